This design comes from an exercise in tuning for small area on the open sky130 flow, not from production work. At most, simulation tests tie the RTL to the original design; equivalence was not proved. Order is by start time. A run may have started before the one above it ended, and the first run may already hold edits. The series may have gaps, and a smaller design here may also do less where the tests do not look. Only the layout flow was run in run 1; the RTL was not checked for function there.

**design.v**
```verilog
module scct_counter (
		     clk,
		     rst,
		     counter,
		     counter_changed,
		     irq_enable_i, irq_enable_i_wen,
		     irq_status_i, irq_status_i_wen,
		     prescaler_i, prescaler_i_wen,
		     counter_i, counter_i_wen,
		     irq_enable_o,
		     irq_status_o,
		     prescaler_o
		     );
   input 	 clk;
   input 	 rst;
   output [32-1:0] counter;
   input 				irq_enable_i;
   input 				irq_enable_i_wen;
   input 				irq_status_i;
   input 				irq_status_i_wen;
   input [32-1:0] 	prescaler_i;
   input 				prescaler_i_wen;
   input [32-1:0] 	counter_i;
   input 				counter_i_wen;
   output 				irq_enable_o;
   output 				irq_status_o;
   output [32-1:0] prescaler_o;
   output 				counter_changed;
   reg [32:0] 	my_counter;
   reg 					counter_changed;
   reg [32-1:0] 	prescaler;
   reg [32-1:0] 	prescaler_shadow;  
   reg [32-1:0] 	prescaler_count;
   reg 					irq_enable;
   reg 					irq_status;
   wire 				prescaler_match;
   wire 				counter_overflow;
   assign prescaler_match = (prescaler_count == prescaler_shadow);
   assign counter[32-1:0] = my_counter[32-1:0];
   assign counter_overflow = my_counter[32];
   assign prescaler_o = prescaler;
   assign irq_enable_o = irq_enable;
   assign irq_status_o = irq_status;
   always @(posedge clk or posedge rst)
     begin
	if (rst)
	  begin
	  end
	else
	  begin
	  end  
     end  
   always @(posedge clk or posedge rst)
     begin
	if(rst)
	  begin
	     prescaler_shadow <= 32'b0;
	     prescaler_count <= 32'b0;
	     my_counter <= 0;
	     irq_status <= 0;
	     prescaler <= 32'b0;
	     irq_enable <= 0;
	     counter_changed <= 0;
	  end  
	else
	  begin
	     prescaler_count <= prescaler_count + 1;
	     if (prescaler_match)
	       begin
		  my_counter <= my_counter + 1;
		  prescaler_count <= 32'b0;
		  prescaler_shadow <= prescaler;
		  counter_changed <= 1;
	       end
	     else
	       begin
		  counter_changed <= 0;
	       end  
	     if (counter_overflow)
	       begin
		  my_counter[32] <= 0;
		  irq_status <= irq_enable ? 1 : 0;
	       end
	     if (irq_enable_i_wen)
	       irq_enable <= irq_enable_i;
	     if ( (irq_status_i_wen) && (irq_status_i == 1) && (!counter_overflow))
	       begin
		  irq_status <= 0;
	       end
	     if (prescaler_i_wen)
	       prescaler <= prescaler_i;
	     if (counter_i_wen)
	       my_counter <= {1'b0, counter_i};
	  end  
     end  
endmodule  
module scct_channel (
		 clk, rst, counter, counter_changed,
		 icoc_select_i, icoc_select_i_wen,
		 icoc_action_i, icoc_action_i_wen,
		 i_cc_reg, i_cc_reg_wen,
		 irq_enable_i, irq_enable_i_wen,
		 irq_status_i, irq_status_i_wen,
		 force_oc_i, force_oc_i_wen,
		 icoc_select_o, icoc_action_o, cc_reg_o, irq_enable_o, irq_status_o,
		 pin_i, pin_o
		 );
   input 			     clk;
   input 			     rst;
   input [32-1:0] counter;
   input 			       counter_changed;
   input 			       icoc_select_i;
   input 			       icoc_select_i_wen;
   input [1:0] 			       icoc_action_i;
   input 			       icoc_action_i_wen;
   input [32-1:0] i_cc_reg;
   input 			       i_cc_reg_wen;
   input 			       irq_enable_i;
   input 			       irq_enable_i_wen;
   input 			       irq_status_i;  
   input 			       irq_status_i_wen;
   input 			       force_oc_i;
   input 			       force_oc_i_wen;
   output 			       icoc_select_o;
   output [1:0] 		       icoc_action_o;
   output [32-1:0] cc_reg_o;
   output 				irq_enable_o;
   output 				irq_status_o;
   input 				pin_i;
   output 				pin_o;
   reg 					outval;
   reg 					icoc_select;
   reg [1:0] 				icoc_action;
   reg 					irq_enable;
   reg 					irq_status;
   reg 					icirq;  
   reg 					ocirq;  
   wire 				intistat;
   reg [32-1:0] 	cc_reg;
   wire 				oc_match;
   reg 					last_input_state;
   assign icoc_select_o = icoc_select;
   assign icoc_action_o = icoc_action;
   assign cc_reg_o = cc_reg;
   assign irq_enable_o = irq_enable;
   assign irq_status_o = irq_status;
   assign pin_o = outval;
   assign intistat = (icoc_select == 1'b0) ? icirq : ocirq;
   assign oc_match = (cc_reg == counter) && counter_changed;
   always @(posedge clk or posedge rst)
     begin
	if (rst)
	  begin
	     cc_reg <= 32'b0;
	     icoc_select <= 1'b0;
	     icoc_action <= 2'b00;
	     irq_enable <= 1'b0;
	     icirq <= 1'b0;
	     ocirq <= 1'b0;
	     irq_status <= 1'b0;
	     outval <= 1'b0;
	     last_input_state <= 1'b0;	     
	  end
	else
	  begin
	     if (icoc_select_i_wen)
	       begin
		  icoc_select <= icoc_select_i;
		  case (icoc_select_i)
		    1'b0: icirq <= 0;
		    1'b1: ocirq <= 0;
		  endcase  
	       end
	     if (icoc_action_i_wen)
	       icoc_action <= icoc_action_i;
	     if (i_cc_reg_wen)
	       cc_reg <= i_cc_reg;
	     if (irq_enable_i_wen)
	       irq_enable <= irq_enable_i;
	     if ( (irq_status_i_wen) && (irq_status_i == 1) )
	       begin
		  icirq <= 0;
		  ocirq <= 0;
		  irq_status <= 0;
	       end
	     else
 	       irq_status <= irq_enable ? intistat : 0;
	     if (icoc_select == 1'b1)
	       begin
		  if ( oc_match || (force_oc_i_wen && force_oc_i) )
		    begin
		       case (icoc_action)
			 2'b01: outval <= 1;
			 2'b10: outval <= 0;
			 2'b11: outval <= !outval;
		       endcase
		       if (oc_match) ocirq <= 1;
		    end
	       end  
	     else if (icoc_select == 1'b0)
	       begin
		  if ( (icoc_action[0] == 1) && (last_input_state == 0) && (pin_i == 1) )
		    begin
		       cc_reg <= counter;
		       icirq <= 1;
		    end
		  else if ( (icoc_action[1] == 1) && (last_input_state == 1) && (pin_i == 0) )
		    begin
		       cc_reg <= counter;
		       icirq <= 1;
		    end
	       end
	     last_input_state <= pin_i;
	  end
     end
endmodule  
module scct (
	     clk,
	     rst,
	     address,
	     read,
	     readdata,
	     writedata,
	     write,
	     irq,
	     pins_i,
	     pins_o
	     );
   input clk;
   input rst;
   input [4:0] address;
   input 			  read;   
   output [31:0] 		  readdata;
   input [31:0] 		  writedata;
   input 			  write;
   output 			  irq;
   input [8-1:0]   pins_i;
   output [8-1:0]  pins_o;
   reg [31:0] 		  readdata;
   wire [32-1:0] counter;
   reg 				      ctr_irq_enable_i;
   reg 				      ctr_irq_enable_i_wen;
   reg 				      ctr_irq_status_i;
   reg 				      ctr_irq_status_i_wen;
   reg [32-1:0]  ctr_prescaler_i;
   reg 				      ctr_prescaler_i_wen;
   wire 			      ctr_irq_enable_o;
   wire 			      ctr_irq_status_o;
   wire [32-1:0] ctr_prescaler_o;
   wire 			      ctr_counter_changed;
   reg [32-1:0]  ctr_counter_i;
   reg 				      ctr_counter_i_wen;
   reg [8-1:0] 	      ch_icoc_select_i;
   reg 				      ch_icoc_select_i_wen;
   reg [8*2-1:0]       ch_icoc_action_i;
   reg 				      ch_icoc_action_i_wen;
   reg [32-1:0]  ch_i_cc_reg [0:8-1];
   reg [8-1:0] 	      ch_i_cc_reg_wen;
   reg [8-1:0] 	      ch_irq_enable_i;
   reg 				      ch_irq_enable_i_wen;
   reg [8-1:0] 	      ch_irq_status_i;
   reg 				      ch_irq_status_i_wen;
   reg [8-1:0] 	      ch_force_oc_i;
   reg 				      ch_force_oc_i_wen;
   wire [8-1:0] 	      ch_icoc_select_o;
   wire [8*2-1:0]      ch_icoc_action_o;
   wire [32-1:0] ch_cc_reg_o [0:8-1];
   wire [8-1:0] 	      ch_irq_enable_o;
   wire [8-1:0] 	      ch_irq_status_o;
   reg 				      irq;
   always @(ctr_irq_status_o or ch_irq_status_o)
     irq <= ((ctr_irq_status_o == 1) || (ch_irq_status_o != 0)) ? 1 : 0;
   scct_counter my_counter(
			   .clk(clk),
			   .rst(rst),
			   .counter(counter),
			   .counter_changed(ctr_counter_changed),
			   .irq_enable_i(ctr_irq_enable_i),
			   .irq_enable_i_wen(ctr_irq_enable_i_wen),
			   .irq_status_i(ctr_irq_status_i),
			   .irq_status_i_wen(ctr_irq_status_i_wen),
			   .prescaler_i(ctr_prescaler_i),
			   .prescaler_i_wen(ctr_prescaler_i_wen),
			   .counter_i(ctr_counter_i),
			   .counter_i_wen(ctr_counter_i_wen),
			   .irq_enable_o(ctr_irq_enable_o),
			   .irq_status_o(ctr_irq_status_o),
			   .prescaler_o(ctr_prescaler_o)
			   );
   scct_channel channel0(
                    .clk(clk),
                    .rst(rst),
                    .counter(counter),
                    .counter_changed(ctr_counter_changed),
                    .icoc_select_i(ch_icoc_select_i[0]),
                    .icoc_select_i_wen(ch_icoc_select_i_wen),
                    .icoc_action_i(ch_icoc_action_i[1:0]),
                    .icoc_action_i_wen(ch_icoc_action_i_wen),
                    .i_cc_reg(ch_i_cc_reg[0]),
                    .i_cc_reg_wen(ch_i_cc_reg_wen[0]),
                    .irq_enable_i(ch_irq_enable_i[0]),
                    .irq_enable_i_wen(ch_irq_enable_i_wen),
                    .irq_status_i(ch_irq_status_i[0]),
                    .irq_status_i_wen(ch_irq_status_i_wen),
                    .force_oc_i(ch_force_oc_i[0]),
                    .force_oc_i_wen(ch_force_oc_i_wen),
                    .icoc_select_o(ch_icoc_select_o[0]),
                    .icoc_action_o(ch_icoc_action_o[1:0]),
                    .cc_reg_o(ch_cc_reg_o[0]),
                    .irq_enable_o(ch_irq_enable_o[0]),
                    .irq_status_o(ch_irq_status_o[0]),
                    .pin_i(pins_i[0]),
                    .pin_o(pins_o[0])
                    );
   scct_channel channel1(
                    .clk(clk),
                    .rst(rst),
                    .counter(counter),
                    .counter_changed(ctr_counter_changed),
                    .icoc_select_i(ch_icoc_select_i[1]),
                    .icoc_select_i_wen(ch_icoc_select_i_wen),
                    .icoc_action_i(ch_icoc_action_i[3:2]),
                    .icoc_action_i_wen(ch_icoc_action_i_wen),
                    .i_cc_reg(ch_i_cc_reg[1]),
                    .i_cc_reg_wen(ch_i_cc_reg_wen[1]),
                    .irq_enable_i(ch_irq_enable_i[1]),
                    .irq_enable_i_wen(ch_irq_enable_i_wen),
                    .irq_status_i(ch_irq_status_i[1]),
                    .irq_status_i_wen(ch_irq_status_i_wen),
                    .force_oc_i(ch_force_oc_i[1]),
                    .force_oc_i_wen(ch_force_oc_i_wen),
                    .icoc_select_o(ch_icoc_select_o[1]),
                    .icoc_action_o(ch_icoc_action_o[3:2]),
                    .cc_reg_o(ch_cc_reg_o[1]),
                    .irq_enable_o(ch_irq_enable_o[1]),
                    .irq_status_o(ch_irq_status_o[1]),
                    .pin_i(pins_i[1]),
                    .pin_o(pins_o[1])
                    );
   scct_channel channel2(
                    .clk(clk),
                    .rst(rst),
                    .counter(counter),
                    .counter_changed(ctr_counter_changed),
                    .icoc_select_i(ch_icoc_select_i[2]),
                    .icoc_select_i_wen(ch_icoc_select_i_wen),
                    .icoc_action_i(ch_icoc_action_i[5:4]),
                    .icoc_action_i_wen(ch_icoc_action_i_wen),
                    .i_cc_reg(ch_i_cc_reg[2]),
                    .i_cc_reg_wen(ch_i_cc_reg_wen[2]),
                    .irq_enable_i(ch_irq_enable_i[2]),
                    .irq_enable_i_wen(ch_irq_enable_i_wen),
                    .irq_status_i(ch_irq_status_i[2]),
                    .irq_status_i_wen(ch_irq_status_i_wen),
                    .force_oc_i(ch_force_oc_i[2]),
                    .force_oc_i_wen(ch_force_oc_i_wen),
                    .icoc_select_o(ch_icoc_select_o[2]),
                    .icoc_action_o(ch_icoc_action_o[5:4]),
                    .cc_reg_o(ch_cc_reg_o[2]),
                    .irq_enable_o(ch_irq_enable_o[2]),
                    .irq_status_o(ch_irq_status_o[2]),
                    .pin_i(pins_i[2]),
                    .pin_o(pins_o[2])
                    );
   scct_channel channel3(
                    .clk(clk),
                    .rst(rst),
                    .counter(counter),
                    .counter_changed(ctr_counter_changed),
                    .icoc_select_i(ch_icoc_select_i[3]),
                    .icoc_select_i_wen(ch_icoc_select_i_wen),
                    .icoc_action_i(ch_icoc_action_i[7:6]),
                    .icoc_action_i_wen(ch_icoc_action_i_wen),
                    .i_cc_reg(ch_i_cc_reg[3]),
                    .i_cc_reg_wen(ch_i_cc_reg_wen[3]),
                    .irq_enable_i(ch_irq_enable_i[3]),
                    .irq_enable_i_wen(ch_irq_enable_i_wen),
                    .irq_status_i(ch_irq_status_i[3]),
                    .irq_status_i_wen(ch_irq_status_i_wen),
                    .force_oc_i(ch_force_oc_i[3]),
                    .force_oc_i_wen(ch_force_oc_i_wen),
                    .icoc_select_o(ch_icoc_select_o[3]),
                    .icoc_action_o(ch_icoc_action_o[7:6]),
                    .cc_reg_o(ch_cc_reg_o[3]),
                    .irq_enable_o(ch_irq_enable_o[3]),
                    .irq_status_o(ch_irq_status_o[3]),
                    .pin_i(pins_i[3]),
                    .pin_o(pins_o[3])
                    );
   scct_channel channel4(
                    .clk(clk),
                    .rst(rst),
                    .counter(counter),
                    .counter_changed(ctr_counter_changed),
                    .icoc_select_i(ch_icoc_select_i[4]),
                    .icoc_select_i_wen(ch_icoc_select_i_wen),
                    .icoc_action_i(ch_icoc_action_i[9:8]),
                    .icoc_action_i_wen(ch_icoc_action_i_wen),
                    .i_cc_reg(ch_i_cc_reg[4]),
                    .i_cc_reg_wen(ch_i_cc_reg_wen[4]),
                    .irq_enable_i(ch_irq_enable_i[4]),
                    .irq_enable_i_wen(ch_irq_enable_i_wen),
                    .irq_status_i(ch_irq_status_i[4]),
                    .irq_status_i_wen(ch_irq_status_i_wen),
                    .force_oc_i(ch_force_oc_i[4]),
                    .force_oc_i_wen(ch_force_oc_i_wen),
                    .icoc_select_o(ch_icoc_select_o[4]),
                    .icoc_action_o(ch_icoc_action_o[9:8]),
                    .cc_reg_o(ch_cc_reg_o[4]),
                    .irq_enable_o(ch_irq_enable_o[4]),
                    .irq_status_o(ch_irq_status_o[4]),
                    .pin_i(pins_i[4]),
                    .pin_o(pins_o[4])
                    );
   scct_channel channel5(
                    .clk(clk),
                    .rst(rst),
                    .counter(counter),
                    .counter_changed(ctr_counter_changed),
                    .icoc_select_i(ch_icoc_select_i[5]),
                    .icoc_select_i_wen(ch_icoc_select_i_wen),
                    .icoc_action_i(ch_icoc_action_i[11:10]),
                    .icoc_action_i_wen(ch_icoc_action_i_wen),
                    .i_cc_reg(ch_i_cc_reg[5]),
                    .i_cc_reg_wen(ch_i_cc_reg_wen[5]),
                    .irq_enable_i(ch_irq_enable_i[5]),
                    .irq_enable_i_wen(ch_irq_enable_i_wen),
                    .irq_status_i(ch_irq_status_i[5]),
                    .irq_status_i_wen(ch_irq_status_i_wen),
                    .force_oc_i(ch_force_oc_i[5]),
                    .force_oc_i_wen(ch_force_oc_i_wen),
                    .icoc_select_o(ch_icoc_select_o[5]),
                    .icoc_action_o(ch_icoc_action_o[11:10]),
                    .cc_reg_o(ch_cc_reg_o[5]),
                    .irq_enable_o(ch_irq_enable_o[5]),
                    .irq_status_o(ch_irq_status_o[5]),
                    .pin_i(pins_i[5]),
                    .pin_o(pins_o[5])
                    );
   scct_channel channel6(
                    .clk(clk),
                    .rst(rst),
                    .counter(counter),
                    .counter_changed(ctr_counter_changed),
                    .icoc_select_i(ch_icoc_select_i[6]),
                    .icoc_select_i_wen(ch_icoc_select_i_wen),
                    .icoc_action_i(ch_icoc_action_i[13:12]),
                    .icoc_action_i_wen(ch_icoc_action_i_wen),
                    .i_cc_reg(ch_i_cc_reg[6]),
                    .i_cc_reg_wen(ch_i_cc_reg_wen[6]),
                    .irq_enable_i(ch_irq_enable_i[6]),
                    .irq_enable_i_wen(ch_irq_enable_i_wen),
                    .irq_status_i(ch_irq_status_i[6]),
                    .irq_status_i_wen(ch_irq_status_i_wen),
                    .force_oc_i(ch_force_oc_i[6]),
                    .force_oc_i_wen(ch_force_oc_i_wen),
                    .icoc_select_o(ch_icoc_select_o[6]),
                    .icoc_action_o(ch_icoc_action_o[13:12]),
                    .cc_reg_o(ch_cc_reg_o[6]),
                    .irq_enable_o(ch_irq_enable_o[6]),
                    .irq_status_o(ch_irq_status_o[6]),
                    .pin_i(pins_i[6]),
                    .pin_o(pins_o[6])
                    );
   scct_channel channel7(
                    .clk(clk),
                    .rst(rst),
                    .counter(counter),
                    .counter_changed(ctr_counter_changed),
                    .icoc_select_i(ch_icoc_select_i[7]),
                    .icoc_select_i_wen(ch_icoc_select_i_wen),
                    .icoc_action_i(ch_icoc_action_i[15:14]),
                    .icoc_action_i_wen(ch_icoc_action_i_wen),
                    .i_cc_reg(ch_i_cc_reg[7]),
                    .i_cc_reg_wen(ch_i_cc_reg_wen[7]),
                    .irq_enable_i(ch_irq_enable_i[7]),
                    .irq_enable_i_wen(ch_irq_enable_i_wen),
                    .irq_status_i(ch_irq_status_i[7]),
                    .irq_status_i_wen(ch_irq_status_i_wen),
                    .force_oc_i(ch_force_oc_i[7]),
                    .force_oc_i_wen(ch_force_oc_i_wen),
                    .icoc_select_o(ch_icoc_select_o[7]),
                    .icoc_action_o(ch_icoc_action_o[15:14]),
                    .cc_reg_o(ch_cc_reg_o[7]),
                    .irq_enable_o(ch_irq_enable_o[7]),
                    .irq_status_o(ch_irq_status_o[7]),
                    .pin_i(pins_i[7]),
                    .pin_o(pins_o[7])
                    );
   always @(posedge clk or posedge rst)
     begin
	if (rst)
	  begin
	     readdata <= 0;
	  end
	else
	  begin
	     if (read)
	       begin
		  case (address)
		    5'h00: readdata <= counter;
		    5'h01: readdata <= ctr_prescaler_o;
		    5'h02: readdata <= ctr_irq_enable_o;
		    5'h03: readdata <= ctr_irq_status_o;
		    5'h08: readdata <= {24'b0, ch_icoc_select_o};
		    5'h09: readdata <= {16'b0, ch_icoc_action_o};
		    5'h0a: readdata <= {24'b0, ch_irq_enable_o};
		    5'h0b: readdata <= {24'b0, ch_irq_status_o};
		    5'h0c: readdata <= 32'b0;
		    5'h0d: readdata <= {24'b0, pins_i};
		    5'h0e: readdata <= {24'b0, pins_o};
		    5'h10: readdata <= ch_cc_reg_o[0];
		    5'h11: readdata <= ch_cc_reg_o[1];
		    5'h12: readdata <= ch_cc_reg_o[2];
		    5'h13: readdata <= ch_cc_reg_o[3];
		    5'h14: readdata <= ch_cc_reg_o[4];
		    5'h15: readdata <= ch_cc_reg_o[5];
		    5'h16: readdata <= ch_cc_reg_o[6];
		    5'h17: readdata <= ch_cc_reg_o[7];
		    default:;
		  endcase  
	       end
	  end
     end
   always @(posedge clk or posedge rst)
     begin
	if (rst)
	  begin
	  end
	else
	  begin
	  end
     end
   always @(posedge clk or posedge rst)
     begin
	if (rst)
	  begin
	     ctr_prescaler_i_wen <= 0;
	     ctr_counter_i_wen <= 0;
	     ctr_irq_enable_i_wen <= 0;
	     ctr_irq_status_i_wen <= 0;
	     ch_icoc_select_i_wen <= 0;
	     ch_icoc_action_i_wen <= 0;
	     ch_irq_enable_i_wen <= 0;
	     ch_irq_status_i_wen <= 0;
	     ch_force_oc_i_wen <= 0;
	     ch_i_cc_reg_wen[0] <= 0;
	     ch_i_cc_reg_wen[1] <= 0;
	     ch_i_cc_reg_wen[2] <= 0;
	     ch_i_cc_reg_wen[3] <= 0;
	     ch_i_cc_reg_wen[4] <= 0;
	     ch_i_cc_reg_wen[5] <= 0;
	     ch_i_cc_reg_wen[6] <= 0;
	     ch_i_cc_reg_wen[7] <= 0;
	  end
	else
	  begin
	     ctr_prescaler_i_wen <= 0;
	     ctr_counter_i_wen <= 0;
	     ctr_irq_enable_i_wen <= 0;
	     ctr_irq_status_i_wen <= 0;
	     ch_icoc_select_i_wen <= 0;
	     ch_icoc_action_i_wen <= 0;
	     ch_irq_enable_i_wen <= 0;
	     ch_irq_status_i_wen <= 0;
	     ch_force_oc_i_wen <= 0;
	     ch_i_cc_reg_wen <= 0;
	     if (write)
	       begin
		  case (address)
		    5'h00: begin
		       ctr_counter_i <= writedata;
		       ctr_counter_i_wen <= 1;
		    end
		    5'h01: begin
		       ctr_prescaler_i <= writedata;
		       ctr_prescaler_i_wen <= 1;
		    end
		    5'h02: begin
		       ctr_irq_enable_i <= writedata;
		       ctr_irq_enable_i_wen <= 1;
		    end
		    5'h03: begin
		       ctr_irq_status_i <= writedata;
		       ctr_irq_status_i_wen <= 1;
		    end
		    5'h08: begin
		       ch_icoc_select_i <= writedata[7:0];
		       ch_icoc_select_i_wen <= 1;
		    end
		    5'h09: begin
		       ch_icoc_action_i <= writedata[15:0];
		       ch_icoc_action_i_wen <= 1;
		    end
		    5'h0a: begin
		       ch_irq_enable_i <= writedata[7:0];
		       ch_irq_enable_i_wen <= 1;
		    end
		    5'h0b: begin
		       ch_irq_status_i <= writedata[7:0];
		       ch_irq_status_i_wen <= 1;
		    end
		    5'h0c: begin
		       ch_force_oc_i <= writedata[7:0];
		       ch_force_oc_i_wen <= 1;
		    end
		    5'h10: begin
		       ch_i_cc_reg[0] <= writedata;
		       ch_i_cc_reg_wen[0] <= 1;
		    end
		    5'h11: begin
		       ch_i_cc_reg[1] <= writedata;
		       ch_i_cc_reg_wen[1] <= 1;
		    end
		    5'h12: begin
		       ch_i_cc_reg[2] <= writedata;
		       ch_i_cc_reg_wen[2] <= 1;
		    end
		    5'h13: begin
		       ch_i_cc_reg[3] <= writedata;
		       ch_i_cc_reg_wen[3] <= 1;
		    end
		    5'h14: begin
		       ch_i_cc_reg[4] <= writedata;
		       ch_i_cc_reg_wen[4] <= 1;
		    end
		    5'h15: begin
		       ch_i_cc_reg[5] <= writedata;
		       ch_i_cc_reg_wen[5] <= 1;
		    end
		    5'h16: begin
		       ch_i_cc_reg[6] <= writedata;
		       ch_i_cc_reg_wen[6] <= 1;
		    end
		    5'h17: begin
		       ch_i_cc_reg[7] <= writedata;
		       ch_i_cc_reg_wen[7] <= 1;
		    end
		    default: begin
		    end
		  endcase  
	       end  
	  end  
     end  
endmodule  
```
**run.sh**
```bash
#!/bin/bash
# synth_recipe.tcl (not shown) runs the flow's synth.tcl, then flattens the netlist and writes it again
# the make line also repeats each setting of config.mk as NAME=value (left out here)
make -C /OpenROAD-flow-scripts/flow DESIGN_CONFIG=/design/flow/config.mk WORK_HOME=/design/flow/orfs CLKGATE_MAP_FILE= SYNTH_SCRIPT=/design/flow/synth_recipe.tcl finish
```
**config.mk**
```make
export PLATFORM = sky130hd
export DESIGN_NAME = scct
export DESIGN_NICKNAME = scct
export VERILOG_FILES = /design/flow/design.v
export SDC_FILE = /design/flow/constraint.sdc
export NUM_CORES = 4
export LEC_CHECK = 0
export CAP_MARGIN = 20
export CORE_MARGIN = 2
export CORE_UTILIZATION = 40
export PLACE_DENSITY = 0.6
export SLEW_MARGIN = 20
```
**constraint.sdc**
```tcl
create_clock -name core_clock -period 8.0 [get_ports {clk}]
set_input_delay 1.6000 -clock core_clock [delete_from_list [all_inputs] [get_ports {clk}]]
set_output_delay 1.6000 -clock core_clock [all_outputs]
set_load 0.01 [all_outputs]
```
==> results of run 1 <==
==> through the flow <==
step	hold WS (ns)	setup TNS (ns)	util	instance area, sq um
global placement	0.432	0	0.428	41400
detailed placement	0.446	0	0.429	41500
CTS	0.459	0	0.462	44700
finish	0.453	0	0.463	44800
floorplan	0.430	-1305.82	-	39100
global route	0.470	0	0.463	44800
==> cells by family (layout without fill, tap and decap cells) <==
| kind of cell | count (synthesis) | in the layout | synth area share |
|---|---|---|---|
| multiplexers | 324 | 324 | 0.0850 |
| other | 0 | 1 | 0 |
| flip-flops | 879 | 879 | 0.611 |
| XOR/XNOR | 334 | 334 | 0.0749 |
| AND/OR/NAND/NOR | 932 | 932 | 0.111 |
| AO/OA/AOI/OAI | 565 | 565 | 0.0902 |
| adder cells (fa/ha/maj) | 2 | 2 | 0.000641 |
| buffers and inverters | 265 | 365 | 0.0271 |
==> layout by cell type (no fill, tap or decap), types with 53 or more instances in the layout <==
cell type and count:
mux2i_1 265, clkbuf_16 99, o21ai_0 303, xnor2_1 101
nand4_1 65, edfxtp_1 370, nor2_1 83, xor2_1 233
buf_4 69, mux2_2 59, nand2_1 499, nor4_1 53
nand3_1 65, clkdlybuf4s50_1 89, a22oi_1 133, dfrtp_1 499
==> critical path, stage by stage <==
cell,delay [ns]
clkdlybuf4s50_1,0.93
nand2_1,0.76
nor3_4,1.10
buf_4,0.49
==> cell type report <==
type	count	area, sq um	share of cell area
diodes	1	2.50	0.0000559
clock buffers	147	2820	0.0629
clock inverters	33	377	0.00841
inverters	17	70.1	0.00156
multi-input cells	2157	14400	0.322
flip-flops and latches	879	23900	0.533
well taps	1276	1600	0.0357
repair buffers	168	1640	0.0366
==> final timing paths <==
kind	to	depth (start not counted)
worst max-delay path	ch_i_cc_reg[1][16]	4
worst min-delay path	my_counter.my_counter[10]	2
worst max register to register	my_counter.my_counter[30]	6
worst min register to register	my_counter.my_counter[10]	2
max in group asynchronous	channel0.cc_reg[30]	5
min in group asynchronous	channel0.irq_enable	3
==> routing by layer <==
metal  track usage  wire (microns)  vias to the layer above
li1              -               -                    11900
met1         0.397           59600                    14300
met2         0.448           65300                     1426
met3        0.0659           13600                      327
met4         0.111            6470                        2
met5             0              12                        -
==> cell usage after synthesis, drive strengths merged, types with 9 or more instances <==
cell type / number
nand2: 499
buf: 54
a22oi: 133
and4: 9
clkbuf: 194
a21oi: 17
nand2b: 11
or4: 12
nor4: 54
nor3: 27
dfrtp: 509
a222oi: 22
nand4: 66
nand3: 65
nor2: 94
and3: 40
xor2: 233
mux2i: 265
inv: 17
a21o: 12
and2: 16
a31oi: 19
xnor2: 101
mux2: 59
nand3b: 18
o21ai: 305
edfxtp: 370
==> impl_metrics.yaml, run 1 <==
synth:
  synth.avg_cell_area_sq_um: 11.8
  ys_seq_area_frac: 0.611
  synth_top_area_frac: 0.326
  yosys_most_used_dff: "dfrtp_1"
  synth_nets: 3352
  syn_inst: 3301
  synth-edff-count: 370
  ys_types: 62
  yosys.area.top_type: "dfrtp_1"
  async_flop_share: 0.579
  ys_seq_elements: 879
  ys_warn_count: 5
  synthTopCellsByArea: "dfrtp_1 33%, edfxtp_1 28%, mux2i_1 6.8%"
  synth_area_sq_um: 39000
place:
  place_ws_ns: 2.68
  hpwl_microns: 96500
  numPortBuffers: 89
  placed_cells: 4494
  place_congestion: 1.03
clock_network:
  cts_root_buffer: "clkbuf_16"
  clkTransAtPathRegs_ns: 0.06
  htree_levels: 3
  clk_latency_ns: 0.68
  cts-resized-gates: 0
  hold_buffers: 0
  cts_buffers: 96
  clk_path_buf_depth: 3
  postCtsSetupBuffers: 0
  clock_sinks: 879
  tritoncts: "yes"
routing:
  drc: 0
  drt_iter0_markers: 3838
  vias_per_cell: 5.97
  routedWlPerCell_microns: 31.0
  ant_nets: 0
  vias: 27900
  wirelength_microns: 145000
  dr.pass1.iters: 9
sta:
  layout_min_cycle_time_ns: 4.63
  rsz0062_at_grt: "no"
  max_freq_mhz: 216
  setup_slack_ns: 3.37
  final_max_slew_viol_count: 0
  fin_crit_sh: 0.579
  tightest_slew_ns: 1.23
  finalHoldViolCount: 0
  clock_skew_ns: 0.0202
  slew-limit-headroom: 0.177
  final-setup-viol-count: 0
setup_path:
  critPathMaxFanout: 19
  r2r_start: "my_counter.my_counter[4]"
  startpoint_type: "input pin"
  cp.arrival_ns: 4.96
  startpoint: "write"
  worstSetupEndpointType: "register"
  worst-setup-path-type: "in2reg"
  rrSetupSlack_ns: 4.07
  cp.required_ns: 8.33
grt:
  grt_pass1_wl_microns: 205000
  grt_max_degree: 162
  track_usage: 0.289
  grt_overflow_total: 0
  grt_pass1_vias: 26400
  antenna_found_initial: 7
final_layout:
  fillers: 8829
  area.growth.synth_to_final_pct: 14.7
  layout.cells.non_filler: 4678
  final_nets: 3370
  drive_gt1_frac: 0.102
  largest_reg_flops: 256
min_path:
  hold_start: "ctr_counter_i[10]"
  hp-class: "reg2reg"
floorplanning:
  dieArea_sq_um: 100000
  fp-row-count: 114
  ios: 90
  start_util: 0.404
  die_x_microns: 316
  core_sq_um: 96700
  die_h_microns: 316
run:
  drv_cap: 0
run_status:
  status: "finished clean"
Power of run 1 is not shown: the default activity estimate is doubtful for this run.
==> inputs of run 2 (changes only) <==
==> design.v (replaced) <==
module scct_counter (
    input             clk,
    input             rst,
    input      [31:0] wd,         
    input             wen_ctr,
    input             wen_psc,
    input             wen_ie,
    input             wen_is,
    output reg [31:0] ctr,
    output reg        chg,        
    output reg [31:0] psc,
    output reg        ie,
    output reg        is
);
   reg [31:0] pd;
   reg        ovf;
   wire       tick = (pd == 32'd0);
   wire [32:0] inc = {1'b0, ctr} + 33'd1;
   always @(posedge clk or posedge rst)
     if (rst) begin
        ctr <= 0; chg <= 0; psc <= 0; ie <= 0; is <= 0; pd <= 0; ovf <= 0;
     end else begin
        pd  <= tick ? psc : pd - 32'd1;
        chg <= tick;
        if (wen_ctr) ctr <= wd;
        else if (tick) ctr <= inc[31:0];
        ovf <= tick & inc[32] & ~wen_ctr;
        if (wen_psc) psc <= wd;
        if (wen_ie) ie <= wd[0];
        if (ovf) is <= ie;
        else if (wen_is & wd[0]) is <= 1'b0;
     end
endmodule
module scct_channel (
    input             clk,
    input             rst,
    input      [31:0] ctr,
    input             chg,
    input      [31:0] wd,
    input             wd_k,       
    input      [1:0]  wd_act,     
    input             wen_ms,
    input             wen_act,
    input             wen_ie,
    input             wen_is,
    input             wen_ocf,
    input             wen_cc,
    input             pin_i,
    output reg        sel,
    output reg [1:0]  act,
    output reg        ie,
    output reg        is,
    output reg        out,
    output reg [31:0] cc
);
   reg pend, last;
   wire match = sel & chg & (cc == ctr);
   wire cap   = ~sel & ((act[0] & ~last & pin_i) | (act[1] & last & ~pin_i));
   wire frc   = sel & wen_ocf & wd_k;
   wire isclr = wen_is & wd_k;
   wire ev    = match | cap;
   always @(posedge clk or posedge rst)
     if (rst) begin
        sel <= 0; act <= 0; ie <= 0; is <= 0; out <= 0; cc <= 0; pend <= 0; last <= 0;
     end else begin
        if (wen_ms) sel <= wd_k;
        if (wen_act) act <= wd_act;
        if (wen_ie) ie <= wd_k;
        pend <= (ev & ~(wen_ms & (wd_k ^ sel))) | (pend & ~wen_ms & ~isclr);
        is <= ~isclr & ie & pend;
        if (match | frc)
          case (act)
            2'd1: out <= 1'b1;
            2'd2: out <= 1'b0;
            2'd3: out <= ~out;
            default: ;
          endcase
        if (cap) cc <= ctr;
        else if (wen_cc) cc <= wd;
        last <= pin_i;
     end
endmodule
module scct (
    input             clk,
    input             rst,
    input      [4:0]  address,
    input             read,
    output reg [31:0] readdata,
    input      [31:0] writedata,
    input             write,
    output            irq,
    input      [7:0]  pins_i,
    output     [7:0]  pins_o
);
   reg        wv;
   reg [4:0]  wa;
   reg [31:0] wd;
   always @(posedge clk) begin
      wa <= address;
      wd <= writedata;
   end
   always @(posedge clk or posedge rst)
     if (rst) wv <= 1'b0;
     else wv <= write;
   wire wen_lo  = wv & (wa[4:2] == 3'b000);
   wire wen_ch  = wv & (wa[4:3] == 2'b01);
   wire wen_ccr = wv & wa[4] & ~wa[3];
   wire wen_ctr = wen_lo & (wa[1:0] == 2'd0);
   wire wen_psc = wen_lo & (wa[1:0] == 2'd1);
   wire wen_cie = wen_lo & (wa[1:0] == 2'd2);
   wire wen_cis = wen_lo & (wa[1:0] == 2'd3);
   wire wen_ms  = wen_ch & (wa[2:0] == 3'd0);
   wire wen_act = wen_ch & (wa[2:0] == 3'd1);
   wire wen_ie  = wen_ch & (wa[2:0] == 3'd2);
   wire wen_is  = wen_ch & (wa[2:0] == 3'd3);
   wire wen_ocf = wen_ch & (wa[2:0] == 3'd4);
   wire [31:0] ctr, psc;
   wire        chg, cie, cis;
   scct_counter u_ctr (
      .clk(clk), .rst(rst), .wd(wd),
      .wen_ctr(wen_ctr), .wen_psc(wen_psc), .wen_ie(wen_cie), .wen_is(wen_cis),
      .ctr(ctr), .chg(chg), .psc(psc), .ie(cie), .is(cis));
   wire [7:0]  sel, ie, is;
   wire [15:0] act;
   wire [31:0] cc [0:7];
   genvar k;
   generate
      for (k = 0; k < 8; k = k + 1) begin : ch
         scct_channel u_ch (
            .clk(clk), .rst(rst), .ctr(ctr), .chg(chg),
            .wd(wd), .wd_k(wd[k]), .wd_act(wd[2*k+1:2*k]),
            .wen_ms(wen_ms), .wen_act(wen_act), .wen_ie(wen_ie), .wen_is(wen_is),
            .wen_ocf(wen_ocf), .wen_cc(wen_ccr & (wa[2:0] == k)),
            .pin_i(pins_i[k]),
            .sel(sel[k]), .act(act[2*k+1:2*k]), .ie(ie[k]), .is(is[k]),
            .out(pins_o[k]), .cc(cc[k]));
      end
   endgenerate
   assign irq = cis | (|is);
   always @(posedge clk or posedge rst)
     if (rst) readdata <= 32'd0;
     else if (read)
       case (address)
         5'h00: readdata <= ctr;
         5'h01: readdata <= psc;
         5'h02: readdata <= {31'd0, cie};
         5'h03: readdata <= {31'd0, cis};
         5'h08: readdata <= {24'd0, sel};
         5'h09: readdata <= {16'd0, act};
         5'h0a: readdata <= {24'd0, ie};
         5'h0b: readdata <= {24'd0, is};
         5'h0c: readdata <= 32'd0;
         5'h0d: readdata <= {24'd0, pins_i};
         5'h0e: readdata <= {24'd0, pins_o};
         5'h10, 5'h11, 5'h12, 5'h13, 5'h14, 5'h15, 5'h16, 5'h17:
           readdata <= cc[address[2:0]];
         default: ;
       endcase
endmodule
==> run 2 against run 1 <==
Still clean on timing, DRC and antenna. Clock skew up 0.022 ns. First-iteration DRC count down 16%. Wire length down 22%. Worst hold slack better by 0.022 ns. Highest routed layer unchanged.
==> impl_metrics.yaml, run 2 <==
run_status:
  status: "finished clean"
final_layout:
  postLayoutCellArea_sq_um: 31200
  largest_reg_flops: 256
  layout_common_cells: "453 x dfrtp_1, 405 x nand2_1, 382 x o21ai_0, 285 x mux2i_1, 165 x xor2_1"
  final_nets: 2922
  area.growth.synth_to_final_pct: 13.3
  drive_gt1_frac: 0.100
  layout_commonest_cell: "dfrtp_1"
  layout.cells.non_filler: 3803
synth:
  ys_seq_area_frac: 0.438
  synth_nets: 2992
  synthTopCellsByArea: "dfrtp_1 41%, mux2i_1 10%, o21ai_0 6.9%"
  async_flop_share: 0.924
  yosys_most_used_dff: "dfrtp_1"
  synthTopCellsByCount: "453 x dfrtp_1, 412 x nand2_1, 382 x o21ai_0"
  synth_top_area_frac: 0.411
  ys_types: 69
  synth.avg_cell_area_sq_um: 9.38
  synth_area_sq_um: 27600
  ys_warn_count: 3
  syn_inst: 2940
  yosys.area.top_type: "dfrtp_1"
  synth-edff-count: 0
  ys_seq_elements: 490
  yosysMostFrequentCell: "dfrtp_1"
sta:
  clock_skew_ns: 0.0423
  slew-limit-headroom: 0.229
  fin_crit_sh: 0.495
  tightest_slew_ns: 1.15
  final-setup-viol-count: 0
  rsz0062_at_grt: "no"
  final_max_slew_viol_count: 0
  layout_min_cycle_time_ns: 3.96
  tns_ns: 0
  finalHoldViolCount: 0
  max_freq_mhz: 252
setup_path:
  cp_top_family: "simple AND/OR/NAND/NOR gates"
  r2r_end: "ch[0].u_ch.out"
  path_cells: "xor2_1, nor4_1, nand2_1, nor4_1, o21ai_0, mux2i_1"
  critPathMaxFanout: 20
  cpMaxStageDelayCell: "dfrtp_1"
  startpoint_type: "register"
  rrSetupSlack_ns: 4.04
  r2r_start: "u_ctr.ctr[0]"
  path_common_cell: "nor4_1"
  worst-setup-path-type: "reg2reg"
  cp.required_ns: 8.56
  cp.arrival_ns: 4.52
  crit_buf_inv: 0
  startpoint: "u_ctr.ctr[0]"
  r2r_cells: 6
  cp_slowest_stage_delay_ns: 0.99
  worstSetupEndpointType: "register"
routing:
  drc: 0
  vias_per_cell: 6.21
  wirelength_microns: 114000
  drt_iter0_markers: 3220
  ant_nets: 0
  dr.pass1.iters: 9
  vias: 23600
  routedWlPerCell_microns: 29.9
clock_network:
  hold_buffers: 0
  postCtsSetupBuffers: 0
  cts-resized-gates: 0
  tritoncts: "yes"
  clock_sinks: 490
  cts_buffers: 58
  clk_path_buf_depth: 3
  cts_root_buffer: "clkbuf_16"
  clkTransAtPathRegs_ns: 0.06
  clk_latency_ns: 0.67
  htree_levels: 2
min_path:
  hold_depth: 1
  hp-class: "reg2reg"
  min_to: "u_ctr.is"
  hold_start: "u_ctr.ovf"
grt:
  antenna_found_initial: 2
  grt_max_degree: 185
  grt_overflow_total: 0
  grt_pass1_vias: 22600
  track_usage: 0.319
  grt_pass1_wl_microns: 165000
floorplanning:
  dieArea_sq_um: 71100
  start_util: 0.403
  die_h_microns: 267
  ios: 90
  die_x_microns: 267
  core_sq_um: 68500
  fp-row-count: 96
place:
  numPortBuffers: 89
  placed_cells: 3691
  hpwl_microns: 77900
  place_congestion: 0.988
  place_area_sq_um: 29200
run:
  drv_cap: 0
-- run 2: cell count changes in the layout (fill, tap and decap cells not counted), moves of 40 or more --
| cell | change |
|---|---|
| o21ai_0 | +79 |
| a22oi_1 | -115 |
| xnor2_1 | +48 |
| a21oi_1 | +49 |
| clkbuf_16 | -40 |
| xor2_1 | -68 |
| edfxtp_1 | -370 |
| nand2_1 | -94 |
| dfrtp_1 | -46 |
-- run 2: area by class of cell --
type | count | area [sq um]
diodes | 1 | 2.50
clock buffers | 86 | 1670
clock inverters | 24 | 357
fillers | 6500 | 37200
inverters | 32 | 124
multi-input cells | 2129 | 14500
flip-flops and latches | 490 | 12100
well taps | 882 | 1100
repair buffers | 159 | 1450
-- run 2: cells by family after synthesis --
| kind of cell | Yosys count | share of synthesized area |
|---|---|---|
| buffers and inverters | 321 | 0.0460 |
| XOR/XNOR | 314 | 0.0997 |
| adder cells (fa/ha/maj) | 3 | 0.00136 |
| multiplexers | 369 | 0.139 |
| AND/OR/NAND/NOR | 809 | 0.140 |
| AO/OA/AOI/OAI | 634 | 0.135 |
| flip-flops | 490 | 0.438 |
-- run 2: how the worst max path moves through the flow --
stage,end,slack (ns),cells past startpoint
after floorplan,ch[0].u_ch.act[0],0.27,1
after global placement,readdata[4],3.65,7
after detailed placement,readdata[23],3.66,8
after CTS,u_ctr.ctr[10],4.17,8
after global routing,ch[0].u_ch.out,3.98,6
final,ch[0].u_ch.out,4.04,6
-- run 2: metrics by stage --
step           worst slack [ns]   util  hold WS [ns]
3_3_place_gp               3.65  0.426         0.445
5_1_grt                    3.98  0.456         0.515
6_report                   4.04  0.456         0.476
4_1_cts                    4.17  0.456         0.478
2_1_floorplan             0.273      -         0.435
3_5_place_dp               3.66  0.426         0.470
-- run 2: per-layer routing --
| metal | part of all wire | global-route usage | up-vias |
|---|---|---|---|
| li1 | - | - | 10200 |
| met1 | 0.40 | 0.420 | 11800 |
| met2 | 0.44 | 0.485 | 1350 |
| met3 | 0.094 | 0.0653 | 317 |
| met4 | 0.067 | 0.189 | 2 |
| met5 | 0.00011 | 0 | - |
Power of run 2 is not shown: the default activity estimate is doubtful for this run.
==> inputs of run 3 (changes only) <==
--- a/design.v
+++ b/design.v
@@ -14,19 +14,27 @@
 );
    reg [31:0] pd;
    reg        ovf;
-   wire       tick = (pd == 32'd0);
-   wire [32:0] inc = {1'b0, ctr} + 33'd1;
+   wire [32:0] dec = {1'b0, pd} - 33'd1;
+   wire        tick = dec[32];
+   wire [32:0] inc = {1'b0, ctr} + {32'd0, tick};
+   wire w_ctr = ~rst & wen_ctr;
+   wire h_ctr = ~rst & ~wen_ctr;
+   wire w_psc = ~rst & wen_psc;
+   wire h_psc = ~rst & ~wen_psc;
+   wire w_ie  = ~rst & wen_ie;
+   wire h_ie  = ~rst & ~wen_ie;
+   always @(posedge clk) begin
+      ctr <= ({32{w_ctr}} & wd) | ({32{h_ctr}} & inc[31:0]);
+      psc <= ({32{w_psc}} & wd) | ({32{h_psc}} & psc);
+      ie  <= (w_ie & wd[0]) | (h_ie & ie);
+   end
    always @(posedge clk or posedge rst)
      if (rst) begin
-        ctr <= 0; chg <= 0; psc <= 0; ie <= 0; is <= 0; pd <= 0; ovf <= 0;
+        chg <= 0; is <= 0; pd <= 0; ovf <= 0;
      end else begin
-        pd  <= tick ? psc : pd - 32'd1;
+        pd  <= dec[31:0] & (psc | {32{~tick}});
         chg <= tick;
-        if (wen_ctr) ctr <= wd;
-        else if (tick) ctr <= inc[31:0];
-        ovf <= tick & inc[32] & ~wen_ctr;
-        if (wen_psc) psc <= wd;
-        if (wen_ie) ie <= wd[0];
+        ovf <= inc[32] & ~wen_ctr;
         if (ovf) is <= ie;
         else if (wen_is & wd[0]) is <= 1'b0;
      end
@@ -51,22 +59,30 @@
     output reg        ie,
     output reg        is,
     output reg        out,
-    output reg [31:0] cc
+    output     [31:0] cc
 );
    reg pend, last;
+   reg [31:0] ccn;
+   assign cc = ~ccn;
    wire match = sel & chg & (cc == ctr);
    wire cap   = ~sel & ((act[0] & ~last & pin_i) | (act[1] & last & ~pin_i));
    wire frc   = sel & wen_ocf & wd_k;
    wire isclr = wen_is & wd_k;
    wire ev    = match | cap;
+   wire s_cap  = ~rst & cap;
+   wire s_wr   = ~rst & ~cap & wen_cc;
+   wire s_hold = ~rst & ~cap & ~wen_cc;
+   always @(posedge clk) begin
+      ccn  <= ~(({32{s_cap}} & ctr) | ({32{s_wr}} & wd) | ({32{s_hold}} & cc));
+      sel  <= ~rst & (wen_ms ? wd_k : sel);
+      act  <= {2{~rst}} & (wen_act ? wd_act : act);
+      ie   <= ~rst & (wen_ie ? wd_k : ie);
+      pend <= ~rst & ((ev & ~(wen_ms & (wd_k ^ sel))) | (pend & ~wen_ms & ~isclr));
+   end
    always @(posedge clk or posedge rst)
      if (rst) begin
-        sel <= 0; act <= 0; ie <= 0; is <= 0; out <= 0; cc <= 0; pend <= 0; last <= 0;
+        is <= 0; out <= 0; last <= 0;
      end else begin
-        if (wen_ms) sel <= wd_k;
-        if (wen_act) act <= wd_act;
-        if (wen_ie) ie <= wd_k;
-        pend <= (ev & ~(wen_ms & (wd_k ^ sel))) | (pend & ~wen_ms & ~isclr);
         is <= ~isclr & ie & pend;
         if (match | frc)
           case (act)
@@ -75,8 +91,6 @@
             2'd3: out <= ~out;
             default: ;
           endcase
-        if (cap) cc <= ctr;
-        else if (wen_cc) cc <= wd;
         last <= pin_i;
      end
 endmodule
@@ -137,23 +151,32 @@
       end
    endgenerate
    assign irq = cis | (|is);
+   wire hit_ccr = address[4] & ~address[3];
+   wire hit_lo  = (address[4:2] == 3'b000);
+   wire hit_ch  = (address[4:3] == 2'b01);
+   wire r_ctr = hit_lo & (address[1:0] == 2'd0);
+   wire r_psc = hit_lo & (address[1:0] == 2'd1);
+   wire r_cie = hit_lo & (address[1:0] == 2'd2);
+   wire r_cis = hit_lo & (address[1:0] == 2'd3);
+   wire r_ms  = hit_ch & (address[2:0] == 3'd0);
+   wire r_act = hit_ch & (address[2:0] == 3'd1);
+   wire r_ie  = hit_ch & (address[2:0] == 3'd2);
+   wire r_is  = hit_ch & (address[2:0] == 3'd3);
+   wire r_inp = hit_ch & (address[2:0] == 3'd5);
+   wire r_out = hit_ch & (address[2:0] == 3'd6);
+   wire hit   = hit_lo | hit_ccr | (hit_ch & (address[2:0] != 3'd7));
+   reg [31:0] rbus;
+   integer j;
+   always @* begin
+      rbus = ({32{r_ctr}} & ctr) | ({32{r_psc}} & psc)
+           | {31'd0, r_cie & cie} | {31'd0, r_cis & cis}
+           | {24'd0, {8{r_ms}} & sel} | {16'd0, {16{r_act}} & act}
+           | {24'd0, {8{r_ie}} & ie} | {24'd0, {8{r_is}} & is}
+           | {24'd0, {8{r_inp}} & pins_i} | {24'd0, {8{r_out}} & pins_o};
+      for (j = 0; j < 8; j = j + 1)
+        rbus = rbus | ({32{hit_ccr & (address[2:0] == j)}} & cc[j]);
+   end
    always @(posedge clk or posedge rst)
      if (rst) readdata <= 32'd0;
-     else if (read)
-       case (address)
-         5'h00: readdata <= ctr;
-         5'h01: readdata <= psc;
-         5'h02: readdata <= {31'd0, cie};
-         5'h03: readdata <= {31'd0, cis};
-         5'h08: readdata <= {24'd0, sel};
-         5'h09: readdata <= {16'd0, act};
-         5'h0a: readdata <= {24'd0, ie};
-         5'h0b: readdata <= {24'd0, is};
-         5'h0c: readdata <= 32'd0;
-         5'h0d: readdata <= {24'd0, pins_i};
-         5'h0e: readdata <= {24'd0, pins_o};
-         5'h10, 5'h11, 5'h12, 5'h13, 5'h14, 5'h15, 5'h16, 5'h17:
-           readdata <= cc[address[2:0]];
-         default: ;
-       endcase
+     else if (read & hit) readdata <= rbus;
 endmodule
==> flow/run.sh (new file) <==
#!/bin/bash
# The standard synthesis, then its combinational logic re-mapped by ABC with
# an area-oriented script (every register stays as synthesis made it), then
# the standard layout from that netlist, with the smallest buffer on the
# ports, small repair buffers and a clock tree without dummy loads.
set -euo pipefail
R=orfs/results/$FLOW_PLATFORM/scct/base
LIB=$FLOW_HOME/platforms/$FLOW_PLATFORM/lib/sky130_fd_sc_hd__tt_025C_1v80.lib
bash standard.sh synth > standard_synth.log 2>&1
cp $R/1_2_yosys.v $R/1_2_yosys_std.v
bash flow/remap.sh $R/1_2_yosys_std.v $R/1_2_yosys.v "$LIB" flow/area.abc \
  "$FLOW_HOME/platforms/$FLOW_PLATFORM/config.mk" remap
rm -f $R/1_synth.odb $R/1_synth.sdc
export BUFFER_PORTS_ARGS="-buffer_cell sky130_fd_sc_hd__buf_1"
# clock tree: clkbuf_8 leaf buffers on clusters of up to 15 sinks, no dummy loads
export CTS_ARGS="-sink_clustering_enable -repair_clock_nets -dont_use_dummy_load -buf_list sky130_fd_sc_hd__clkbuf_8 -sink_clustering_size 15 -sink_clustering_max_diameter 50"
# repair buffers no larger than buf_2
DU="$(sed -n '/DONT_USE_CELLS/,/^$/p' $FLOW_HOME/platforms/$FLOW_PLATFORM/config.mk | tr -d '\\' | tr ' ' '\n' | grep sky130 | tr '\n' ' ')"
DU="$DU sky130_fd_sc_hd__buf_4 sky130_fd_sc_hd__buf_6 sky130_fd_sc_hd__buf_8 sky130_fd_sc_hd__buf_12 sky130_fd_sc_hd__buf_16 sky130_fd_sc_hd__bufbuf_8 sky130_fd_sc_hd__bufbuf_16"
bash standard.sh ${TARGET:-finish} "DONT_USE_CELLS=$DU" > standard_layout.log 2>&1
==> flow/area.abc (new file) <==
&get -n
&st
&syn4
&dc2
&dch -f
&nf -R 1000
&st
&syn4
&dc2
&dch -f
&nf -R 1000
&put
==> flow/remap.sh (new file) <==
#!/bin/bash
# Re-map the combinational logic of a mapped netlist with ABC.
# Sequential cells are kept as they are (same instances, names and types).
# usage: remap.sh IN.v OUT.v LIB ABCSCRIPT CONFIG_MK LOGPREFIX
set -euo pipefail
IN=$1; OUT=$2; LIB=$3; ABC=$4; PCFG=$5; LOG=$6
W=$(dirname "$OUT")
# the library's combinational cells as techmap rules
yosys -l "${LOG}_cells.log" -p "read_liberty -ignore_miss_func $LIB; delete sky130_fd_sc_hd__df* sky130_fd_sc_hd__dl[rx]* sky130_fd_sc_hd__edf* sky130_fd_sc_hd__sdf* sky130_fd_sc_hd__sedf* *inputisolatch*; write_verilog -noattr $W/cells_comb.v" > /dev/null
DU=$(sed -n '/DONT_USE_CELLS/,/^$/p' "$PCFG" | tr -d '\\' | tr ' ' '\n' | grep sky130 | sed 's/^/-dont_use /' | tr '\n' ' ')
yosys -l "${LOG}_remap.log" -p "
read_liberty -lib $LIB
read_verilog $IN
hierarchy -top scct
techmap -map $W/cells_comb.v
techmap
opt -fast
opt_clean -purge
abc -script $ABC -liberty $LIB $DU
opt_clean -purge
hilomap -singleton -hicell sky130_fd_sc_hd__conb_1 HI -locell sky130_fd_sc_hd__conb_1 LO
insbuf -buf sky130_fd_sc_hd__buf_4 A X
splitnets
opt_clean -purge
tee -o ${LOG}_stat.txt stat -liberty $LIB
write_verilog -noattr -noexpr -nohex -nodec $OUT
" > /dev/null
==> standard.sh (new file) <==
#!/bin/bash
# synth_recipe.tcl (not shown) runs the flow's synth.tcl, then flattens the netlist and writes it again
# the make line also repeats each setting of config.mk as NAME=value (left out here)
make -C /OpenROAD-flow-scripts/flow DESIGN_CONFIG=/design/flow/config.mk WORK_HOME=/design/flow/orfs CLKGATE_MAP_FILE= SYNTH_SCRIPT=/design/flow/synth_recipe.tcl "${@:-finish}"
--- a/config.mk
+++ b/config.mk
@@ -7,6 +7,6 @@
 export LEC_CHECK = 0
 export CAP_MARGIN = 20
 export CORE_MARGIN = 2
-export CORE_UTILIZATION = 40
+export CORE_UTILIZATION = 45
 export PLACE_DENSITY = 0.6
 export SLEW_MARGIN = 20
removed: run.sh
==> run 3 against run 2 <==
Core utilization rose by 5.4 points. Wire length up 9.8%. Sequential cell count did not move. Clock skew increased by 0.025 ns. Cell count down 18%. Fmax is 48% lower. Critical path type unchanged. Still clean on timing, DRC and antenna. Design area decreased by 24%.
==> impl_metrics.yaml, run 3 <==
floorplanning:
  core_sq_um: 46600
  die_h_microns: 221
  dieArea_sq_um: 48900
  fp-row-count: 79
  die_x_microns: 221
  start_util: 0.455
  ios: 90
setup_path:
  critPathMaxFanout: 5
  path_common_cell: "and3_1"
  r2r_cells: 33
  cp_slowest_stage_delay_ns: 0.57
  worstSetupEndpointType: "register"
  cp.required_ns: 8.61
  cpMaxStageDelayCell: "or4_4"
  cp.arrival_ns: 8.26
  worst-setup-path-type: "reg2reg"
  startpoint_type: "register"
sta:
  fin_crit_sh: 0.957
  final_max_slew_viol_count: 0
  tightest_slew_ns: 1.40
  finalHoldViolCount: 0
  layout_min_cycle_time_ns: 7.65
  hold-worst-slack_ns: 0.472
  max_freq_mhz: 131
  clock_skew_ns: 0.0672
  tns_ns: 0
  slew-limit-headroom: 0.0633
  final-setup-viol-count: 0
final_layout:
  largest_reg_flops: 256
  layout_commonest_cell: "nor2_1"
  layout_common_cells: "411 x nor2_1, 398 x dfxtp_1, 292 x a221oi_1, 153 x nand2_1, 147 x buf_1"
  drive_gt1_frac: 0.0652
  final_nets: 2566
  area.growth.synth_to_final_pct: 12.0
  fillers: 4393
synth:
  syn_inst: 2264
  synth_area_sq_um: 21200
  synth.avg_cell_area_sq_um: 9.36
  synth_nets: 2313
  ys_warn_count: 3
grt:
  grt_pass1_wl_microns: 172000
  antenna_found_initial: 7
  grt_max_degree: 36
  grt_use_met1: 0.630
  track_usage: 0.492
  grt_overflow_total: 0
  use_met2: 0.703
  met3_usage: 0.170
  grt_pass1_vias: 22200
  top_usage_layer: "met2"
routing:
  vias: 24400
  routedWlPerCell_microns: 39.9
  wirelength_microns: 125000
  ant_nets: 0
  vias_per_cell: 7.79
  drc: 0
  drt_iter0_markers: 4447
  dr.pass1.iters: 8
clock_network:
  tritoncts: "yes"
  cts_root_buffer: "clkbuf_8"
  clock_sinks: 490
  clkTransAtPathRegs_ns: 0.10
  clk_path_buf_depth: 3
  htree_levels: 2
  cts_buffers: 50
  clk_latency_ns: 0.69
place:
  numPortBuffers: 89
  place_congestion: 1.09
  hpwl_microns: 88600
min_path:
  hold_depth: 1
  hp-class: "reg2reg"
run_status:
  status: "finished clean"
run:
  drv_cap: 0
[run 3: area by class of cell]
| class | count | area (sq um) | share of cell area |
|---|---|---|---|
| tap | 607 | 759 | 0.0320 |
| multi-input combinational | 1760 | 11100 | 0.468 |
| timing repair buffer | 209 | 862 | 0.0363 |
| inverter | 6 | 28.8 | 0.00121 |
| clock buffer | 50 | 688 | 0.0290 |
| sequential | 490 | 10300 | 0.433 |
| antenna | 7 | 17.5 | 0.000738 |
[run 3: path summary, 6_finish.rpt]
check / start / to / slack, ns
max reg2reg: u_ctr.pd[1] / u_ctr.ctr[31] / 0.35
max: u_ctr.pd[1] / u_ctr.ctr[31] / 0.35
min in group asynchronous: rst / ch[6].u_ch.is / 1.25
min reg2reg: ch[6].u_ch.ie / ch[6].u_ch.is / 0.47
min: ch[6].u_ch.ie / ch[6].u_ch.is / 0.47
max in group asynchronous: rst / u_ctr.pd[24] / 4.94
[run 3: per-layer routing]
| layer | up-vias | wire length [microns] |
|---|---|---|
| met3 | 611 | 17900 |
| met5 | - | 28 |
| met2 | 2458 | 50200 |
| met4 | 4 | 11000 |
| met1 | 11800 | 45700 |
| li1 | 9540 | - |
[run 3: stage by stage]
stage          setup WS, ns  instances  instance area [sq um]   util
2_1_floorplan        0.0416       2264                  21200      -
3_3_place_gp         0.0269       3066                  22900  0.492
3_5_place_dp         0.0304       3069                  22900  0.492
4_1_cts              0.0519       3119                  23600  0.507
5_1_grt             -0.0148       3122                  23700  0.510
6_report              0.347       3129                  23700  0.510
[run 3: worst max-delay path, delay by kind of cell (launching register included)]
kind,cells,cell delay (ns)
simple gates,30,6.83
flops,1,0.42
compound gates,2,0.17
buf+inv,1,0.14
[run 3: what timing repair did]
| item | 4_1_cts | 5_1_grt |
|---|---|---|
| pin swaps | 0 | 2 |
| hold buffers | 0 | 0 |
| gates resized for setup | 1 | 17 |
| endpoints found under the setup margin | 1 | 6 |
| buffers inserted | 0 | 3 |
Power of run 3 is not shown: the default activity estimate is doubtful for this run.
==> inputs of run 4 (changes only) <==
==> run.sh (new file) <==
#!/bin/bash
# synth_recipe.tcl (not shown) runs the flow's synth.tcl, then flattens the netlist and writes it again
# the make line also repeats each setting of config.mk as NAME=value (left out here)
make -C /OpenROAD-flow-scripts/flow DESIGN_CONFIG=/design/flow/config.mk WORK_HOME=/design/flow/orfs CLKGATE_MAP_FILE= SYNTH_SCRIPT=/design/flow/synth_recipe.tcl finish
removed: flow/run.sh
removed: flow/area.abc
removed: flow/remap.sh
removed: standard.sh
==> run 4 against run 3 <==
Area after synthesis is 11% higher. Clock skew is 0.054 ns lower. Sequential share of layout area fell by 4.6 points. Worst hold slack improved by 0.025 ns. First-iteration DRC count is 14% lower. Design area increased by 12%. Wire length down 6.9%. Register-to-register slack better by 2.5 ns. Largest cell class unchanged.
==> impl_metrics.yaml, run 4 <==
sta:
  final_max_slew_viol_count: 0
  rsz0062_at_grt: "no"
  clock_skew_ns: 0.0135
  max_freq_mhz: 194
  tightest_slew_ns: 1.23
  final-setup-viol-count: 0
  slew-limit-headroom: 0.177
  finalHoldViolCount: 0
  tns_ns: 0
  fin_crit_sh: 0.644
  layout_min_cycle_time_ns: 5.16
run:
  drv_cap: 0
synth:
  synth_xor_area_frac: 0.116
  synthTopCellsByArea: "dfxtp_1 34%, xor2_1 10%, a221oi_1 9.9%"
  synth_nets: 2716
  synth.avg_cell_area_sq_um: 8.86
  synth_top_area_frac: 0.338
  ys_types: 64
  ys_seq_area_frac: 0.435
  synth_area_sq_um: 23600
  synth_compound_area_frac: 0.208
  async_flop_share: 0.188
  yosys.area_share.adder: 0.00159
  yosys_most_used_dff: "dfxtp_1"
  syn_inst: 2664
  synth_simple_gate_area_frac: 0.186
  ys_warn_count: 3
  yosysMostFrequentCell: "nor2_1"
  muxShareOfSynthArea: 0.00170
  synth-edff-count: 0
  yosys.area.top_type: "dfxtp_1"
  synthTopCellsByCount: "434 x nor2_1, 398 x dfxtp_1, 273 x xor2_1"
  synth_top_family_by_area: "compound AO/OA/AOI/OAI gates"
  ys_seq_elements: 490
run_status:
  status: "finished clean"
setup_path:
  worstSetupEndpointType: "register"
  path_cells: "or4_4, or4b_4, or4_4, inv_1, ha_1, ha_1, and3_1, nand3_1, nor4_1, xnor2_1, a211oi_1"
  startpoint: "u_ctr.pd[20]"
  cpMaxStageDelayCell: "or4_4"
  worst-setup-path-type: "reg2reg"
  r2r_cells: 11
  cp_top_family: "simple AND/OR/NAND/NOR gates"
  crit_cells: 11
  crit_buf_inv: 1
  critPathMaxFanout: 28
  cp.required_ns: 8.55
  cp_slowest_stage_delay_ns: 0.78
  critPathCapture: "u_ctr.ctr[24]"
  r2r_end: "u_ctr.ctr[24]"
  cp.arrival_ns: 5.70
  r2r_start: "u_ctr.pd[20]"
  rrSetupSlack_ns: 2.84
  startpoint_type: "register"
clock_network:
  postCtsSetupBuffers: 0
  hold_buffers: 0
  cts_buffers: 54
  clock_sinks: 490
  htree_levels: 2
  clk_latency_ns: 0.63
  clk_path_buf_depth: 3
  tritoncts: "yes"
  cts_root_buffer: "clkbuf_16"
  cts-resized-gates: 0
  clkTransAtPathRegs_ns: 0.06
grt:
  antenna_found_initial: 1
  grt_pass1_wl_microns: 164000
  met3_usage: 0.143
  grt_max_degree: 65
  top_usage_layer: "met2"
  grt_pass1_vias: 21900
  track_usage: 0.423
  grt_use_met1: 0.547
  grt_overflow_total: 0
  use_met2: 0.606
floorplanning:
  start_util: 0.457
  dieArea_sq_um: 54300
  die_h_microns: 233
  fp-row-count: 83
  core_sq_um: 51600
  die_x_microns: 233
  ios: 90
place:
  place_congestion: 1.01
  hpwl_microns: 75400
  numPortBuffers: 89
routing:
  vias_per_cell: 7.09
  vias: 23400
  wirelength_microns: 116000
  ant_nets: 0
  routedWlPerCell_microns: 35.1
  drc: 0
  drt_iter0_markers: 3831
  dr.pass1.iters: 6
final_layout:
  drive_gt1_frac: 0.0808
  area.growth.synth_to_final_pct: 12.6
  layout_common_cells: "434 x nor2_1, 398 x dfxtp_1, 273 x xor2_1, 267 x a221oi_1"
  layout_commonest_cell: "nor2_1"
  largest_reg_flops: 256
  final_nets: 2633
  fillers: 4788
min_path:
  hp-class: "reg2reg"
-- run 4: logic make-up after synthesis --
family                   count (synthesis)
AND/OR/NAND/NOR                        923
buffers and inverters                  310
AO/OA/AOI/OAI                          622
flip-flops                             490
XOR/XNOR                               312
adder cells (fa/ha/maj)                  3
multiplexers                             4
-- run 4: cell type report --
cell class	instances	area, sq um	share of cell area
sequential	490	10300	0.386
clock inverter	22	205	0.00772
inverter	17	66.3	0.00249
clock buffer	78	1560	0.0587
tap	680	851	0.0320
timing repair buffer	154	1380	0.0519
antenna	2	5.00	0.000188
multi-input combinational	1864	12200	0.461
-- run 4: stage by stage --
stage | utilization | cell area, sq um | hold slack (ns) | std cells | worst slack, ns
6_report | 0.515 | 26600 | 0.496 | 3307 | 2.84
5_1_grt | 0.515 | 26600 | 0.505 | 3305 | 2.51
4_1_cts | 0.515 | 26600 | 0.496 | 3305 | 2.96
3_5_place_dp | 0.481 | 24800 | 0.484 | 3205 | 2.99
3_3_place_gp | 0.480 | 24800 | 0.471 | 3204 | 3.02
2_1_floorplan | - | 23600 | 0.435 | 2664 | 2.40
-- run 4: how the worst min path moves through the flow --
| stage | start | endpoint | slack, ns | depth (start not counted) |
|---|---|---|---|---|
| detailed placement | ch[3].u_ch.pend | ch[3].u_ch.is | 0.48 | 1 |
| global placement | ch[5].u_ch.pend | ch[5].u_ch.is | 0.47 | 1 |
| floorplan | u_ctr.ovf | u_ctr.is | 0.44 | 1 |
| global route | ch[5].u_ch.pend | ch[5].u_ch.is | 0.51 | 1 |
| finish | ch[2].u_ch.pend | ch[2].u_ch.is | 0.50 | 1 |
| CTS | ch[5].u_ch.pend | ch[5].u_ch.is | 0.50 | 1 |
-- run 4: per-layer routing --
| metal | routed length, microns | vias to the layer above |
|---|---|---|
| met5 | 0 | - |
| met4 | 8630 | 0 |
| met3 | 16100 | 458 |
| met2 | 47700 | 1912 |
| met1 | 43700 | 11400 |
| li1 | - | 9637 |
Power of run 4 is not shown: the default activity estimate is doubtful for this run.
==> inputs of run 5 (changes only) <==
--- a/config.mk
+++ b/config.mk
@@ -8,5 +8,8 @@
 export CAP_MARGIN = 20
 export CORE_MARGIN = 2
 export CORE_UTILIZATION = 45
+export CTS_BUF_LIST = sky130_fd_sc_hd__clkbuf_8
+export CTS_CLUSTER_DIAMETER = 50
+export CTS_CLUSTER_SIZE = 15
 export PLACE_DENSITY = 0.6
 export SLEW_MARGIN = 20
==> run 5 against run 4 <==
First-iteration DRC count up 1.6%. Critical path depth unchanged. Count of clock-buffer cells in the layout down 19. Sequential cell count unchanged. Global-route usage down 0.15 points. Non-clock buffer count unchanged. Clock skew up 0.015 ns. Worst hold slack better by 0.00074 ns. Fmax down 0.16%. Area after synthesis unchanged. Register-to-register slack about the same. Critical endpoint unchanged. Highest routed layer is now met5.
==> impl_metrics.yaml, run 5 <==
synth:
  synth_top_area_frac: 0.338
  yosys.area.top_type: "dfxtp_1"
  ys_seq_area_frac: 0.435
  yosys_most_used_dff: "dfxtp_1"
  ys_warn_count: 3
  synth_xor_area_frac: 0.116
  synthTopCellsByCount: "434 x nor2_1, 398 x dfxtp_1, 273 x xor2_1"
  synth.avg_cell_area_sq_um: 8.86
  async_flop_share: 0.188
  yosys.area_share.adder: 0.00159
  synth_top_family_by_area: "compound AO/OA/AOI/OAI gates"
  synth_compound_area_frac: 0.208
  synth_nets: 2716
  synth_area_sq_um: 23600
  synth-edff-count: 0
  synth_simple_gate_area_frac: 0.186
  synthTopCellsByArea: "dfxtp_1 34%, xor2_1 10%, a221oi_1 9.9%"
  syn_inst: 2664
  muxShareOfSynthArea: 0.00170
  ys_seq_elements: 490
  yosysMostFrequentCell: "nor2_1"
  ys_types: 64
grt:
  grt_overflow_total: 0
  grt_pass1_wl_microns: 163000
  grt_pass1_vias: 21900
  antenna_found_initial: 4
  track_usage: 0.422
  grt_max_degree: 65
sta:
  fin_crit_sh: 0.646
  max_freq_mhz: 194
  tns_ns: 0
  setup_slack_ns: 2.84
  final-setup-viol-count: 0
  layout_min_cycle_time_ns: 5.16
  rsz0062_at_grt: "no"
  final_max_slew_viol_count: 0
  clock_skew_ns: 0.0285
  tightest_slew_ns: 1.21
  finalHoldViolCount: 0
  slew-limit-headroom: 0.196
setup_path:
  startpoint_type: "register"
  startpoint: "u_ctr.pd[20]"
  r2r_end: "u_ctr.ctr[24]"
  r2r_start: "u_ctr.pd[20]"
  worstSetupEndpointType: "register"
  cp.arrival_ns: 5.80
  cp.required_ns: 8.64
  rrSetupSlack_ns: 2.84
  critPathCapture: "u_ctr.ctr[24]"
  r2r_cells: 11
  worst-setup-path-type: "reg2reg"
  critPathMaxFanout: 28
floorplanning:
  dieArea_sq_um: 54300
  fp-row-count: 83
  start_util: 0.457
  die_h_microns: 233
  core_sq_um: 51600
  ios: 90
  die_x_microns: 233
final_layout:
  final_nets: 2631
  layout_commonest_cell: "nor2_1"
  largest_reg_flops: 256
  area.growth.synth_to_final_pct: 10.5
  utilization: 0.505
  fillers: 4860
  layout_common_cells: "434 x nor2_1, 398 x dfxtp_1, 273 x xor2_1, 267 x a221oi_1"
  postLayoutCellArea_sq_um: 26100
  drive_gt1_frac: 0.0835
clock_network:
  clk_path_buf_depth: 3
  clock_sinks: 490
  cts-resized-gates: 0
  cts_root_buffer: "clkbuf_8"
  cts_buffers: 52
  tritoncts: "yes"
  clk_latency_ns: 0.73
  clkTransAtPathRegs_ns: 0.09
  htree_levels: 2
  hold_buffers: 0
  postCtsSetupBuffers: 0
place:
  numPortBuffers: 89
  place_ws_ns: 2.99
  hpwl_microns: 75400
  place_congestion: 1.01
  place_area_sq_um: 24800
min_path:
  hp-class: "reg2reg"
routing:
  dr.pass1.iters: 6
  vias_per_cell: 7.14
  drc: 0
  ant_nets: 0
  wirelength_microns: 116000
  vias: 23600
  routedWlPerCell_microns: 35.1
  drt_iter0_markers: 3892
run:
  drv_cap: 0
run_status:
  status: "finished clean"
[run 5: worst min-delay path by stage]
stage / from / to / slack [ns] / cells past startpoint
final: ch[7].u_ch.pend / ch[7].u_ch.is / 0.50 / 1
after CTS: ch[7].u_ch.pend / ch[7].u_ch.is / 0.50 / 1
after global placement: ch[5].u_ch.pend / ch[5].u_ch.is / 0.47 / 1
after global routing: ch[5].u_ch.pend / ch[5].u_ch.is / 0.52 / 1
after floorplan: u_ctr.ovf / u_ctr.is / 0.44 / 1
after detailed placement: ch[3].u_ch.pend / ch[3].u_ch.is / 0.48 / 1
[run 5: critical path, stage by stage, from the launching register on]
cell      delay [ns]
dfrtp_1         0.41
or4_4           0.55
or4b_4          0.58
or4_4           0.77
inv_1           0.19
ha_1            0.41
ha_1            0.26
and3_1          0.32
nand3_1         0.69
nor4_1          0.56
xnor2_1         0.10
a211oi_1        0.23
[run 5: routing by layer]
metal	global-route usage	vias to the layer above	wire length [microns]
met3	0.141	475	15800
met2	0.612	1913	48000
met5	0.0147	-	107
li1	-	9647	-
met1	0.537	11600	43500
met4	0.264	2	8610
[run 5: stage by stage]
stage | cells | hold slack [ns]
finish | 3307 | 0.497
global route | 3304 | 0.516
CTS | 3303 | 0.497
detailed placement | 3205 | 0.484
global placement | 3204 | 0.471
floorplan | 2664 | 0.435
[run 5: area by class of cell]
| cell class | count | area (sq um) | area share |
|---|---|---|---|
| Tap cell | 680 | 851 | 0.0326 |
| Antenna cell | 4 | 10.0 | 0.000384 |
| Multi-Input combinational cell | 1864 | 12200 | 0.469 |
| Timing Repair Buffer | 154 | 1380 | 0.0529 |
| Clock buffer | 59 | 812 | 0.0311 |
| Clock inverter | 39 | 457 | 0.0175 |
| Sequential cell | 490 | 10300 | 0.394 |
| Inverter | 17 | 66.3 | 0.00254 |
[run 5: cells by family (layout without fill, tap and decap cells)]
| logic type | count (synthesis) | count (layout) |
|---|---|---|
| buffers and inverters | 310 | 269 |
| AOI/OAI and AO/OA | 622 | 622 |
| muxes | 4 | 4 |
| adders and majority gates | 3 | 3 |
| DFF | 490 | 490 |
| other | 0 | 4 |
| xor gates and xnor gates | 312 | 312 |
| and+or+nand+nor | 923 | 923 |
Power of run 5 is not shown: the default activity estimate is doubtful for this run.
==> inputs of run 6 (changes only) <==
--- a/design.v
+++ b/design.v
@@ -14,8 +14,10 @@
 );
    reg [31:0] pd;
    reg        ovf;
-   wire [32:0] dec = {1'b0, pd} - 33'd1;
-   wire        tick = dec[32];
+   reg        pnz;         
+   wire [31:0] dec = pd - 32'd1;
+   wire        tick = ~pnz;
+   wire [31:0] pd_next = dec & (psc | {32{~tick}});
    wire [32:0] inc = {1'b0, ctr} + {32'd0, tick};
    wire w_ctr = ~rst & wen_ctr;
    wire h_ctr = ~rst & ~wen_ctr;
@@ -30,9 +32,10 @@
    end
    always @(posedge clk or posedge rst)
      if (rst) begin
-        chg <= 0; is <= 0; pd <= 0; ovf <= 0;
+        chg <= 0; is <= 0; pd <= 0; ovf <= 0; pnz <= 0;
      end else begin
-        pd  <= dec[31:0] & (psc | {32{~tick}});
+        pd  <= pd_next;
+        pnz <= |pd_next;
         chg <= tick;
         ovf <= inc[32] & ~wen_ctr;
         if (ovf) is <= ie;
==> flow/run.sh (new file) <==
#!/bin/bash
# The standard synthesis, then its combinational logic re-mapped by ABC with
# an area-oriented script (every register stays as synthesis made it), then
# the standard layout from that netlist, with the smallest buffer on the
# ports, small repair buffers and a clock tree without dummy loads.
set -euo pipefail
R=orfs/results/$FLOW_PLATFORM/scct/base
LIB=$FLOW_HOME/platforms/$FLOW_PLATFORM/lib/sky130_fd_sc_hd__tt_025C_1v80.lib
bash standard.sh synth > standard_synth.log 2>&1
cp $R/1_2_yosys.v $R/1_2_yosys_std.v
bash flow/remap.sh $R/1_2_yosys_std.v $R/1_2_yosys.v "$LIB" flow/area.abc \
  "$FLOW_HOME/platforms/$FLOW_PLATFORM/config.mk" remap
rm -f $R/1_synth.odb $R/1_synth.sdc
export BUFFER_PORTS_ARGS="-buffer_cell sky130_fd_sc_hd__buf_1"
# clock tree: clkbuf_8 leaf buffers on clusters of up to 15 sinks, no dummy loads
export CTS_ARGS="-sink_clustering_enable -repair_clock_nets -dont_use_dummy_load -buf_list sky130_fd_sc_hd__clkbuf_8 -sink_clustering_size 15 -sink_clustering_max_diameter 50"
# repair buffers no larger than buf_2
DU="$(sed -n '/DONT_USE_CELLS/,/^$/p' $FLOW_HOME/platforms/$FLOW_PLATFORM/config.mk | tr -d '\\' | tr ' ' '\n' | grep sky130 | tr '\n' ' ')"
DU="$DU sky130_fd_sc_hd__buf_4 sky130_fd_sc_hd__buf_6 sky130_fd_sc_hd__buf_8 sky130_fd_sc_hd__buf_12 sky130_fd_sc_hd__buf_16 sky130_fd_sc_hd__bufbuf_8 sky130_fd_sc_hd__bufbuf_16"
bash standard.sh ${TARGET:-finish} "DONT_USE_CELLS=$DU" > standard_layout.log 2>&1
==> flow/area.abc (new file) <==
&get -n
&st
&syn4
&dc2
&dch -f
&nf -R 1000
&st
&syn4
&dc2
&dch -f
&nf -R 1000
&put
==> flow/remap.sh (new file) <==
#!/bin/bash
# Re-map the combinational logic of a mapped netlist with ABC.
# Sequential cells are kept as they are (same instances, names and types).
# usage: remap.sh IN.v OUT.v LIB ABCSCRIPT CONFIG_MK LOGPREFIX
set -euo pipefail
IN=$1; OUT=$2; LIB=$3; ABC=$4; PCFG=$5; LOG=$6
W=$(dirname "$OUT")
# the library's combinational cells as techmap rules
yosys -l "${LOG}_cells.log" -p "read_liberty -ignore_miss_func $LIB; delete sky130_fd_sc_hd__df* sky130_fd_sc_hd__dl[rx]* sky130_fd_sc_hd__edf* sky130_fd_sc_hd__sdf* sky130_fd_sc_hd__sedf* *inputisolatch*; write_verilog -noattr $W/cells_comb.v" > /dev/null
DU=$(sed -n '/DONT_USE_CELLS/,/^$/p' "$PCFG" | tr -d '\\' | tr ' ' '\n' | grep sky130 | sed 's/^/-dont_use /' | tr '\n' ' ')
yosys -l "${LOG}_remap.log" -p "
read_liberty -lib $LIB
read_verilog $IN
hierarchy -top scct
techmap -map $W/cells_comb.v
techmap
opt -fast
opt_clean -purge
abc -script $ABC -liberty $LIB $DU
opt_clean -purge
hilomap -singleton -hicell sky130_fd_sc_hd__conb_1 HI -locell sky130_fd_sc_hd__conb_1 LO
insbuf -buf sky130_fd_sc_hd__buf_4 A X
splitnets
opt_clean -purge
tee -o ${LOG}_stat.txt stat -liberty $LIB
write_verilog -noattr -noexpr -nohex -nodec $OUT
" > /dev/null
==> standard.sh (new file) <==
#!/bin/bash
# synth_recipe.tcl (not shown) runs the flow's synth.tcl, then flattens the netlist and writes it again
# the make line also repeats each setting of config.mk as NAME=value (left out here)
make -C /OpenROAD-flow-scripts/flow DESIGN_CONFIG=/design/flow/config.mk WORK_HOME=/design/flow/orfs CLKGATE_MAP_FILE= SYNTH_SCRIPT=/design/flow/synth_recipe.tcl "${@:-finish}"
--- a/config.mk
+++ b/config.mk
@@ -8,8 +8,5 @@
 export CAP_MARGIN = 20
 export CORE_MARGIN = 2
 export CORE_UTILIZATION = 45
-export CTS_BUF_LIST = sky130_fd_sc_hd__clkbuf_8
-export CTS_CLUSTER_DIAMETER = 50
-export CTS_CLUSTER_SIZE = 15
 export PLACE_DENSITY = 0.6
 export SLEW_MARGIN = 20
removed: run.sh
==> run 6 against run 5 <==
Fmax shrank 17%. Count of clock-buffer cells in the layout shrank 10. First-iteration DRC count increased by 18%. Non-clock buffer count grew 38. Setup slack got worse by 1.0 ns. Critical path depth is 9 higher. Sequential share of layout area increased by 4.0 points. Core utilization increased by 0.35 points. Cell count fell by 5.3%. Still clean on timing, DRC and antenna.
==> impl_metrics.yaml, run 6 <==
run_status:
  status: "finished clean"
setup_path:
  r2r_start: "u_ctr.pd[1]"
  critPathMaxFanout: 5
  cp_slowest_stage_delay_ns: 0.57
  cp.arrival_ns: 6.73
  startpoint: "u_ctr.pd[1]"
  worstSetupEndpointType: "register"
  r2r_end: "u_ctr.pnz"
  startpoint_type: "register"
  cpMaxStageDelayCell: "or4_1"
  path_cells: "or3_1, or2_0, nor4_1, nand2b_1, nor3_1, nand2b_1, nor3_1, nand2b_1, or4_1, nor3_1, nand2b_1, or4_1, or3_1, or3_1, or3_1, nor2_1, xnor2_1, nor2_1, nor4_1, nand3_1"
  worst-setup-path-type: "reg2reg"
  cp.required_ns: 8.54
  rrSetupSlack_ns: 1.81
  r2r_cells: 20
routing:
  ant_nets: 0
  wl_met1_microns: 44700
  dr.pass1.iters: 18
  dr_wl_met2_microns: 50700
  vias: 24300
  drt_iter0_markers: 4589
  routedWlPerCell_microns: 40.0
  vias_per_cell: 7.75
  top_layer: "met5"
  drc: 0
  dr_wl_met3_microns: 18400
  wirelength_microns: 125000
floorplanning:
  core_sq_um: 46700
  fp-row-count: 79
  die_x_microns: 222
  die_h_microns: 222
  dieArea_sq_um: 49200
  ios: 90
  start_util: 0.457
clock_network:
  clock_sinks: 491
  clk_latency_ns: 0.72
  cts_buffers: 49
  tritoncts: "yes"
  cts-resized-gates: 0
  cts_root_buffer: "clkbuf_8"
  clkTransAtPathRegs_ns: 0.09
  clk_path_buf_depth: 3
  postCtsSetupBuffers: 0
  hold_buffers: 0
  htree_levels: 2
synth:
  synth_area_sq_um: 21300
  syn_inst: 2289
  synth.avg_cell_area_sq_um: 9.32
  ys_warn_count: 3
  synth_nets: 2338
sta:
  finalHoldViolCount: 0
  hold-worst-slack_ns: 0.461
  clock_skew_ns: 0.102
  final_max_slew_viol_count: 0
  rsz0062_at_grt: "no"
  layout_min_cycle_time_ns: 6.19
  max_freq_mhz: 162
  tightest_slew_ns: 1.34
  slew-limit-headroom: 0.100
  tns_ns: 0
  fin_crit_sh: 0.774
  final-setup-viol-count: 0
place:
  place_congestion: 1.07
  place_area_sq_um: 23000
  numPortBuffers: 89
  hpwl_microns: 88100
final_layout:
  final_nets: 2573
  area.growth.synth_to_final_pct: 11.3
  layout_commonest_cell: "nor2_1"
  largest_reg_flops: 256
  layout_common_cells: "427 x nor2_1, 398 x dfxtp_1, 301 x a221oi_1, 143 x nand2_1, 136 x buf_1"
  drive_gt1_frac: 0.0555
  postLayoutCellArea_sq_um: 23700
min_path:
  hold_start: "u_ctr.ctr[18]"
  hp-class: "reg2reg"
  hold_depth: 1
  min_to: "ch[0].u_ch.ccn[18]"
run:
  drv_cap: 0
grt:
  grt_overflow_total: 0
  grt_pass1_wl_microns: 173000
  antenna_found_initial: 5
  track_usage: 0.494
  grt_pass1_vias: 22600
  grt_max_degree: 35
==> run 6: routing by layer <==
| layer | up-vias | track usage |
|---|---|---|
| li1 | 9630 | - |
| met1 | 11700 | 0.612 |
| met3 | 597 | 0.175 |
| met2 | 2385 | 0.715 |
| met4 | 4 | 0.347 |
| met5 | - | 0.00587 |
==> run 6: worst max path at each step <==
stage	cells after the start	endpoint	slack, ns
after detailed placement	20	u_ctr.pnz	1.95
after global placement	20	u_ctr.pnz	2.16
final	20	u_ctr.pnz	1.81
after global routing	20	u_ctr.pnz	1.17
after floorplan	5	ch[7].u_ch.ccn[0]	1.45
after CTS	20	u_ctr.pnz	1.86
==> run 6: area by class of cell <==
| type | instances | area [sq um] |
|---|---|---|
| fillers | 4511 | 22900 |
| multi-input cells | 1779 | 11200 |
| flip-flops and latches | 491 | 10300 |
| repair buffers | 192 | 811 |
| well taps | 607 | 759 |
| clock buffers | 49 | 674 |
| inverters | 11 | 43.8 |
| diodes | 4 | 10.0 |
==> run 6: worst max-delay path, delay by kind of cell, from the launching register on <==
family,cells,cell delay [ns]
simple gates,19,5.42
xor+xnor,1,0.15
flops,1,0.41
==> run 6: per-stage QoR <==
step                setup WS [ns]  std cells   util
global route                 1.17       3129  0.509
floorplan                    1.45       2289      -
CTS                          1.86       3126  0.508
detailed placement           1.95       3077  0.493
finish                       1.81       3133  0.509
global placement             2.16       3075  0.492
Power of run 6 is not shown: the default activity estimate is doubtful for this run.
==> inputs of run 7 (changes only) <==
--- a/config.mk
+++ b/config.mk
@@ -7,6 +7,6 @@
 export LEC_CHECK = 0
 export CAP_MARGIN = 20
 export CORE_MARGIN = 2
-export CORE_UTILIZATION = 45
-export PLACE_DENSITY = 0.6
+export CORE_UTILIZATION = 65
+export PLACE_DENSITY = 0.75
 export SLEW_MARGIN = 20
==> run 7 against run 6 <==
Still clean on timing, DRC and antenna. Design area fell by 1.2%. First-iteration DRC count rose by 43%. Area after synthesis unchanged. Count of clock-buffer cells in the layout down 6. Non-clock buffer count fell by 14. Worst hold slack improved by 0.019 ns. Core utilization is 21 points higher. Critical path type unchanged. Critical endpoint unchanged. Largest cell class unchanged.
==> impl_metrics.yaml, run 7 <==
final_layout:
  largest_reg_flops: 256
  drive_gt1_frac: 0.0532
  layout_common_cells: "425 x nor2_1, 398 x dfxtp_1, 301 x a221oi_1, 141 x nand2_1, 133 x buf_1"
  multi_input_area_sq_um: 11200
  fillers: 2512
  postLayoutCellArea_sq_um: 23500
  layout_commonest_cell: "nor2_1"
  final_nets: 2553
  layout.cells.non_filler: 2956
  area.growth.synth_to_final_pct: 10.0
  seq_area_sq_um: 10300
clock_network:
  cts_root_buffer: "clkbuf_8"
  clk_path_buf_depth: 3
  clk_latency_ns: 0.66
  clkTransAtPathRegs_ns: 0.10
  clock_sinks: 491
  cts-resized-gates: 0
  cts_buffers: 43
  tritoncts: "yes"
  htree_levels: 2
  hold_buffers: 0
  postCtsSetupBuffers: 0
place:
  place_ws_ns: 1.98
  hpwl_microns: 73600
  place_congestion: 1.25
  place_area_sq_um: 22700
  placed_cells: 2894
  numPortBuffers: 89
setup_path:
  path_cells: "or3_1, or2_0, nor4_1, nand2b_1, nor3_1, nand2b_1, nor3_1, nand2b_1, or4_1, nor3_1, nand2b_1, or4_1, or3_1, or3_1, or3_1, nor2_1, xnor2_1, nor2_1, nor4_1, nand3_1"
  startpoint_type: "register"
  cpMaxStageDelayCell: "or4_1"
  cp.arrival_ns: 6.63
  critPathMaxFanout: 5
  worstSetupEndpointType: "register"
  cp_slowest_stage_delay_ns: 0.56
  crit_buf_inv: 0
  cp_top_family: "simple AND/OR/NAND/NOR gates"
  cp.required_ns: 8.50
  worst-setup-path-type: "reg2reg"
grt:
  use_met2: 0.838
  grt_use_met1: 0.717
  grt_pass1_vias: 23200
  track_usage: 0.640
  grt_max_degree: 43
  antenna_found_initial: 14
  grt_pass1_wl_microns: 158000
  top_usage_layer: "met2"
  met3_usage: 0.400
  grt_overflow_total: 0
sta:
  setup_slack_ns: 1.87
  tns_ns: 0
  finalHoldViolCount: 0
  layout_min_cycle_time_ns: 6.13
  final_max_slew_viol_count: 0
  rsz0062_at_grt: "no"
  final-setup-viol-count: 0
  clock_skew_ns: 0.0795
  max_freq_mhz: 163
  fin_crit_sh: 0.766
  slew-limit-headroom: 0.0640
  tightest_slew_ns: 1.37
synth:
  ys_warn_count: 3
  synth_nets: 2338
  synth.avg_cell_area_sq_um: 9.32
  synth_area_sq_um: 21300
  syn_inst: 2289
routing:
  drc: 0
  wirelength_microns: 110000
  drt_iter0_markers: 6582
  dr.pass1.iters: 13
  vias: 25300
  routedWlPerCell_microns: 37.4
  ant_nets: 0
  vias_per_cell: 8.56
run:
  drv_cap: 0
floorplanning:
  die_x_microns: 185
  die_h_microns: 185
  start_util: 0.657
  dieArea_sq_um: 34300
  core_sq_um: 32500
  fp-row-count: 66
  ios: 90
min_path:
  hp-class: "reg2reg"
run_status:
  status: "finished clean"
run 7: area by class of cell:
cell class              count  share of cell area
well taps                 442              0.0236
multi-input cells        1779               0.476
diodes                     12             0.00128
flip-flops and latches    491               0.439
inverters                  11             0.00187
repair buffers            178              0.0337
clock buffers              43              0.0252
run 7: final timing paths:
check                      cells past startpoint        endpoint  slack, ns          start
max                                           20       u_ctr.pnz       1.87    u_ctr.pd[1]
min                                            1   ch[2].u_ch.is       0.48  ch[2].u_ch.ie
max reg2reg                                   20       u_ctr.pnz       1.87    u_ctr.pd[1]
min reg2reg                                    1   ch[2].u_ch.is       0.48  ch[2].u_ch.ie
max in group asynchronous                      4    readdata[20]       4.65            rst
min in group asynchronous                      2  ch[2].u_ch.out       1.42            rst
run 7: worst reg2reg max path, delay by kind of cell, from the launching register on:
family	cells	cell delay, ns
xor gates and xnor gates	1	0.15
DFF	1	0.41
and+or+nand+nor	19	5.43
run 7: metrics by stage:
| stage | hold WS [ns] | util |
|---|---|---|
| after floorplan | 0.436 | - |
| after global placement | 0.461 | 0.699 |
| after detailed placement | 0.461 | 0.699 |
| after CTS | 0.473 | 0.717 |
| after global routing | 0.495 | 0.722 |
| final | 0.480 | 0.723 |
run 7: per-layer routing:
layer | wire length (microns) | vias up
met5 | 353 | -
met4 | 13900 | 21
met3 | 21400 | 1189
met2 | 40500 | 3156
met1 | 34200 | 11300
li1 | - | 9597
Power of run 7 is not shown: the default activity estimate is doubtful for this run.
==> inputs of run 8 (changes only) <==
--- a/flow/run.sh
+++ b/flow/run.sh
@@ -2,7 +2,8 @@
 # The standard synthesis, then its combinational logic re-mapped by ABC with
 # an area-oriented script (every register stays as synthesis made it), then
 # the standard layout from that netlist, with the smallest buffer on the
-# ports, small repair buffers and a clock tree without dummy loads.
+# ports, small repair buffers, a clock tree without dummy loads and the
+# non-critical gates downsized after global routing.
 set -euo pipefail
 R=orfs/results/$FLOW_PLATFORM/scct/base
 LIB=$FLOW_HOME/platforms/$FLOW_PLATFORM/lib/sky130_fd_sc_hd__tt_025C_1v80.lib
@@ -17,4 +18,4 @@
 # repair buffers no larger than buf_2
 DU="$(sed -n '/DONT_USE_CELLS/,/^$/p' $FLOW_HOME/platforms/$FLOW_PLATFORM/config.mk | tr -d '\\' | tr ' ' '\n' | grep sky130 | tr '\n' ' ')"
 DU="$DU sky130_fd_sc_hd__buf_4 sky130_fd_sc_hd__buf_6 sky130_fd_sc_hd__buf_8 sky130_fd_sc_hd__buf_12 sky130_fd_sc_hd__buf_16 sky130_fd_sc_hd__bufbuf_8 sky130_fd_sc_hd__bufbuf_16"
-bash standard.sh ${TARGET:-finish} "DONT_USE_CELLS=$DU" > standard_layout.log 2>&1
+bash standard.sh ${TARGET:-finish} "DONT_USE_CELLS=$DU" RECOVER_POWER=100 > standard_layout.log 2>&1
--- a/config.mk
+++ b/config.mk
@@ -7,6 +7,6 @@
 export LEC_CHECK = 0
 export CAP_MARGIN = 20
 export CORE_MARGIN = 2
-export CORE_UTILIZATION = 65
-export PLACE_DENSITY = 0.75
+export CORE_UTILIZATION = 50
+export PLACE_DENSITY = 0.65
 export SLEW_MARGIN = 20
==> run 8 against run 7 <==
Now fails the layout checks on capacitance limit, slew limit. Core utilization decreased by 16 points. Sequential cell count did not move. Wire length is 12% higher. Global-route usage fell by 9.4 points. Setup slack lost 0.11 ns. Synthesized cell count did not move. Cell count rose by 3.8%. Die area rose by 29%. Non-clock buffer count rose by 15. Critical endpoint unchanged.
==> impl_metrics.yaml, run 8 <==
clock_network:
  cts_buffers: 47
  clock_sinks: 491
  tritoncts: "yes"
  postCtsSetupBuffers: 0
  cts_root_buffer: "clkbuf_8"
  htree_levels: 2
  cts-resized-gates: 0
  clkTransAtPathRegs_ns: 0.10
  clk_latency_ns: 0.75
  hold_buffers: 0
  clk_path_buf_depth: 3
grt:
  antenna_found_initial: 8
  grt_pass1_wl_microns: 171000
  grt_pass1_vias: 23200
  track_usage: 0.545
  grt_overflow_total: 0
  grt_max_degree: 34
final_layout:
  layout_commonest_cell: "nor2_1"
  layout_common_cells: "427 x nor2_1, 398 x dfxtp_1, 301 x a221oi_1, 142 x nand2_1"
  postLayoutCellArea_sq_um: 23600
  final_nets: 2572
  area.growth.synth_to_final_pct: 10.5
  utilization: 0.561
  drive_gt1_frac: 0.0472
  largest_reg_flops: 256
  fillers: 3802
routing:
  top_layer: "met5"
  vias_per_cell: 8.15
  wl_met1_microns: 42300
  dr.pass1.iters: 13
  vias: 25000
  ant_nets: 0
  drt_iter0_markers: 5371
  dr_wl_met2_microns: 47300
  routedWlPerCell_microns: 40.4
  dr_wl_met3_microns: 20400
  drc: 0
  wirelength_microns: 124000
synth:
  synth_area_sq_um: 21300
  synth_nets: 2338
  synth.avg_cell_area_sq_um: 9.32
  ys_warn_count: 3
  syn_inst: 2289
setup_path:
  rrSetupSlack_ns: 1.76
  path_cells: "or3_1, or2_0, nor4_1, nand2b_1, nor3_1, nand2b_1, nor3_1, nand2b_1, or4_1, nor3_1, nand2b_1, or4_1, or3_1, or3_1, or3_1, nor2_1, xnor2_1, nor2_1, nor4_1, nand3_1"
  crit_buf_inv: 0
  cpMaxStageDelayCell: "or4_1"
  cp_slowest_stage_delay_ns: 0.58
  cp.required_ns: 8.62
  crit_cells: 20
  startpoint_type: "register"
  critPathCapture: "u_ctr.pnz"
  r2r_cells: 20
  cp_top_family: "simple AND/OR/NAND/NOR gates"
  cp.arrival_ns: 6.86
  worstSetupEndpointType: "register"
  startpoint: "u_ctr.pd[1]"
  worst-setup-path-type: "reg2reg"
  critPathMaxFanout: 5
  r2r_start: "u_ctr.pd[1]"
  r2r_end: "u_ctr.pnz"
place:
  place_area_sq_um: 22900
  place_ws_ns: 1.86
  place_congestion: 1.12
  hpwl_microns: 86200
  numPortBuffers: 89
sta:
  slew-limit-headroom: -1.45
  final-setup-viol-count: 0
  fin_crit_sh: 0.780
  setup_slack_ns: 1.76
  tightest_slew_ns: 3.65
  final_max_slew_viol_count: 396
  finalHoldViolCount: 0
  layout_min_cycle_time_ns: 6.24
  max_freq_mhz: 160
  rsz0062_at_grt: "no"
  clock_skew_ns: 0.109
  tns_ns: 0
floorplanning:
  core_sq_um: 42000
  ios: 90
  die_h_microns: 211
  dieArea_sq_um: 44300
  start_util: 0.507
  die_x_microns: 211
  fp-row-count: 75
min_path:
  hp-class: "reg2reg"
run_status:
  violations: "capacitance limit, slew limit"
  status: "complete, but fails checks"
run:
  drv_cap: 15
==> run 8: stage by stage <==
stage	instances	hold slack [ns]
global route	3062	0.470
finish	3067	0.467
CTS	3055	0.462
global placement	3005	0.464
floorplan	2289	0.436
detailed placement	3008	0.473
==> run 8: how the worst min path moves through the flow <==
stage	slack (ns)	to	cells after the start	from
floorplan	0.44	u_ctr.is	1	u_ctr.ovf
global placement	0.46	readdata[13]	2	readdata[13]
detailed placement	0.47	readdata[13]	2	readdata[13]
CTS	0.46	ch[7].u_ch.is	1	ch[7].u_ch.ie
global route	0.47	ch[7].u_ch.is	1	ch[7].u_ch.ie
finish	0.47	ch[7].u_ch.is	1	ch[7].u_ch.ie
==> run 8: layout make-up <==
class / count / area [sq um] / area share
antenna: 7 / 17.5 / 0.000743
clock buffer: 47 / 647 / 0.0274
inverter: 11 / 42.5 / 0.00180
multi-input combinational: 1779 / 11100 / 0.470
sequential: 491 / 10300 / 0.437
tap: 539 / 674 / 0.0286
timing repair buffer: 193 / 818 / 0.0347
==> run 8: metal layers <==
metal	up-vias	track usage
li1	9614	-
met1	11700	0.658
met2	2778	0.740
met3	876	0.250
met4	10	0.443
met5	-	0.0111
Power of run 8 is not shown: the default activity estimate is doubtful for this run.
==> inputs of run 9 (changes only) <==
--- a/design.v
+++ b/design.v
@@ -111,10 +111,11 @@
 );
    reg        wv;
    reg [4:0]  wa;
-   reg [31:0] wd;
+   reg [31:0] wdn;            
+   wire [31:0] wd = ~wdn;
    always @(posedge clk) begin
       wa <= address;
-      wd <= writedata;
+      wdn <= ~writedata;
    end
    always @(posedge clk or posedge rst)
      if (rst) wv <= 1'b0;
--- a/flow/run.sh
+++ b/flow/run.sh
@@ -2,8 +2,7 @@
 # The standard synthesis, then its combinational logic re-mapped by ABC with
 # an area-oriented script (every register stays as synthesis made it), then
 # the standard layout from that netlist, with the smallest buffer on the
-# ports, small repair buffers, a clock tree without dummy loads and the
-# non-critical gates downsized after global routing.
+# ports, small repair buffers and a clock tree without dummy loads.
 set -euo pipefail
 R=orfs/results/$FLOW_PLATFORM/scct/base
 LIB=$FLOW_HOME/platforms/$FLOW_PLATFORM/lib/sky130_fd_sc_hd__tt_025C_1v80.lib
@@ -18,4 +17,4 @@
 # repair buffers no larger than buf_2
 DU="$(sed -n '/DONT_USE_CELLS/,/^$/p' $FLOW_HOME/platforms/$FLOW_PLATFORM/config.mk | tr -d '\\' | tr ' ' '\n' | grep sky130 | tr '\n' ' ')"
 DU="$DU sky130_fd_sc_hd__buf_4 sky130_fd_sc_hd__buf_6 sky130_fd_sc_hd__buf_8 sky130_fd_sc_hd__buf_12 sky130_fd_sc_hd__buf_16 sky130_fd_sc_hd__bufbuf_8 sky130_fd_sc_hd__bufbuf_16"
-bash standard.sh ${TARGET:-finish} "DONT_USE_CELLS=$DU" RECOVER_POWER=100 > standard_layout.log 2>&1
+bash standard.sh ${TARGET:-finish} "DONT_USE_CELLS=$DU" > standard_layout.log 2>&1
--- a/config.mk
+++ b/config.mk
@@ -7,6 +7,6 @@
 export LEC_CHECK = 0
 export CAP_MARGIN = 20
 export CORE_MARGIN = 2
-export CORE_UTILIZATION = 50
-export PLACE_DENSITY = 0.65
+export CORE_UTILIZATION = 55
+export PLACE_DENSITY = 0.7
 export SLEW_MARGIN = 20
==> run 9 against run 8 <==
The run now finishes clean. Sequential cell count unchanged. Count of clock-buffer cells in the layout rose by 1. Worst hold slack worse by 0.0093 ns. Global-route usage up 4.7 points. Highest routed layer unchanged.
==> impl_metrics.yaml, run 9 <==
grt:
  grt_overflow_total: 0
  grt_max_degree: 36
  grt_pass1_vias: 22800
  antenna_found_initial: 11
  grt_pass1_wl_microns: 166000
  track_usage: 0.592
clock_network:
  clock_sinks: 491
  htree_levels: 2
  clkTransAtPathRegs_ns: 0.08
  clk_path_buf_depth: 3
  cts-resized-gates: 0
  clk_latency_ns: 0.72
  cts_root_buffer: "clkbuf_8"
  cts_buffers: 48
  postCtsSetupBuffers: 0
  tritoncts: "yes"
  hold_buffers: 0
floorplanning:
  start_util: 0.560
  dieArea_sq_um: 40000
  core_sq_um: 37800
  die_h_microns: 200
  die_x_microns: 200
  fp-row-count: 71
  ios: 90
final_layout:
  drive_gt1_frac: 0.0520
  utilization: 0.617
  layout_commonest_cell: "dfxtp_1"
  largest_reg_flops: 256
  area.growth.synth_to_final_pct: 10.2
  postLayoutCellArea_sq_um: 23300
  layout_common_cells: "398 x dfxtp_1, 342 x o22ai_1, 336 x a21oi_1, 195 x nand2_1, 176 x o21ai_0"
  final_nets: 2609
run_status:
  status: "finished clean"
sta:
  tns_ns: 0
  max_freq_mhz: 153
  rsz0062_at_grt: "no"
  clock_skew_ns: 0.0659
  final_max_slew_viol_count: 0
  tightest_slew_ns: 1.31
  layout_min_cycle_time_ns: 6.53
  finalHoldViolCount: 0
  fin_crit_sh: 0.816
  setup_slack_ns: 1.47
  final-setup-viol-count: 0
  slew-limit-headroom: 0.127
setup_path:
  path_cells: "or3_1, or2_0, nor4_1, nand2b_1, or4_1, nor3_1, nand2b_1, or3_1, or2_0, nor3_1, nand2b_1, or4_1, or3_1, or3_1, or3_1, nor3_1, a21oi_1, or4_1"
  cpMaxStageDelayCell: "or4_1"
  cp_slowest_stage_delay_ns: 0.53
  path_common_cell: "or3_1"
  critPathMaxFanout: 5
  r2r_cells: 18
  startpoint_type: "register"
  r2r_start: "u_ctr.pd[2]"
  rrSetupSlack_ns: 1.47
  cp_top_family: "simple AND/OR/NAND/NOR gates"
  cp.required_ns: 8.56
  worstSetupEndpointType: "register"
  r2r_end: "u_ctr.pnz"
  crit_buf_inv: 0
  cp.arrival_ns: 7.09
  worst-setup-path-type: "reg2reg"
routing:
  vias_per_cell: 8.29
  drt_iter0_markers: 5872
  ant_nets: 0
  routedWlPerCell_microns: 39.2
  dr.pass1.iters: 11
  drc: 0
  vias: 25500
  wirelength_microns: 121000
synth:
  synth_nets: 2380
  synth_area_sq_um: 21100
  synth.avg_cell_area_sq_um: 9.07
  syn_inst: 2331
  ys_warn_count: 3
place:
  numPortBuffers: 89
  place_area_sq_um: 22600
  place_congestion: 1.18
  place_ws_ns: 1.54
  hpwl_microns: 83900
min_path:
  hold_start: "ch[0].u_ch.pend"
  min_to: "ch[0].u_ch.is"
  hp-class: "reg2reg"
  hold_depth: 1
run:
  drv_cap: 0
run 9: changes by cell type in the layout (fill, tap and decap cells not counted), moves of 28 or more:
cell / previous run / this run
a21oi_1: 122 / 336
a221oi_1: 301 / 44
a22o_1: 65 / 7
clkbuf_1: 28 / 0
clkinv_1: 10 / 39
nand2_1: 142 / 195
nor2_1: 427 / 146
o21ai_0: 92 / 176
o22ai_1: 103 / 342
run 9: how the worst max path moves through the flow:
stage,startpoint,slack [ns],end,depth (start not counted)
final,u_ctr.pd[2],1.47,u_ctr.pnz,18
after global routing,u_ctr.pd[2],0.99,u_ctr.pnz,19
after CTS,u_ctr.pd[2],1.49,u_ctr.pnz,18
after detailed placement,u_ctr.pd[2],1.54,u_ctr.pnz,18
after global placement,u_ctr.pd[1],1.81,u_ctr.pnz,19
after floorplan,u_ctr.pd[1],2.22,u_ctr.pnz,18
run 9: final cells by class:
type | count | area [sq um]
clock buffers | 48 | 661
inverters | 40 | 153
well taps | 511 | 639
flip-flops and latches | 491 | 10300
repair buffers | 187 | 774
fillers | 3297 | 14500
diodes | 12 | 30.0
multi-input cells | 1792 | 10800
run 9: through the flow:
stage,instances,hold slack (ns)
4_1_cts,3068,0.446
3_5_place_dp,3020,0.436
2_1_floorplan,2331,0.423
6_report,3081,0.458
5_1_grt,3069,0.468
3_3_place_gp,3019,0.433
run 9: routing by layer:
metal	vias up	global-route usage	wire length, microns
met5	-	0.0506	434
met4	32	0.426	12100
met3	936	0.350	22900
met2	2894	0.799	45900
met1	12000	0.688	39400
li1	9703	-	-
run 9: worst reg2reg max path, stage by stage, from the launching register on:
cell	delay [ns]
dfrtp_1	0.40
or3_1	0.40
or2_0	0.31
nor4_1	0.29
nand2b_1	0.19
or4_1	0.53
nor3_1	0.30
nand2b_1	0.17
or3_1	0.37
or2_0	0.31
nor3_1	0.28
nand2b_1	0.18
or4_1	0.53
or3_1	0.43
or3_1	0.40
or3_1	0.39
nor3_1	0.24
a21oi_1	0.14
or4_1	0.52
Power of run 9 is not shown: the default activity estimate is doubtful for this run.
==> inputs of run 10 (changes only) <==
--- a/config.mk
+++ b/config.mk
@@ -7,6 +7,6 @@
 export LEC_CHECK = 0
 export CAP_MARGIN = 20
 export CORE_MARGIN = 2
-export CORE_UTILIZATION = 55
-export PLACE_DENSITY = 0.7
+export CORE_UTILIZATION = 45
+export PLACE_DENSITY = 0.6
 export SLEW_MARGIN = 20
==> run 10 against run 9 <==
Register-to-register slack worse by 0.08 ns. Wire length is 7.5% higher. Synthesized cell count stayed put.
==> impl_metrics.yaml, run 10 <==
place:
  numPortBuffers: 89
  place_area_sq_um: 22700
  hpwl_microns: 91500
  place_congestion: 1.08
final_layout:
  area.growth.synth_to_final_pct: 10.9
  postLayoutCellArea_sq_um: 23400
  final_nets: 2616
  layout_common_cells: "397 x dfxtp_1, 342 x o22ai_1, 336 x a21oi_1, 194 x nand2_1, 176 x o21ai_0"
  layout_commonest_cell: "dfxtp_1"
  multi_input_area_sq_um: 10700
  seq_area_sq_um: 10300
  drive_gt1_frac: 0.0542
  largest_reg_flops: 256
  fillers: 4555
grt:
  grt_pass1_wl_microns: 176000
  grt_overflow_total: 0
  antenna_found_initial: 13
  grt_pass1_vias: 22300
  track_usage: 0.520
  grt_max_degree: 33
routing:
  dr_wl_met2_microns: 51600
  top_layer: "met5"
  routedWlPerCell_microns: 40.8
  vias_per_cell: 7.83
  vias: 24900
  ant_nets: 0
  dr_wl_met3_microns: 20700
  wl_met1_microns: 46600
  drc: 0
  drt_iter0_markers: 4669
  dr.pass1.iters: 10
  wirelength_microns: 130000
setup_path:
  r2r_start: "u_ctr.pd[1]"
  crit_cells: 19
  cp.arrival_ns: 7.17
  cp_slowest_stage_delay_ns: 0.53
  cp_top_family: "simple AND/OR/NAND/NOR gates"
  cpMaxStageDelayCell: "or4_1"
  rrSetupSlack_ns: 1.39
  cp.required_ns: 8.56
  startpoint_type: "register"
  worstSetupEndpointType: "register"
  crit_buf_inv: 0
  r2r_cells: 19
  r2r_end: "u_ctr.pnz"
  worst-setup-path-type: "reg2reg"
  path_cells: "or3_1, or2_0, nor4_1, nand2b_1, or4_1, nor3_1, nand2b_1, or3_1, or2_0, nor3_1, nand2b_1, or4_1, or3_1, or3_1, or3_1, nor2_1, xnor2_1, nor2_1, or4_1"
  path_common_cell: "or3_1"
  critPathMaxFanout: 5
min_path:
  hp-class: "reg2reg"
  min_to: "ch[0].u_ch.is"
  hold_depth: 1
  hold_start: "ch[0].u_ch.pend"
synth:
  synth_area_sq_um: 21100
  synth.avg_cell_area_sq_um: 9.07
  syn_inst: 2331
  ys_warn_count: 3
  synth_nets: 2380
floorplanning:
  die_x_microns: 221
  ios: 90
  die_h_microns: 221
  fp-row-count: 79
  start_util: 0.455
  dieArea_sq_um: 48700
  core_sq_um: 46500
clock_network:
  cts_buffers: 51
  clkTransAtPathRegs_ns: 0.11
  htree_levels: 2
  postCtsSetupBuffers: 0
  cts_root_buffer: "clkbuf_8"
  clk_path_buf_depth: 3
  hold_buffers: 0
  clock_sinks: 491
  tritoncts: "yes"
  clk_latency_ns: 0.73
  cts-resized-gates: 0
run_status:
  status: "finished clean"
sta:
  tightest_slew_ns: 1.32
  rsz0062_at_grt: "no"
  final_max_slew_viol_count: 0
  clock_skew_ns: 0.0792
  slew-limit-headroom: 0.117
  tns_ns: 0
  finalHoldViolCount: 0
  layout_min_cycle_time_ns: 6.61
  final-setup-viol-count: 0
  fin_crit_sh: 0.826
  max_freq_mhz: 151
run:
  drv_cap: 0
run 10: cell type report:
type | instances | share of cell area
well taps | 607 | 0.0324
multi-input cells | 1792 | 0.457
diodes | 6 | 0.000640
flip-flops and latches | 491 | 0.439
inverters | 40 | 0.00651
clock buffers | 51 | 0.0299
repair buffers | 191 | 0.0339
run 10: per-stage QoR:
stage	instances	hold WS (ns)	worst slack (ns)	util
floorplan	2331	0.423	2.22	-
global placement	3118	0.438	1.61	0.488
global route	3172	0.451	0.981	0.504
finish	3178	0.441	1.39	0.505
CTS	3171	0.441	1.39	0.504
detailed placement	3120	0.442	1.43	0.489
run 10: per-layer routing:
layer	track usage	vias up
met5	0	-
met4	0.328	14
met3	0.220	673
met2	0.731	2553
met1	0.654	11900
li1	-	9697
run 10: worst max-delay path by stage:
stage / startpoint / to / slack (ns)
finish: u_ctr.pd[1] / u_ctr.pnz / 1.39
global route: u_ctr.pd[2] / u_ctr.pnz / 0.98
CTS: u_ctr.pd[1] / u_ctr.pnz / 1.39
detailed placement: u_ctr.pd[1] / u_ctr.pnz / 1.43
global placement: u_ctr.pd[1] / u_ctr.pnz / 1.61
floorplan: u_ctr.pd[1] / u_ctr.pnz / 2.22
run 10: worst reg2reg max path, stage by stage (launching register included):
cell	delay (ns)
dfrtp_1	0.41
or3_1	0.38
or2_0	0.31
nor4_1	0.30
nand2b_1	0.17
or4_1	0.51
nor3_1	0.38
nand2b_1	0.19
or3_1	0.38
or2_0	0.29
nor3_1	0.29
nand2b_1	0.19
or4_1	0.53
or3_1	0.42
or3_1	0.40
or3_1	0.40
nor2_1	0.22
xnor2_1	0.15
nor2_1	0.08
or4_1	0.49
Power of run 10 is not shown: the default activity estimate is doubtful for this run.

## separate check: timing with driven ports
How much do the figures lean on ideal ports? The routed layouts below were timed once more, with nothing changed but the port constraints. Step 1, drivers: a clkbuf_16 drives clk and a buf_2 each remaining input, both assumed. Step 2 also shifts input and output timing later by t, the mid clock arrival at the registers, as if the neighbouring blocks saw the same clock. a / b / c = ideal / step 1 / step 2; a / b = the first two.
run	shift t [ns]	slack for setup (ns)	worst hold slack (ns)	clock arrival spread, ns	cell pins on the clock port's net
run 1	0.736	3.370 / 3.407 / 2.671	0.453 / 0.453 / 0.453	0.024 / 0.024	1
run 2	0.713	4.037 / 4.037 / 3.450	0.476 / 0.476 / 0.476	0.043 / 0.044	1
run 3	0.722	0.347 / 0.347 / 0.347	0.472 / 0.472 / 0.472	0.078 / 0.078	1
run 4	0.693	2.844 / 2.844 / 2.831	0.496 / 0.496 / 0.496	0.015 / 0.015	1
run 5	0.768	2.836 / 2.836 / 2.811	0.497 / 0.497 / 0.497	0.029 / 0.029	1
run 6	0.730	1.810 / 1.810 / 1.810	0.461 / 0.461 / 0.461	0.103 / 0.103	1
run 7	0.675	1.870 / 1.870 / 1.870	0.480 / 0.480 / 0.480	0.080 / 0.080	1
run 8	0.752	1.759 / 1.759 / 1.320	0.467 / 0.467 / 0.467	0.110 / 0.110	1
run 9	0.740	1.474 / 1.474 / 1.474	0.458 / 0.458 / 0.458	0.066 / 0.067	1
run 10	0.748	1.395 / 1.395 / 1.395	0.441 / 0.441 / 0.441	0.088 / 0.089	1
For run 1, which loses most, drivers alone change the setup slack by +0.037 ns; drivers and shift together by -0.699 ns.
